From an optimization exercise on the open Yosys and OpenROAD flow, aimed at small area and a short achievable clock period; shortcuts taken in it are not production practice. Function was checked by simulation only, so behaviour that the tests miss may differ from the original. The runs stand in the order in which they began. Some may have run side by side, so a run need not build on the results above it, and the first need not be the original design. Not every run is shown, and edits may drop behaviour that the tests do not exercise. Power is estimated from default activity; no workload was simulated.

==> design/flow/design.v <==
module adder_for_auipc (
    input [31:0] pc_for_auipc,    
    input [31:0] imm_for_btype,   
    output [31:0] pc_plus_imm_for_auipc 
);
    assign pc_plus_imm_for_auipc = pc_for_auipc + imm_for_btype; 
endmodule
module alu(
  input [31:0] dataA, dataB,
    input [3:0] sel,
    output reg [31:0] out,
    output reg branch_taken  
);
    always @(*) begin
        branch_taken = 1'b0;  
        case(sel)
            4'b0000: out = dataA + dataB;  
            4'b0001: out = dataA << dataB[4:0];  
            4'b0010: out = (dataA < dataB) ? 32'b1 : 32'b0;  
            4'b0011: out = ($unsigned(dataA) < $unsigned(dataB)) ? 32'b1 : 32'b0;  
            4'b0100: out = dataA ^ dataB;  
            4'b0101: out = dataA >> dataB[4:0];  
            4'b0110: out = dataA | dataB;  
            4'b0111: out = dataA & dataB;  
            4'b1000: out = dataA - dataB;  
            4'b1001: out = $signed(dataA) >>> dataB[4:0];  
            4'b1010: begin  
                out = (dataA == dataB) ? 32'b1 : 32'b0;
                branch_taken = (dataA == dataB) ? 1'b1 : 1'b0;
            end
            4'b1011: begin  
                out = (dataA != dataB) ? 32'b1 : 32'b0;
                branch_taken = (dataA != dataB) ? 1'b1 : 1'b0;
            end
            4'b1100: begin  
                out = ($signed(dataA) < $signed(dataB)) ? 32'b1 : 32'b0;
                branch_taken = ($signed(dataA) < $signed(dataB)) ? 1'b1 : 1'b0;
            end
            4'b1101: begin  
                out = ($signed(dataA) >= $signed(dataB)) ? 32'b1 : 32'b0;
                branch_taken = ($signed(dataA) >= $signed(dataB)) ? 1'b1 : 1'b0;
            end
            4'b1110: begin  
                out = (dataA < dataB) ? 32'b1 : 32'b0;
                branch_taken = (dataA < dataB) ? 1'b1 : 1'b0;
            end
            4'b1111: begin  
                out = (dataA >= dataB) ? 32'b1 : 32'b0;
                branch_taken = (dataA >= dataB) ? 1'b1 : 1'b0;
            end
            default: out = 32'b0;
        endcase
    end
endmodule
module control_unit (
  input [31:0] instruction,
  input wire branch_taken,
    output reg [3:0] sel,
    output reg [1:0] sel_bit_mux,
    output addr, sub, sllr, sltr, sltur, xorr, srlr, srar, orr, andr,
    output addi,addi2, slli, slti, sltui, xori, srli, srai, ori, andi,
    output sw, sh, sb, lb, lh, lw, lbu, lhu,
    output jal, jalr,jalreverse,
    output beq, bne, blt, bge, bltu, bgeu,
    output add, sll, slt, sltu, xorrr, srl, sra, orrr, andd,
    output out0, out1, out2, out3,
    output wenb, rs2_imm_sel,
    output lui_enb, auipc_wenb, load_enb, jal_enb, branch_enb, in_to_pr
);
    wire i0, i1, i2, i3, i4, i5, i6, i7, i8;
    wire [8:0] selected_bits;
    assign i0 = instruction[2];
    assign i1 = instruction[3];
    assign i2 = instruction[4];
    assign i3 = instruction[5];
    assign i4 = instruction[6];
    assign i5 = instruction[12];
    assign i6 = instruction[13];
    assign i7 = instruction[14];
    assign i8 = instruction[30];
    assign addr = (~i0)&(~i1)&(i2)&(i3)&(~i4)&(~i5)&(~i6)&(~i7)&(~i8);
    assign sub = (~i0)&(~i1)&(i2)&(i3)&(~i4)&(~i5)&(~i6)&(~i7)&(i8);
    assign sllr = (~i0)&(~i1)&(i2)&(i3)&(~i4)&(i5)&(~i6)&(~i7)&(~i8);
    assign sltr = (~i0)&(~i1)&(i2)&(i3)&(~i4)&(~i5)&(i6)&(~i7)&(~i8);
    assign sltur = (~i0)&(~i1)&(i2)&(i3)&(~i4)&(i5)&(i6)&(~i7)&(~i8);
    assign xorr = (~i0)&(~i1)&(i2)&(i3)&(~i4)&(~i5)&(~i6)&(i7)&(~i8);
    assign srlr = (~i0)&(~i1)&(i2)&(i3)&(~i4)&(i5)&(~i6)&(i7)&(~i8);
    assign srar = (~i0)&(~i1)&(i2)&(i3)&(~i4)&(i5)&(~i6)&(i7)&(i8);
    assign orr = (~i0)&(~i1)&(i2)&(i3)&(~i4)&(~i5)&(i6)&(i7)&(~i8);
    assign andr = (~i0)&(~i1)&(i2)&(i3)&(~i4)&(i5)&(i6)&(i7)&(~i8);
    assign addi = (~i0)&(~i1)&(i2)&(~i3)&(~i4)&(~i5)&(~i6)&(~i7)&(~i8);
  assign addi2 = (~i0)&(~i1)&(i2)&(~i3)&(~i4)&(~i5)&(~i6)&(~i7)&(i8);
    assign slli = (~i0)&(~i1)&(i2)&(~i3)&(~i4)&(i5)&(~i6)&(~i7)&(~i8); 
    assign slti = (~i0)&(~i1)&(i2)&(~i3)&(~i4)&(~i5)&(i6)&(~i7)&(~i8);
    assign sltui = (~i0)&(~i1)&(i2)&(~i3)&(~i4)&(i5)&(i6)&(~i7)&(~i8);
    assign xori = (~i0)&(~i1)&(i2)&(~i3)&(~i4)&(~i5)&(~i6)&(i7)&(~i8);
    assign srli = (~i0)&(~i1)&(i2)&(~i3)&(~i4)&(i5)&(~i6)&(i7)&(~i8);
    assign srai = (~i0)&(~i1)&(i2)&(~i3)&(~i4)&(i5)&(~i6)&(i7)&(i8);
    assign ori = (~i0)&(~i1)&(i2)&(~i3)&(~i4)&(~i5)&(i6)&(i7)&(~i8);
    assign andi = (~i0)&(~i1)&(i2)&(~i3)&(~i4)&(i5)&(i6)&(i7)&(~i8);
    assign sw = (~i0)&(~i1)&(~i2)&(i3)&(~i4)&(~i5)&(i6)&(~i7)&(~i8);
    assign sh = (~i0)&(~i1)&(~i2)&(i3)&(~i4)&(i5)&(~i6)&(~i7)&(~i8);
    assign sb = (~i0)&(~i1)&(~i2)&(i3)&(~i4)&(~i5)&(~i6)&(~i7)&(~i8);
    assign lb = (~i0)&(~i1)&(~i2)&(~i3)&(~i4)&(~i5)&(~i6)&(~i7)&(~i8);
    assign lh = (~i0)&(~i1)&(~i2)&(~i3)&(~i4)&(i5)&(~i6)&(~i7)&(~i8);
    assign lw = (~i0)&(~i1)&(~i2)&(~i3)&(~i4)&(~i5)&(i6)&(~i7)&(~i8);
    assign lbu = (~i0)&(~i1)&(~i2)&(~i3)&(~i4)&(~i5)&(i6)&(i7)&(~i8);
    assign lhu = (~i0)&(~i1)&(~i2)&(~i3)&(~i4)&(i5)&(~i6)&(i7)&(~i8);
    assign load_enb = (lb) | (lh) | (lw) | (lbu) | (lhu);
    assign jal = (i0)&(i1)&(~i2)&(i3)&(i4)&(~i5)&(~i6)&(~i7)&(~i8);
  	assign jalreverse = (i0)&(i1)&(~i2)&(i3)&(i4)&(i5)&(i6)&(i7)&(i8);
    assign jalr = (i0)&(~i1)&(~i2)&(i3)&(i4)&(~i5)&(~i6)&(~i7)&(~i8);
    assign jal_enb = (jal) | (jalr);
    assign lui_enb = (i0)&(~i1)&(i2)&(i3)&(~i4);
    assign auipc_wenb = (i0)&(~i1)&(i2)&(~i3)&(~i4);
    assign beq = (~i0)&(~i1)&(~i2)&(i3)&(i4)&(~i5)&(~i6)&(~i7);
    assign bne = (~i0)&(~i1)&(~i2)&(i3)&(i4)&(i5)&(~i6)&(~i7);
    assign blt = (~i0)&(~i1)&(~i2)&(i3)&(i4)&(~i5)&(~i6)&(i7);
    assign bge = (~i0)&(~i1)&(~i2)&(i3)&(i4)&(i5)&(~i6)&(i7);
    assign bltu = (~i0)&(~i1)&(~i2)&(i3)&(i4)&(~i5)&(i6)&(i7);
    assign bgeu = (~i0)&(~i1)&(~i2)&(i3)&(i4)&(i5)&(i6)&(i7);
  assign branch_enb = (beq) | (bne) | (blt) | (bge) | (bltu) | (bgeu);
    assign add = (addr) | (addi);
    assign sll = (sllr) | (slli);
    assign slt = (sltr) | (slti);
    assign sltu = (sltur) | (sltui);
    assign xorrr = (xorr) | (xori);
    assign srl = (srlr) | (srli);
    assign sra = (srar) | (srai);
    assign orrr = (orr) | (ori);
    assign andd = (andr) | (andi);
      assign out0 = (sub)| (sra) | (beq) | (bne) | (blt) | (bge) | (bltu) | (bgeu);
  assign out1 = (xorrr) | (orrr) | (andd) | (blt)  | (bge) | (bltu) | (bgeu) | (srl);
  assign out2 =  (orrr) | (andd) | (beq)  | (bne) | (bltu) | (bgeu) | (slt) | (sltu) ;
  assign out3 =  (sra) | (bne)  | (bge) | (bgeu) | (andd) | (sll) | (srl) | (sltu) ;
    always @(*) begin
        sel = {out0, out1, out2, out3};
     end 
    assign wenb = (lw) | (jal) | (lh) | (lb) | (addr) | (sub) | (srar) | (sllr) | (orr) | (andr) | (sltur) | (sltr) | (srai) | (xorr) | (srlr) | (andi) | (auipc_wenb) | (ori) | (xori) | (sltui) | (srli) | (slli) | (addi) | (slti) | (sb) | (sh) | (sw) | (lbu) | (lhu) | (jalr) | (lui_enb) | (addi2);
    assign rs2_imm_sel = (lui_enb) | (jal) | (lb) | (lh) |(addi) | (sh) | (sb) | (sw) | (slli) | (srai) | (auipc_wenb) | (ori) | (andi) | (srli) | (xori) | (sltui) | (slti) | (lbu) | (lhu) | (jalr) | (lw) | (jalreverse) | (addi2);
  assign in_to_pr = ~(jal | jalr | branch_taken);
    always @(*) 
    begin
      casez({branch_taken, jalr, {jal | jalreverse}, in_to_pr})
    		4'b1000 : sel_bit_mux = 2'b11;
    		4'b0100 : sel_bit_mux = 2'b10;
    		4'b0010 : sel_bit_mux = 2'b01;
    		4'b0001 : sel_bit_mux = 2'b00;
    		default : sel_bit_mux = 2'b01;
    	endcase
    end
endmodule
module data_mem(
    input load_enb,
    input sb, sh, sw,
    input lb, lh, lw, lbu, lhu,
    input [31:0] mem_rdata,
    output [3:0] wmask,
    output reg [31:0] read_data
);
    always @(*) begin
        if (load_enb) begin
            case (1'b1)
                lb:  read_data = {{24{mem_rdata[7]}}, mem_rdata[7:0]};
                lh:  read_data = {{16{mem_rdata[15]}}, mem_rdata[15:0]};
                lw:  read_data = mem_rdata;
                lbu: read_data = {24'b0, mem_rdata[7:0]};
                lhu: read_data = {16'b0, mem_rdata[15:0]};
                default: read_data = 32'b0;
            endcase
        end
        else begin
            read_data = 32'b0;
        end
    end
    assign wmask = sb ? 4'b0001 : sh ? 4'b0011 : sw ? 4'b1111 : 4'b0000;
endmodule
module decoder(
    input [31:0] instruction,
    output [4:0] rs1, rs2, rdi
);
    assign rs1 = instruction[19:15];
    assign rs2 = instruction[24:20];
    assign rdi = instruction[11:7];
endmodule
module fetch (
    input wire clk,
    input wire rst,
  	input [1:0] sel,
    input [31:0] pc_plus_4,
  	input [31:0] pc_plus_imm, pc_plus_imm_2,
    input [31:0] rs1_plus_imm_for_jalr,
    output wire [31:0] pc
);
    wire [31:0] pc_next;
    pc PC (
        .clk(clk),
        .rst(rst),
        .pc_next(pc_next),
        .pc_write(1'b1),
        .pc_out(pc)
    );
  	mux_4to1 mux4 (
    .sel(sel),
    .pc_plus_4(pc_plus_4),
    .pc_plus_imm(pc_plus_imm),
    .pc_plus_imm_2(pc_plus_imm_2),
    .rs1_plus_imm_for_jalr(rs1_plus_imm_for_jalr),
    .out(pc_next)
  );
endmodule
module immediate_generator(
  input [31:0] instruction,
  output reg [31:0] imm,
  output reg [3:0] sel
);
  always @(*) begin
    casez (instruction[6:0])
      7'b0010011: sel = 4'b0000;  
      7'b0100011: sel = 4'b0001;  
      7'b1100011: sel = 4'b0010;  
      7'b0110111: sel = 4'b0011;  
      7'b1101111: sel = 4'b0100;  
      7'b0110011: sel = 4'b0101;  
      7'b0000011: sel = 4'b0110;  
      7'b1100111: sel = 4'b0111;  
      7'b0010111: sel = 4'b0011;  
      default: sel = 4'b1111;  
    endcase
  end
  always @(*) begin
    case (sel)
      4'b0000: imm = {{20{instruction[31]}}, instruction[31:20]};  
      4'b0001: imm = {{20{instruction[31]}}, instruction[31:25], instruction[11:7]};  
      4'b0010: imm = {{19{instruction[31]}}, instruction[31], instruction[7], instruction[30:25], instruction[11:8], 1'b0};  
      4'b0011: imm = {instruction[31:12], 12'b0};  
      4'b0100: imm = {{11{instruction[31]}}, instruction[31], instruction[19:12], instruction[20], instruction[30:21], 1'b0};  
      4'b0101: imm = 32'b0;  
      4'b0110: imm = {{20{instruction[31]}}, instruction[31:20]};  
      4'b0111: imm = {{20{instruction[31]}}, instruction[31:20]};  
      default: imm = 32'b0;  
    endcase
  end
endmodule
module pc_plus_4(
    input wire [31:0] pc,        
    output wire [31:0] pc_plus4  
);
    assign pc_plus4 = pc + 32'd4;  
endmodule
module mux_rs2 (
    input [31:0] rs2,   
    input [3:0] sel_bit, 
    output reg [31:0] output_data_forstore 
);
    always @(*) begin
      case (sel_bit)
            4'b0000: output_data_forstore = rs2;                 
            4'b0010: output_data_forstore = {24'b0, rs2[7:0]};   
            4'b0100: output_data_forstore = {16'b0, rs2[15:0]};  
            default: output_data_forstore = 32'b0;               
        endcase
    end
endmodule
module mux2to1(
	input wire [31:0] imm_input,
  input wire [31:0] reg_input,
	input select,
	output wire [31:0] out
);
	assign out = select ? imm_input : reg_input;
endmodule	
module mux_4to1(
  	input [1:0] sel,
    input [31:0] pc_plus_4,
  	input [31:0] pc_plus_imm, pc_plus_imm_2,
    input [31:0] rs1_plus_imm_for_jalr,
    output reg [31:0] out
);
    always @(*) begin
        case (sel)
            2'b00: out = pc_plus_4;
            2'b01: out = pc_plus_imm;
            2'b10: out = rs1_plus_imm_for_jalr;
            2'b11: out = pc_plus_imm_2; 
            default: out = 32'b0; 
        endcase
    end
endmodule
module mux8to1(
    input wire [31:0] alu_result, load_result, pc_plus_4, pc_plus_imm, imm_for_b_type,  
    input wire [2:0] sel,  
    output reg [31:0] out  
);
    always @(*) begin
        case (sel)
            3'b000: out = alu_result;      
            3'b001: out = load_result;     
            3'b010: out = pc_plus_4;       
            3'b011: out = pc_plus_imm;     
            3'b100: out = imm_for_b_type;  
            default: out = 32'b0;          
        endcase
    end
endmodule
module pc (
    input wire clk,             
    input wire rst,             
    input wire [31:0] pc_next,  
    input wire pc_write,        
    output reg [31:0] pc_out    
);
    always @(posedge clk or posedge rst) begin
        if (rst)
            pc_out <= 32'h00000000; 
        else if (pc_write)
            pc_out <= pc_next;      
    end
endmodule
module prienc(
	input wire enable,
	output wire mux_select
);
	assign mux_select = enable;
endmodule
module priority_encoder_8to3 (
    input wire alu_result,     
    input wire load_enable,    
    input wire jal_enb,        
    input wire enable_for_auipc,
    input wire lui_enable,      
    output reg [2:0] sel        
);
    wire [4:0] input_concat = {lui_enable, enable_for_auipc, jal_enb, load_enable, alu_result};
    always @(*) begin
        casez (input_concat)
            5'b1????: sel = 3'b100;  
            5'b01???: sel = 3'b011;  
            5'b001??: sel = 3'b010;  
            5'b0001?: sel = 3'b001;  
            5'b00001: sel = 3'b000;  
            default:  sel = 3'b000;  
        endcase
    end
endmodule
module regfile (
    input clk, reset, enable,
    input [31:0] data_in,
    input [4:0] rs1, rs2, rd_select,
  	output reg [31:0] data_out1, data_out2
);
    reg [31:0] registers [31:0];
    integer i; 
    always @(*) begin
        data_out1 = (rs1 == 0) ? 32'b0 : registers[rs1];
        data_out2 = (rs2 == 0) ? 32'b0 : registers[rs2];
    end    
    always @(posedge clk or posedge reset) begin
        if (reset) begin
            for (i = 0; i < 32; i = i + 1)
                registers[i] <= 32'b0;
        end
        else if (enable && rd_select != 0) begin
            registers[rd_select] <= data_in;   
        end
    end
endmodule
module rs1_plus_imm(
	input [31:0] rs1, imm_input,
	output reg [31:0] rs1_plus_im
);
	always @(*) begin 
        rs1_plus_im = rs1+imm_input+4;
    end 
endmodule
module rs2orimm(
	input [31:0] rs2, imm,
	input select,
	output reg [31:0] dataB
);
	always @(*)
	begin
		dataB = select ? imm : rs2;
	end
endmodule
module riscv_sc_top (
    input         clk,
    input         rst,
    output [31:0] imem_addr,
    input  [31:0] imem_data,
    output        dmem_re,
    output [3:0]  dmem_wmask,
    output [31:0] dmem_addr,
    output [31:0] dmem_wdata,
    input  [31:0] dmem_rdata
);
  wire [31:0] pc, pc_imm, pc_plus4, rs1_plus_imm, out_1;
  wire [31:0] instruction;
  wire [4:0]  rs1, rs2, rdi;
  wire [31:0] imm;
  wire [3:0]  sel, sel_imm;
  wire [31:0] alu_out;
  wire [2:0]  out_for;
  wire [31:0] data1, data2, read_data, outputt;
  wire        branch_taken;
  wire [1:0]  sel_bit_mux;
  wire addr, sub, sllr, sltr, sltur, xorr, srlr, srar, orr, andr, addi, addi2, slli, slti, sltui, xori, srli, srai, ori, andi, sw, sh, sb, lb, lh, lw, lbu, lhu, jal, jalr, jalreverse, beq, bne, blt, bge, bltu, bgeu, add, sll, slt, sltu, xorrr, srl, sra, orrr, andd, out0, out1, out2, out3, wenb, rs2_imm_sel, lui_enb, auipc_wenb, load_enb, jal_enb, branch_enb, in_to_pr;
  assign instruction = imem_data;
  assign imem_addr   = pc;
  assign dmem_re     = load_enb;
  assign dmem_addr   = alu_out;
  assign dmem_wdata  = data2;
  fetch uut (
    .clk(clk),
    .rst(rst),
    .sel(sel_bit_mux),
    .pc_plus_4(pc_plus4),
    .pc_plus_imm(pc_imm),
    .pc_plus_imm_2(pc_imm),
    .rs1_plus_imm_for_jalr(rs1_plus_imm),
    .pc(pc)
  );
  decoder dec (
    .instruction(instruction),
    .rs1(rs1),
    .rs2(rs2),
    .rdi(rdi)
  );
  immediate_generator imm_gen (
    .instruction(instruction),
    .imm(imm),
    .sel(sel_imm)
  );
  alu alu (
    .dataA(data1),
    .dataB(out_1),
    .out(alu_out),
    .sel(sel),
    .branch_taken(branch_taken)
  );
  regfile regfile (
    .clk(clk),
    .reset(rst),
    .enable(1'b1),
    .data_in(outputt),
    .rs1(rs1),
    .rs2(rs2),
    .rd_select(rdi),
    .data_out1(data1),
    .data_out2(data2)
  );
  mux2to1 mux2to1 (
    .imm_input(imm),
    .reg_input(data2),
    .select(rs2_imm_sel),
    .out(out_1)
  );
  control_unit control_inst (
    .branch_taken(branch_taken),
    .addr(addr), .sub(sub), .sllr(sllr), .sltr(sltr), .sltur(sltur),
    .xorr(xorr), .srlr(srlr), .srar(srar), .orr(orr), .andr(andr),
    .addi(addi), .addi2(addi2), .slli(slli), .slti(slti), .sltui(sltui),
    .xori(xori), .srli(srli), .srai(srai), .ori(ori), .andi(andi),
    .sw(sw), .sh(sh), .sb(sb), .lb(lb), .lh(lh), .lw(lw), .lbu(lbu), .lhu(lhu),
    .jal(jal), .jalr(jalr), .jalreverse(jalreverse),
    .beq(beq), .bne(bne), .blt(blt), .bge(bge), .bltu(bltu), .bgeu(bgeu),
    .add(add), .sll(sll), .slt(slt), .sltu(sltu), .xorrr(xorrr), .srl(srl),
    .sra(sra), .orrr(orrr), .andd(andd),
    .out0(out0), .out1(out1), .out2(out2), .out3(out3),
    .instruction(instruction),
    .sel(sel),
    .sel_bit_mux(sel_bit_mux),
    .wenb(wenb),
    .rs2_imm_sel(rs2_imm_sel),
    .lui_enb(lui_enb),
    .auipc_wenb(auipc_wenb),
    .load_enb(load_enb),
    .jal_enb(jal_enb),
    .branch_enb(branch_enb),
    .in_to_pr(in_to_pr)
  );
  data_mem DM (
    .load_enb(load_enb),
    .sb(sb), .sh(sh), .sw(sw),
    .lb(lb), .lh(lh), .lw(lw), .lbu(lbu), .lhu(lhu),
    .mem_rdata(dmem_rdata),
    .wmask(dmem_wmask),
    .read_data(read_data)
  );
  adder_for_auipc adder_auipc (
    .pc_for_auipc(pc),
    .imm_for_btype(imm),
    .pc_plus_imm_for_auipc(pc_imm)
  );
  priority_encoder_8to3 prienc2 (
    .alu_result(1'b1),
    .load_enable(load_enb),
    .jal_enb(jal_enb),
    .enable_for_auipc(branch_taken),
    .lui_enable(lui_enb),
    .sel(out_for)
  );
  mux8to1 mux_8to1 (
    .sel(out_for),
    .alu_result(alu_out),
    .load_result(read_data),
    .pc_plus_4(pc),
    .pc_plus_imm(pc_imm),
    .imm_for_b_type(imm),
    .out(outputt)
  );
  pc_plus_4 pc_4 (
    .pc(pc),
    .pc_plus4(pc_plus4)
  );
  rs1_plus_imm rs1_imm (
    .rs1(data1),
    .imm_input(imm),
    .rs1_plus_im(rs1_plus_imm)
  );
endmodule
==> design/flow/run.sh <==
#!/bin/bash
# synth_recipe.tcl (not shown) runs the flow's synth.tcl, then flattens the netlist and writes it again
# the make line also repeats each setting of config.mk as NAME=value (left out here)
make -C /OpenROAD-flow-scripts/flow DESIGN_CONFIG=/design/flow/config.mk WORK_HOME=/design/flow/orfs CLKGATE_MAP_FILE= SYNTH_SCRIPT=/design/flow/synth_recipe.tcl finish
==> design/flow/config.mk <==
export PLATFORM = sky130hd
export DESIGN_NAME = riscv_sc_top
export DESIGN_NICKNAME = riscv_sc_top
export VERILOG_FILES = /design/flow/design.v
export SDC_FILE = /design/flow/constraint.sdc
export NUM_CORES = 4
export LEC_CHECK = 0
export CAP_MARGIN = 20
export CORE_MARGIN = 2
export CORE_UTILIZATION = 30
export PLACE_DENSITY = 0.5
export SETUP_SLACK_MARGIN = 0.4
export SLEW_MARGIN = 20
==> design/flow/constraint.sdc <==
create_clock -name core_clock -period 11.0 [get_ports {clk}]
set_input_delay 2.2000 -clock core_clock [delete_from_list [all_inputs] [get_ports {clk}]]
set_output_delay 2.2000 -clock core_clock [all_outputs]
set_load 0.01 [all_outputs]
==> results of run 1 <==
==> worst min-delay path, delay by kind of cell (launching register included) <==
kind            cells  cell delay (ns)
compound gates      1             0.06
flops               1             0.36
simple gates        1             0.05
==> final cells by class <==
| cell class | instances | area, µm² |
|---|---|---|
| sequential | 1024 | 25600 |
| tap | 2958 | 3700 |
| fill | 22400 | 134000 |
| clock inverter | 46 | 568 |
| clock buffer | 168 | 3390 |
| multi-input combinational | 6233 | 38500 |
| antenna | 31 | 77.6 |
| timing repair buffer | 1462 | 13200 |
| inverter | 152 | 574 |
==> power groups by stage <==
stage	sequential [µW]	clock (µW)	combinational, µW
after floorplan	6300	0	4740
after global placement	7430	0	9890
after detailed placement	7420	0	9910
after CTS	7370	4180	10100
after global routing	7550	4340	10900
final	7550	4160	10400
==> what timing repair did <==
action	CTS	global route
hold endpoints to repair	0	0
buffers inserted	48	4
gates cloned	2	0
hold buffers	0	0
endpoints found under the setup margin	24	15
gates resized for setup	243	52
pin swaps	70	11
==> worst max-delay path by stage <==
stage	slack, ns	endpoint	depth (start not counted)	from
after CTS	0.40	dmem_addr[30]	31	imem_data[23]
after detailed placement	-1.29	dmem_addr[30]	31	imem_data[23]
after floorplan	-5.31	regfile.registers[10][0]$_DFFE_PP0P_	1	rst
after global placement	-1.34	dmem_addr[30]	28	imem_data[21]
final	0.41	dmem_addr[29]	34	imem_data[23]
after global routing	0.33	dmem_addr[29]	34	imem_data[24]
==> logic make-up after synthesis <==
logic type               synth area share, %
AO/OA/AOI/OAI                           27.2
XOR/XNOR                                1.33
adder cells (fa/ha/maj)                 3.70
buffers and inverters                   5.78
flip-flops                              38.6
multiplexers                            2.04
AND/OR/NAND/NOR                         21.4
==> metal layers <==
| metal | part of all wire (%) | GRT usage [%] |
|---|---|---|
| met4 | 8.5 | 30.1 |
| met5 | 0.027 | 0 |
| met3 | 10 | 10.9 |
| met2 | 42 | 62.8 |
| met1 | 39 | 52.8 |
==> state kept, by name, indices dropped and copies added, names as in the netlist <==
name and count:
uut.PC.pc_out 32, regfile.registers 992
==> through the flow <==
step	TNS [ns]	utilization [%]	instance area, µm²	setup slack, ns
2_1_floorplan	-5441.47	-	66400	-5.31
3_3_place_gp	-13.47	36.4	80100	-1.34
3_5_place_dp	-11.22	36.4	80100	-1.29
4_1_cts	0	38.8	85300	0.401
5_1_grt	0	39.0	85600	0.330
6_report	0	39.0	85700	0.411
==> cell usage in the layout (no fill, tap or decap), types with 34 or more instances in the layout <==
cell / instances
a21oi_1: 433
o21ai_0: 818
ha_1: 185
buf_4: 1134
nor4_1: 51
buf_12: 132
a32oi_1: 38
o211ai_1: 68
o21a_1: 40
xnor2_1: 57
buf_6: 38
a222oi_1: 47
dfrtp_1: 1024
nand2_2: 35
a22oi_1: 483
clkbuf_16: 119
a22o_1: 59
xor2_1: 44
inv_1: 144
clkdlybuf4s50_1: 139
mux2_2: 104
a31oi_1: 106
nand2_1: 1105
nand4_1: 154
nor2_1: 400
o21ai_1: 181
and3_1: 111
nand3_1: 672
and2_1: 40
a21o_1: 73
nor2_4: 37
nor3_1: 155
nand2b_1: 34
==> results.yml, run 1 <==
outcome:
  outcome: "finished clean"
timing:
  final-setup-viol-count: 0
  finalHoldViolCount: 0
  relSlewSlack_pct: 22.2
  finClkSkew_ns: 0.113
  drv_slew: 0
  worst_pin_slew_ns: 1.17
  rsz0062_at_grt: "true"
  period_needed_ns: 10.59
  period_share_pct: 96.3
  hold_ws_ns: 0.511
  fmax_ghz: 0.0944
hold_path:
  hold_end: "regfile.registers[8][19]$_DFFE_PP0P_"
  hold_depth: 2
  hold_path_class: "register to register"
  worstHoldStart: "regfile.registers[8][19]$_DFFE_PP0P_"
critical_path:
  r2r_end: "regfile.registers[28][27]$_DFFE_PP0P_"
  cp_max_fo: 8
  end_kind: "primary output"
  path_class: "input pin to primary output"
  crit_path_top_delay_cell: "clkdlybuf4s50_1"
  crit_family: "buffers and inverters"
  crit_buf_inv: 14
  max_stage_delay_ns: 0.54
  critPathRequiredTime_ns: 8.80
  r2r_slack_ns: 3.61
  crit_top_cell: "buf_4"
  start_kind: "input pin"
  reg2reg_from: "regfile.registers[16][4]$_DFFE_PP0P_"
  arrival_ns: 8.39
  ff2ff_path_depth: 26
global_routing:
  grt_overflow: 0
  grt_max_degree: 153
  grt_pass1_vias: 72800
  track_usage_pct: 42.2
  grt_first_pass_wirelength_um: 651000
  antenna_found_initial: 39
place:
  dp.cells: 11800
  io_buffer_count: 166
  post-dp-hpwl_um: 358000
  gp_routability_congestion: 1.03
route:
  postRouteAntennaNets: 0
  drtIter0Drc: 12300
  avgRoutedWirePerCell_um: 40.3
  wl_um: 487000
  dr.pass1.iters: 8
  viasPerCell: 6.42
  drc: 0
  num_vias: 77500
yosys:
  synthTopCellsByCount: "nand2_1 (1140), dfrtp_1 (1024), o21ai_0 (826), nand3_1 (674), clkbuf_1 (535)"
  synth.top_cell.area_share_pct: 38.6
  synth_edf_count: 0
  yosysTopAreaCell: "dfrtp_1"
  ys_seq_area_share_pct: 38.6
  yosys_warnings: 11
  async_reset_ff_share_pct: 100
  avgSynthCellArea_um2: 8.11
  netlist-cell-type-count: 114
  synthCells: 8181
  synthTopCellsByArea: "dfrtp_1 (39%), nand2_1 (6.4%), o21ai_0 (6.2%)"
  synth_area_mm2: 0.0664
  synth_most_common_cell: "nand2_1"
  ys_ff_latch: 1024
  synth_ff_type: "dfrtp_1"
die:
  design.core.area_mm2: 0.220
  die-area_mm2: 0.225
  io_pins: 167
  rows: 172
  fp.dieH_um: 474
  die_w_um: 474
  start_util_pct: 30.2
finish:
  fin_cells: 12100
  area_growth_pct: 29.1
  drive_above_1_share_pct: 21.3
  final_nets: 9252
power_and_ir_drop:
  clkPwrFrac_pct: 18.8
  p_sw_share_pct: 47.9
  ir_drop_mv: 0.146
  share_comb_of_total_power_pct: 47.1
  cellPowerDensity_mw_per_mm2: 258
  power_uw: 22100
  seq_power_share_pct: 34.1
  p_leak_uw: 0.0372
  p_int_uw: 11500
  power.switching_uw: 10600
job:
  drv_cap: 0
cts:
  cts_buffer_depth: 3
  cts_buffers: 119
  cts_tree: "built"
  clock_latency_ns: 0.85
  root_buffer: "clkbuf_16"
  htreeDepth: 3
  cts.sinks: 1024
  path_clk_slew_ns: 0.06
==> inputs of run 2 (changes only) <==
==> design/flow/design.v (replaced) <==
module add32 (
    input  [31:0] a,
    input  [31:0] b,
    input         ci,
    output [31:0] s,
    output        co
);
  wire [31:0] p0 = a ^ b;
  wire [31:0] g0 = (a & b) | {31'b0, p0[0] & ci};
  wire [31:0] g [0:5];
  wire [31:0] p [0:5];
  assign g[0] = g0;
  assign p[0] = p0;
  genvar l, i;
  generate
    for (l = 0; l < 5; l = l + 1) begin : lv
      for (i = 0; i < 32; i = i + 1) begin : bt
        if ((i >> l) & 1) begin : m
          localparam integer J = ((i >> l) << l) - 1;
          assign g[l+1][i] = g[l][i] | (p[l][i] & g[l][J]);
          assign p[l+1][i] = p[l][i] & p[l][J];
        end else begin : t
          assign g[l+1][i] = g[l][i];
          assign p[l+1][i] = p[l][i];
        end
      end
    end
  endgenerate
  assign s  = p0 ^ {g[5][30:0], ci};
  assign co = g[5][31];
endmodule
module riscv_sc_top (
    input         clk,
    input         rst,
    output [31:0] imem_addr,
    input  [31:0] imem_data,
    output        dmem_re,
    output [3:0]  dmem_wmask,
    output [31:0] dmem_addr,
    output [31:0] dmem_wdata,
    input  [31:0] dmem_rdata
);
  wire [31:0] ins = imem_data;
  wire [4:0]  op  = ins[6:2];
  wire [2:0]  f3  = ins[14:12];
  wire        b30 = ins[30];
  wire [4:0]  rs1 = ins[19:15];
  wire [4:0]  rs2 = ins[24:20];
  wire [4:0]  rd  = ins[11:7];
  wire is_op    = op == 5'b01100;
  wire is_opimm = op == 5'b00100;
  wire is_load  = op == 5'b00000;
  wire is_store = op == 5'b01000;
  wire is_br    = op == 5'b11000;
  wire is_jalop = op == 5'b11011;
  wire is_jalrop= op == 5'b11001;
  wire is_lui   = op == 5'b01101;
  wire is_auipc = op == 5'b00101;
  wire arith    = (is_op | is_opimm) & ~b30;          
  wire f_sub    = is_op & b30 & (f3 == 3'b000);
  wire f_sra    = (is_op | is_opimm) & b30 & (f3 == 3'b101);
  wire f_sll    = arith & (f3 == 3'b001);
  wire f_slt    = arith & (f3[2:1] == 2'b01);         
  wire f_xor    = arith & (f3 == 3'b100);
  wire f_srl    = arith & (f3 == 3'b101);
  wire f_or     = arith & (f3 == 3'b110);
  wire f_and    = arith & (f3 == 3'b111);
  wire f_br     = is_br & (f3[2:1] != 2'b01);
  wire f_shift  = f_sll | f_srl | f_sra;
  wire ld_b     = is_load & ~b30 & (f3 == 3'b000);
  wire ld_h     = is_load & ~b30 & (f3 == 3'b001);
  wire ld_w     = is_load & ~b30 & (f3 == 3'b010);
  wire ld_bu    = is_load & ~b30 & (f3 == 3'b110);
  wire ld_hu    = is_load & ~b30 & (f3 == 3'b101);
  wire ld       = ld_b | ld_h | ld_w | ld_bu | ld_hu;
  wire st_b     = is_store & ~b30 & (f3 == 3'b000);
  wire st_h     = is_store & ~b30 & (f3 == 3'b001);
  wire st_w     = is_store & ~b30 & (f3 == 3'b010);
  wire jal      = is_jalop & ~b30 & (f3 == 3'b000);
  wire jalrev   = is_jalop &  b30 & (f3 == 3'b111);
  wire jalr     = is_jalrop & ~b30 & (f3 == 3'b000);
  wire use_imm  = is_lui | is_auipc | jal | jalrev | jalr | ld | st_b | st_h | st_w
                | (is_opimm & (~b30 | (f3 == 3'b000) | (f3 == 3'b101)));
  wire i11 = ins[1:0] == 2'b11;
  wire im_i = i11 & (is_opimm | is_load | is_jalrop);
  wire im_s = i11 & is_store;
  wire im_b = i11 & is_br;
  wire im_u = i11 & (is_lui | is_auipc);
  wire im_j = i11 & is_jalop;
  wire [31:0] imm =
      ({32{im_i}} & {{20{ins[31]}}, ins[31:20]})
    | ({32{im_s}} & {{20{ins[31]}}, ins[31:25], ins[11:7]})
    | ({32{im_b}} & {{20{ins[31]}}, ins[7], ins[30:25], ins[11:8], 1'b0})
    | ({32{im_u}} & {ins[31:12], 12'b0})
    | ({32{im_j}} & {{12{ins[31]}}, ins[19:12], ins[20], ins[30:21], 1'b0});
  reg  [31:0] pc;
  reg  [31:0] rf [1:31];
  reg  [31:1] vld;
  wire [31:0] wd;
  wire [31:1] we;
  wire [31:1] s1, s2;
  wire [32*32-1:0] rfv;
  assign rfv[31:0] = 32'b0;
  genvar g;
  generate
    for (g = 1; g < 32; g = g + 1) begin : word
      assign we[g] = rd == g;
      assign s1[g] = (rs1 == g) & vld[g];
      assign s2[g] = (rs2 == g) & vld[g];
      always @(posedge clk)
        if (we[g]) rf[g] <= wd;
      assign rfv[g*32 +: 32] = rf[g];
    end
  endgenerate
  always @(posedge clk or posedge rst)
    if (rst) vld <= 31'b0;
    else     vld <= vld | we;
  wire [31:0] ra_n, rb_n;
  rf_read rd1 (.s(s1), .d(rfv), .qn(ra_n));
  rf_read rd2 (.s(s2), .d(rfv), .qn(rb_n));
  wire [31:0] ra = ~ra_n;
  wire [31:0] rb = ~rb_n;
  wire        subi  = f_slt & is_opimm;
  wire [31:0] immx  = jalr ? imm + 32'd4 : imm;
  wire [32:0] sumi;
  add32 addi_u (.a(ra), .b(immx ^ {32{subi}}), .ci(subi), .s(sumi[31:0]), .co(sumi[32]));
  wire        subr  = f_sub | (f_slt & is_op) | f_br;
  wire [32:0] sumr;
  add32 addr_u (.a(ra), .b(rb ^ {32{subr}}), .ci(subr), .s(sumr[31:0]), .co(sumr[32]));
  wire        ltu_r = ~sumr[32];
  wire        ltu_i = ~sumi[32];
  wire        lts   = (ra[31] ^ rb[31]) ? ra[31] : ltu_r;
  wire        eq    = ra == rb;
  wire        cnd   = f3[2] ? (f3[1] ? ltu_r : lts) : eq;
  wire        taken = f_br & (cnd ^ f3[0]);
  wire [31:0] B = use_imm ? imm : rb;
  function [31:0] rev32;
    input [31:0] v;
    integer j;
    begin
      for (j = 0; j < 32; j = j + 1) rev32[j] = v[31 - j];
    end
  endfunction
  wire [31:0] sh_in  = f_sll ? rev32(ra) : ra;
  wire [63:0] sh_ext = {{32{f_sra & ra[31]}}, sh_in};
  wire [63:0] sh_r   = sh_ext >> B[4:0];
  wire [31:0] sh_out = f_sll ? rev32(sh_r[31:0]) : sh_r[31:0];
  wire [31:0] ldv =
      ld_w ? dmem_rdata :
      (ld_h | ld_hu) ? {{16{ld_h & dmem_rdata[15]}}, dmem_rdata[15:0]} :
                       {{24{ld_b & dmem_rdata[7]}}, dmem_rdata[7:0]};
  wire [31:0] pc_imm = pc + imm;
  wire [31:0] pc4    = pc + 32'd4;
  wire other   = is_lui | jal | jalr | ld | f_shift | f_xor | f_or | f_and | f_slt | f_br;
  wire sel_si  = ~other & use_imm;
  wire sel_sr  = ~other & ~use_imm;
  wire slt_v   = f_slt & (is_opimm ? ltu_i : ltu_r);
  assign wd = ({32{is_lui}} & imm)
            | ({32{taken}} & pc_imm)
            | ({32{jal | jalr}} & pc)
            | ({32{ld}} & ldv)
            | ({32{f_shift}} & sh_out)
            | ({32{f_xor}} & (ra ^ B))
            | ({32{f_or}} & (ra | B))
            | ({32{f_and}} & (ra & B))
            | {31'b0, slt_v}
            | ({32{sel_si}} & sumi[31:0])
            | ({32{sel_sr}} & sumr[31:0]);
  wire [31:0] pc_next = (taken | jal | jalrev) ? pc_imm :
                        jalr ? sumi[31:0] : pc4;
  always @(posedge clk or posedge rst)
    if (rst) pc <= 32'b0;
    else     pc <= pc_next;
  assign imem_addr  = pc;
  assign dmem_re    = ld;
  assign dmem_wmask = st_w ? 4'b1111 : st_h ? 4'b0011 : st_b ? 4'b0001 : 4'b0000;
  assign dmem_addr  = sumi[31:0];
  assign dmem_wdata = rb;
endmodule
module rf_read (
    input  [31:1]        s,
    input  [32*32-1:0]   d,
    output [31:0]        qn
);
  genvar b, j;
  generate
    for (b = 0; b < 32; b = b + 1) begin : bt
      wire [10:0] n;
      for (j = 0; j < 10; j = j + 1) begin : grp
        rf_aoi222 u (
          .a0(s[3*j+1]), .b0(d[(3*j+1)*32+b]),
          .a1(s[3*j+2]), .b1(d[(3*j+2)*32+b]),
          .a2(s[3*j+3]), .b2(d[(3*j+3)*32+b]),
          .y(n[j]));
      end
      assign n[10] = ~(s[31] & d[31*32+b]);
      rf_and11 o (.a(n), .y(qn[b]));
    end
  endgenerate
endmodule
module rf_aoi222 (input a0, b0, a1, b1, a2, b2, output y);
  assign y = ~((a0 & b0) | (a1 & b1) | (a2 & b2));
endmodule
module rf_and11 (input [10:0] a, output y);
  assign y = &a;
endmodule
--- a/design/flow/config.mk
+++ b/design/flow/config.mk
@@ -9,5 +9,7 @@
 export CORE_MARGIN = 2
-export CORE_UTILIZATION = 30
-export PLACE_DENSITY = 0.5
-export SETUP_SLACK_MARGIN = 0.4
+export CORE_UTILIZATION = 55
+export PLACE_DENSITY = 0.65
+export SETUP_SLACK_MARGIN = 3.0
 export SLEW_MARGIN = 20
+export SYNTH_HIERARCHICAL = 1
+export TNS_END_PERCENT = 5
==> run 2 against run 1 <==
Highest routed layer unchanged; final cell count down 47%; final area down 20%; die area down 55%; fmax up 16%; utilization up 31 points; critical path type unchanged; clock power down 14%; critical path depth down 17; largest power group is now sequential cells; register-to-register slack worse by 0.06 ns.
==> results.yml, run 2 <==
die:
  fp.dieH_um: 319
  start_util_pct: 55.4
  io_pins: 167
  die_w_um: 319
  rows: 115
  die-area_mm2: 0.101
  design.core.area_mm2: 0.0983
job:
  drv_cap: 0
global_routing:
  track_usage_pct: 53.2
  grt_pass1_vias: 47800
  grt_max_degree: 64
  grt_overflow: 0
  grt_first_pass_wirelength_um: 376000
  antenna_found_initial: 15
cts:
  path_clk_slew_ns: 0.06
  cts_buffer_depth: 3
  cts_hold_buf: 0
  cts_buffers: 105
  clock_latency_ns: 0.73
  htreeDepth: 3
  cts.sinks: 1055
  root_buffer: "clkbuf_16"
  cts_tree: "built"
finish:
  mostFrequentLayoutCell: "edfxtp_1"
  fillerInstances: 7009
  seqCellArea_mm2: 0.0314
  reg_top3: "rf x992, pc x32, vld x31"
  largest-register: "rf"
  most-common-layout-cells: "edfxtp_1 (992), a222oi_1 (660), buf_4 (473)"
  fin_cells: 6396
  multiInputGateArea_mm2: 0.0243
  area_growth_pct: 25.7
  final_nets: 5245
  largest_register_ffs: 992
  drive_above_1_share_pct: 25.6
route:
  avgRoutedWirePerCell_um: 43.7
  drc: 0
  wl_um: 280000
  num_vias: 52400
  viasPerCell: 8.19
  drtIter0Drc: 14400
  postRouteAntennaNets: 0
  dr.pass1.iters: 15
yosys:
  synthCells: 4248
  avgSynthCellArea_um2: 12.8
  synth_area_mm2: 0.0544
  yosys_warnings: 9
timing:
  period_share_pct: 82.8
  worst_pin_slew_ns: 1.17
  fmax_ghz: 0.110
  final-setup-viol-count: 0
  drv_slew: 0
  fin_ws_ns: 1.89
  finalHoldViolCount: 0
  rsz0062_at_grt: "true"
  finalSetupTns_ns: 0
  period_needed_ns: 9.11
  relSlewSlack_pct: 21.2
  finClkSkew_ns: 0.0358
power_and_ir_drop:
  power_uw: 13500
  p_leak_uw: 0.0246
  cellPowerDensity_mw_per_mm2: 198
  ir_drop_mv: 0.163
critical_path:
  end_kind: "primary output"
  crit_path_top_delay_cell: "nand4_1"
  cp_max_fo: 6
  start_kind: "input pin"
  crit_chain: "buf_12 > and3_4 > and3_4 > a222oi_1 > nand4_1 > nor3_4 > buf_6 > clkinvlp_4 > ha_4 > a21o_1 > a21o_1 > a221o_1 > a22o_1 > o31a_1 > o21a_1 > a211oi_2 > buf_2"
  max_stage_delay_ns: 0.70
  arrival_ns: 6.91
  critPathRequiredTime_ns: 8.80
  path_class: "input pin to primary output"
place:
  post-dp-hpwl_um: 172000
  dp.cells: 5849
  place_ws_ns: 0.486
  gp_routability_congestion: 1.15
  io_buffer_count: 166
outcome:
  outcome: "finished clean"
hold_path:
  hold_path_class: "register to register"
## run 2: final cells by class
type                    count  share of cell area [%]
clock buffers             134                    4.03
well taps                1287                    2.35
clock inverters            60                   0.889
repair inverters            1                  0.0238
multi-input cells        2916                    35.6
flip-flops and latches   1055                    45.9
repair buffers            752                    10.2
inverters                 178                    1.01
diodes                     13                  0.0476
## run 2: critical path: cells and delay by family
kind	cells	cell delay, ns
buffers and inverters	4	0.63
adder cells (fa/ha/maj)	1	0.26
AND/OR/NAND/NOR	4	1.54
AO/OA/AOI/OAI	8	2.25
## run 2: final timing paths
kind / startpoint / to / slack [ns] / depth (start not counted)
min in group asynchronous: rst / pc[13]$_DFF_PP0_ / 2.13 / 3
worst min register to register: vld[31]$_DFF_PP0_ / vld[31]$_DFF_PP0_ / 0.50 / 1
max in group asynchronous: rst / vld[26]$_DFF_PP0_ / 8.18 / 3
worst max register to register: vld[7]$_DFF_PP0_ / rf[9][8]$_DFFE_PP_ / 3.55 / 27
worst min-delay path: vld[31]$_DFF_PP0_ / vld[31]$_DFF_PP0_ / 0.50 / 1
worst max-delay path: imem_data[17] / dmem_addr[31] / 1.89 / 17
## run 2: stage by stage
stage | hold WS, ns | instance area, µm² | util [%]
final | 0.502 | 68400 | 69.6
after global routing | 0.514 | 68400 | 69.6
after CTS | 0.492 | 67300 | 68.5
after detailed placement | 0.472 | 60000 | 61.0
after global placement | 0.460 | 59900 | 60.9
after floorplan | 0.444 | 54700 | -
## run 2: timing repair
action | in CTS | in global routing
gates cloned | 46 | 9
gates resized for setup | 559 | 98
setup endpoints to repair | 1084 | 1054
pin swaps | 235 | 100
buffers inserted | 219 | 64
endpoints found under the hold margin | 0 | 0
## run 2: routing by layer
layer / track usage [%] / up-vias / routed length, µm
li1: - / 19900 / -
met1: 63.6 / 25000 / 87300
met3: 22.4 / 1535 / 49100
met5: 1.37 / - / 372
met2: 75.0 / 5893 / 112000
met4: 42.8 / 16 / 31100
## run 2: where the power goes
part	internal (µW)	total (µW)	leakage (µW)	switching, µW
clock network	1970	3570	0.00162	1600
registers	5160	5430	0.00972	266
logic	1450	4520	0.0132	3070
==> inputs of run 3 (changes only) <==
--- a/design/flow/design.v
+++ b/design/flow/design.v
@@ -1,3 +1,3 @@
 module add32 (
-    input  [31:0] a,
+    input  [31:0] an,
     input  [31:0] b,
@@ -7,2 +7,3 @@
 );
+  wire [31:0] a  = ~an;
   wire [31:0] p0 = a ^ b;
@@ -30,2 +31,66 @@
   assign co = g[5][31];
+endmodule
+module add32f (
+    input  [31:0] an,
+    input  [31:0] b,
+    input         ci,
+    output [31:0] s,
+    output        co
+);
+  wire [31:0] a  = ~an;
+  wire [31:0] x  = a ^ b;
+  wire [31:0] g [0:5];
+  wire [31:0] t [0:5];
+  assign g[0] = {a[31:1] & b[31:1], (a[0] & b[0]) | (x[0] & ci)};
+  assign t[0] = a | b;
+  genvar l, i;
+  generate
+    for (l = 0; l < 5; l = l + 1) begin : lv
+      for (i = 0; i < 32; i = i + 1) begin : bt
+        localparam FIN = ((i >> (l + 1)) == 0);
+        if ((i >> l) & 1) begin : m
+          localparam integer J = ((i >> l) << l) - 1;
+          if (l % 2 == 0 && FIN) begin : ag
+            pfx_aoi_g u (.gi(g[l][i]), .ti(t[l][i]), .gj(g[l][J]), .y(g[l+1][i]));
+            assign t[l+1][i] = 1'b0;
+          end else if (l % 2 == 0) begin : agt
+            pfx_aoi_gt u (.gi(g[l][i]), .ti(t[l][i]), .gj(g[l][J]), .tj(t[l][J]),
+                          .gy(g[l+1][i]), .ty(t[l+1][i]));
+          end else if (FIN) begin : og
+            pfx_oai_g u (.gi(g[l][i]), .ti(t[l][i]), .gj(g[l][J]), .y(g[l+1][i]));
+            assign t[l+1][i] = 1'b0;
+          end else begin : ogt
+            pfx_oai_gt u (.gi(g[l][i]), .ti(t[l][i]), .gj(g[l][J]), .tj(t[l][J]),
+                          .gy(g[l+1][i]), .ty(t[l+1][i]));
+          end
+        end else begin : p
+          pfx_inv ug (.a(g[l][i]), .y(g[l+1][i]));
+          if (!FIN) begin : tt
+            pfx_inv ut (.a(t[l][i]), .y(t[l+1][i]));
+          end else begin : tz
+            assign t[l+1][i] = 1'b0;
+          end
+        end
+      end
+    end
+  endgenerate
+  assign s  = ~(x ^ {g[5][30:0], ~ci});
+  assign co = ~g[5][31];
+endmodule
+module pfx_aoi_g (input gi, ti, gj, output y);
+  assign y = ~(gi | (ti & gj));
+endmodule
+module pfx_aoi_gt (input gi, ti, gj, tj, output gy, ty);
+  assign gy = ~(gi | (ti & gj));
+  assign ty = ~(ti & tj);
+endmodule
+module pfx_oai_g (input gi, ti, gj, output y);
+  assign y = ~(gi & (ti | gj));
+endmodule
+module pfx_oai_gt (input gi, ti, gj, tj, output gy, ty);
+  assign gy = ~(gi & (ti | gj));
+  assign ty = ~(ti | tj);
+endmodule
+module pfx_inv (input a, output y);
+  assign y = ~a;
 endmodule
@@ -123,8 +188,9 @@
   wire        subi  = f_slt & is_opimm;
-  wire [31:0] immx  = jalr ? imm + 32'd4 : imm;
+  wire [12:0] ij4   = {ins[31], ins[31:20]} + 13'd4;      
+  wire [31:0] immx  = ~jalr ? imm : i11 ? {{19{ij4[12]}}, ij4} : 32'd4;
   wire [32:0] sumi;
-  add32 addi_u (.a(ra), .b(immx ^ {32{subi}}), .ci(subi), .s(sumi[31:0]), .co(sumi[32]));
+  add32f addi_u (.an(ra_n), .b(immx ^ {32{subi}}), .ci(subi), .s(sumi[31:0]), .co(sumi[32]));
   wire        subr  = f_sub | (f_slt & is_op) | f_br;
   wire [32:0] sumr;
-  add32 addr_u (.a(ra), .b(rb ^ {32{subr}}), .ci(subr), .s(sumr[31:0]), .co(sumr[32]));
+  add32 addr_u (.an(ra_n), .b(rb ^ {32{subr}}), .ci(subr), .s(sumr[31:0]), .co(sumr[32]));
   wire        ltu_r = ~sumr[32];
@@ -151,3 +217,5 @@
                        {{24{ld_b & dmem_rdata[7]}}, dmem_rdata[7:0]};
-  wire [31:0] pc_imm = pc + imm;
+  wire [20:0] tim    = ({21{im_b}} & {{9{ins[31]}}, ins[7], ins[30:25], ins[11:8], 1'b0})
+                     | ({21{im_j}} & {ins[31], ins[19:12], ins[20], ins[30:21], 1'b0});
+  wire [31:0] pc_imm = pc + {{11{tim[20]}}, tim};
   wire [31:0] pc4    = pc + 32'd4;
--- a/design/flow/config.mk
+++ b/design/flow/config.mk
@@ -9,4 +9,5 @@
 export CORE_MARGIN = 2
-export CORE_UTILIZATION = 55
-export PLACE_DENSITY = 0.65
+export CORE_UTILIZATION = 65
+export CTS_BUF_LIST = sky130_fd_sc_hd__clkbuf_4 sky130_fd_sc_hd__clkbuf_8
+export PLACE_DENSITY = 0.75
 export SETUP_SLACK_MARGIN = 3.0
==> run 3 against run 2 <==
The flow now stops in global routing; synthesized area rose by 3.1%; synthesized cell count rose by 6.3%.
==> results.yml, run 3 <==
global_routing:
  track_usage_pct: 80.1
  grt_overflow: 121
  grt_max_degree: 65
  antenna_found_initial: 27
outcome:
  outcome: "stopped before the end"
  failing_step: "global routing"
  stop_error: "[ERROR GRT-0232] Routing congestion too high. Check the congestion heatmap in the GUI."
cts:
  htreeDepth: 4
  cts.sinks: 1055
  cts_buffer_depth: 3
  root_buffer: "clkbuf_8"
  cts_hold_buf: 0
  cts_buffers: 161
place:
  io_buffer_count: 166
  post-dp-hpwl_um: 178000
  gp_routability_congestion: 1.15
  place_ws_ns: 0.487
yosys:
  synth_area_mm2: 0.0561
  avgSynthCellArea_um2: 12.4
  yosys_warnings: 10
  synthCells: 4517
die:
  fp.dieH_um: 298
  die_w_um: 298
  start_util_pct: 65.8
  rows: 107
  io_pins: 167
timing:
  crit_endpoint: "dmem_addr[29]"
  worst_endpoint_kind: "primary output"
[run 3: how the worst max path moves through the flow]
stage | start | endpoint | slack [ns]
4_1_cts | imem_data[19] | dmem_addr[5] | 2.69
3_5_place_dp | imem_data[19] | rf[7][20]$_DFFE_PP_ | 0.49
3_3_place_gp | imem_data[16] | dmem_addr[23] | 0.61
2_1_floorplan | imem_data[2] | dmem_addr[16] | 2.83
[run 3: layer usage]
metal	track usage, %	overflow
met5	39.0	0
met4	79.6	66
met3	68.9	3
met2	93.0	51
met1	80.1	1
[run 3: what timing repair did]
action | 4_1_cts
resized for setup | 517
cloned | 14
pin swaps | 161
buffers inserted | 160
setup endpoints to repair | 1087
[run 3: metrics by stage]
step | power, µW | hold slack, ns | instance area, µm² | cells
2_1_floorplan | 7220 | 0.444 | 56300 | 4517
3_3_place_gp | 9030 | 0.463 | 61400 | 5974
3_5_place_dp | 9100 | 0.469 | 61500 | 5980
4_1_cts | 12700 | 0.495 | 67800 | 6451
[run 3: power groups by stage]
stage	registers, µW	logic (µW)	clock network (µW)
after detailed placement	5490	3610	0
after CTS	5420	3870	3390
after floorplan	5430	1790	0
after global placement	5470	3550	0
==> inputs of run 4 (changes only) <==
--- a/design/flow/design.v
+++ b/design/flow/design.v
@@ -49,5 +49,5 @@
       for (i = 0; i < 32; i = i + 1) begin : bt
-        localparam FIN = ((i >> (l + 1)) == 0);
-        if ((i >> l) & 1) begin : m
-          localparam integer J = ((i >> l) << l) - 1;
+        localparam FIN = (i < (2 << l));
+        if (i >= (1 << l)) begin : m
+          localparam integer J = i - (1 << l);
           if (l % 2 == 0 && FIN) begin : ag
@@ -67,7 +67,3 @@
           pfx_inv ug (.a(g[l][i]), .y(g[l+1][i]));
-          if (!FIN) begin : tt
-            pfx_inv ut (.a(t[l][i]), .y(t[l+1][i]));
-          end else begin : tz
-            assign t[l+1][i] = 1'b0;
-          end
+          assign t[l+1][i] = 1'b0;
         end
@@ -172,4 +168,2 @@
       assign we[g] = rd == g;
-      assign s1[g] = (rs1 == g) & vld[g];
-      assign s2[g] = (rs2 == g) & vld[g];
       always @(posedge clk)
@@ -182,6 +176,8 @@
     else     vld <= vld | we;
-  wire [31:0] ra_n, rb_n;
-  rf_read rd1 (.s(s1), .d(rfv), .qn(ra_n));
-  rf_read rd2 (.s(s2), .d(rfv), .qn(rb_n));
-  wire [31:0] ra = ~ra_n;
+  rs_dec dc1 (.r(rs1), .v(vld), .s(s1));
+  rs_dec dc2 (.r(rs2), .v(vld), .s(s2));
+  wire [31:0] ra_n, ra_n2, rb_n;
+  rf_read rd1 (.s(s1), .d(rfv), .qn(ra_n), .qn2(ra_n2));
+  rf_read rd2 (.s(s2), .d(rfv), .qn(rb_n), .qn2());
+  wire [31:0] ra = ~ra_n2;
   wire [31:0] rb = ~rb_n;
@@ -194,3 +190,3 @@
   wire [32:0] sumr;
-  add32 addr_u (.an(ra_n), .b(rb ^ {32{subr}}), .ci(subr), .s(sumr[31:0]), .co(sumr[32]));
+  add32 addr_u (.an(ra_n2), .b(rb ^ {32{subr}}), .ci(subr), .s(sumr[31:0]), .co(sumr[32]));
   wire        ltu_r = ~sumr[32];
@@ -250,3 +246,4 @@
     input  [32*32-1:0]   d,
-    output [31:0]        qn
+    output [31:0]        qn,
+    output [31:0]        qn2
 );
@@ -256,2 +253,3 @@
       wire [10:0] n;
+      wire [2:0]  p;
       for (j = 0; j < 10; j = j + 1) begin : grp
@@ -264,3 +262,7 @@
       assign n[10] = ~(s[31] & d[31*32+b]);
-      rf_and11 o (.a(n), .y(qn[b]));
+      rf_nand4 o0 (.a(n[3:0]), .y(p[0]));
+      rf_nand4 o1 (.a(n[7:4]), .y(p[1]));
+      rf_nand4 o2 (.a({1'b1, n[10:8]}), .y(p[2]));
+      rf_nor3  f1 (.a(p), .y(qn[b]));
+      rf_nor3  f2 (.a(p), .y(qn2[b]));
     end
@@ -271,4 +273,32 @@
 endmodule
-module rf_and11 (input [10:0] a, output y);
-  assign y = &a;
-endmodule
+module rf_nand4 (input [3:0] a, output y);
+  assign y = ~&a;
+endmodule
+module rf_nor3 (input [2:0] a, output y);
+  assign y = ~|a;
+endmodule
+module rs_dec (
+    input  [4:0]  r,
+    input  [31:1] v,
+    output [31:1] s
+);
+  wire [3:0] lo;
+  wire [7:0] hi;
+  rs_dec2 dl (.a(r[1:0]), .y(lo));
+  rs_dec3 dh (.a(r[4:2]), .y(hi));
+  genvar g;
+  generate
+    for (g = 1; g < 32; g = g + 1) begin : w
+      rs_and3 u (.a(lo[g % 4]), .b(hi[g / 4]), .c(v[g]), .y(s[g]));
+    end
+  endgenerate
+endmodule
+module rs_dec2 (input [1:0] a, output [3:0] y);
+  assign y = 4'b1 << a;
+endmodule
+module rs_dec3 (input [2:0] a, output [7:0] y);
+  assign y = 8'b1 << a;
+endmodule
+module rs_and3 (input a, b, c, output y);
+  assign y = a & b & c;
+endmodule
--- a/design/flow/config.mk
+++ b/design/flow/config.mk
@@ -9,6 +9,7 @@
 export CORE_MARGIN = 2
-export CORE_UTILIZATION = 65
-export CTS_BUF_LIST = sky130_fd_sc_hd__clkbuf_4 sky130_fd_sc_hd__clkbuf_8
-export PLACE_DENSITY = 0.75
-export SETUP_SLACK_MARGIN = 3.0
+export CORE_UTILIZATION = 55
+export CTS_BUF_LIST = sky130_fd_sc_hd__clkbuf_4
+export CTS_CLUSTER_SIZE = 24
+export PLACE_DENSITY = 0.65
+export SETUP_SLACK_MARGIN = 2.6
 export SLEW_MARGIN = 20
==> run 4 against run 3 <==
The run now finishes clean; synthesized cell count decreased by 1.7%; synthesized area hardly changed.
==> results.yml, run 4 <==
finish:
  largest_register_ffs: 992
  most-common-layout-cells: "edfxtp_1 (992), a222oi_1 (646), clkbuf_4 (395)"
  area_growth_pct: 21.0
  final_nets: 5521
  drive_above_1_share_pct: 24.9
  fillerInstances: 7735
  final_area_mm2: 0.0679
  mostFrequentLayoutCell: "edfxtp_1"
  largest-register: "rf"
  post-route-util_pct: 66.9
  reg_top3: "rf x992, pc x32, vld x31"
cts:
  cts.sinks: 1055
  path_clk_slew_ns: 0.06
  cts_hold_buf: 0
  cts_tree: "built"
  cts_buffers: 284
  root_buffer: "clkbuf_4"
  htreeDepth: 5
  clock_latency_ns: 1.25
  cts_buffer_depth: 4
critical_path:
  crit_path_top_delay_cell: "a222oi_1"
  start_kind: "input pin"
  critPathRequiredTime_ns: 8.80
  max_stage_delay_ns: 0.70
  reg2reg_from: "vld[14]$_DFF_PP0_"
  crit_top_cell: "a21oi_2"
  path_class: "input pin to primary output"
  r2r_end: "rf[31][2]$_DFFE_PP_"
  cp_max_fo: 16
  crit_buf_inv: 4
  ff2ff_path_depth: 24
  arrival_ns: 6.55
  end_kind: "primary output"
  crit_family: "compound AO/OA/AOI/OAI gates"
  r2r_slack_ns: 3.70
  crit_chain: "buf_4 > and3b_2 > and3_4 > a222oi_1 > nand4_1 > nor3_2 > buf_6 > inv_1 > ha_1 > a21oi_2 > o21ai_2 > a21oi_2 > o21ai_2 > a21oi_2 > xnor2_4 > clkdlybuf4s50_1"
timing:
  period_needed_ns: 8.75
  rsz0062_at_grt: "true"
  final-setup-viol-count: 0
  fmax_ghz: 0.114
  fin_ws_ns: 2.25
  finalSetupTns_ns: 0
  drv_slew: 0
  worst_pin_slew_ns: 1.06
  period_share_pct: 79.5
  finClkSkew_ns: 0.150
  hold_ws_ns: 0.496
  relSlewSlack_pct: 27.6
  finalHoldViolCount: 0
die:
  design.core.area_mm2: 0.101
  io_pins: 167
  die-area_mm2: 0.105
  die_w_um: 323
  start_util_pct: 55.3
  rows: 117
  fp.dieH_um: 323
global_routing:
  grt_first_pass_wirelength_um: 360000
  grt_overflow: 0
  antenna_found_initial: 8
  grt_max_degree: 64
  grt_pass1_vias: 47900
  track_usage_pct: 49.6
power_and_ir_drop:
  ir_drop_mv: 0.143
  cellPowerDensity_mw_per_mm2: 178
  p_leak_uw: 0.0245
route:
  dr.pass1.iters: 17
  postRouteAntennaNets: 0
  num_vias: 51500
  avgRoutedWirePerCell_um: 38.7
  wl_um: 264000
  viasPerCell: 7.55
  drc: 0
  drtIter0Drc: 13300
place:
  gp_routability_congestion: 1.08
  io_buffer_count: 166
  post-dp-hpwl_um: 184000
  dpl_cell_area_mm2: 0.0619
  place_ws_ns: 0.248
hold_path:
  hold_end: "vld[27]$_DFF_PP0_"
  hold_depth: 1
  worstHoldStart: "vld[27]$_DFF_PP0_"
  hold_path_class: "register to register"
job:
  drv_cap: 0
yosys:
  avgSynthCellArea_um2: 12.6
  yosys_warnings: 10
  synth_area_mm2: 0.0561
  synthCells: 4441
outcome:
  outcome: "finished clean"
==> run 4: layout make-up <==
type                    count  area (µm²)  area share [%]
flip-flops and latches   1055       31400            46.2
multi-input cells        3048       25200            37.1
repair buffers            588        5180            7.63
clock buffers             393        2950            4.34
well taps                1368        1710            2.52
inverters                 284        1070            1.57
clock inverters            76         439           0.647
diodes                     11        27.5          0.0405
==> run 4: worst max-delay path by stage <==
stage,from,cells past startpoint,end,slack [ns]
final,imem_data[19],16,dmem_addr[22],2.25
after global routing,imem_data[6],21,dmem_addr[19],2.19
after CTS,imem_data[4],19,dmem_addr[24],2.35
after detailed placement,imem_data[18],27,rf[5][17]$_DFFE_PP_,0.25
after global placement,imem_data[17],27,rf[8][17]$_DFFE_PP_,0.36
after floorplan,imem_data[5],26,rf[10][9]$_DFFE_PP_,2.50
==> run 4: routing by layer <==
layer	routed length (µm)	vias to the layer above	share of wire, %	track usage, %
li1	-	20600	-	-
met1	86600	25000	33	60.5
met2	109000	4984	41	71.2
met3	42200	989	16	17.6
met4	25900	4	9.8	39.7
met5	28	-	0.011	0
==> run 4: through the flow <==
| step | total power (µW) | cells |
|---|---|---|
| CTS | 11900 | 6792 |
| floorplan | 6730 | 4503 |
| global placement | 8380 | 6188 |
| global route | 12400 | 6817 |
| finish | 12100 | 6823 |
| detailed placement | 8400 | 6189 |
==> run 4: worst register-to-register path, cell delays in order, from the launching register on <==
cell and delay (ns):
dfrtp_1 0.51, and3_2 0.47, a222oi_1 0.37, nand4_1 0.46
nor3_2 0.55, inv_1 0.11, ha_1 0.40, a21oi_2 0.26
o21ai_2 0.09, a221oi_2 0.29, o21ai_2 0.15, a211oi_4 0.44
o22ai_2 0.20, a311oi_2 0.41, o21bai_1 0.19, a21oi_1 0.14
o21ai_0 0.11, a221o_1 0.33, o21ai_0 0.10, nand2b_1 0.19
buf_4 0.25, o221ai_1 0.31, a21oi_1 0.26, o21ai_2 0.11
buf_4 0.25
==> run 4: power breakdown <==
group	switching, µW	total [µW]	internal [µW]	leakage (µW)
Clock	1640	3400	1760	0.00203
Combinational	2370	3480	1100	0.0128
Sequential	215	5200	4990	0.00973
==> run 4: repair_timing <==
action | CTS | global route
gates cloned | 7 | 0
setup buffers | 127 | 20
setup endpoints to repair | 1073 | 934
gates resized for setup | 301 | 64
pin swaps | 129 | 27
==> inputs of run 5 (changes only) <==
--- a/design/flow/design.v
+++ b/design/flow/design.v
@@ -5,3 +5,6 @@
     output [31:0] s,
-    output        co
+    output        co,
+    output [31:0] x,       
+    output [31:0] gg,      
+    output [31:0] tt       
 );
@@ -31,2 +34,5 @@
   assign co = g[5][31];
+  assign x  = p0;
+  assign gg = g0;
+  assign tt = a | b;
 endmodule
@@ -183,3 +189,2 @@
   wire [31:0] rb = ~rb_n;
-  wire        subi  = f_slt & is_opimm;
   wire [12:0] ij4   = {ins[31], ins[31:20]} + 13'd4;      
@@ -187,13 +192,14 @@
   wire [32:0] sumi;
-  add32f addi_u (.an(ra_n), .b(immx ^ {32{subi}}), .ci(subi), .s(sumi[31:0]), .co(sumi[32]));
-  wire        subr  = f_sub | (f_slt & is_op) | f_br;
+  add32f addi_u (.an(ra_n), .b(immx), .ci(1'b0), .s(sumi[31:0]), .co(sumi[32]));
+  wire [31:0] B     = use_imm ? imm : rb;
+  wire        subr  = f_sub | f_slt | f_br;
   wire [32:0] sumr;
-  add32 addr_u (.an(ra_n2), .b(rb ^ {32{subr}}), .ci(subr), .s(sumr[31:0]), .co(sumr[32]));
+  wire [31:0] xr, gr, tr;
+  add32 addr_u (.an(ra_n2), .b(B ^ {32{subr}}), .ci(subr), .s(sumr[31:0]), .co(sumr[32]),
+                .x(xr), .gg(gr), .tt(tr));
   wire        ltu_r = ~sumr[32];
-  wire        ltu_i = ~sumi[32];
   wire        lts   = (ra[31] ^ rb[31]) ? ra[31] : ltu_r;
-  wire        eq    = ra == rb;
+  wire        eq    = &xr;                  
   wire        cnd   = f3[2] ? (f3[1] ? ltu_r : lts) : eq;
   wire        taken = f_br & (cnd ^ f3[0]);
-  wire [31:0] B = use_imm ? imm : rb;
   function [31:0] rev32;
@@ -220,3 +226,3 @@
   wire sel_sr  = ~other & ~use_imm;
-  wire slt_v   = f_slt & (is_opimm ? ltu_i : ltu_r);
+  wire slt_v   = f_slt & ltu_r;
   assign wd = ({32{is_lui}} & imm)
@@ -226,5 +232,5 @@
             | ({32{f_shift}} & sh_out)
-            | ({32{f_xor}} & (ra ^ B))
-            | ({32{f_or}} & (ra | B))
-            | ({32{f_and}} & (ra & B))
+            | ({32{f_xor}} & xr)
+            | ({32{f_or}} & tr)
+            | ({32{f_and}} & gr)
             | {31'b0, slt_v}
--- a/design/flow/config.mk
+++ b/design/flow/config.mk
@@ -10,4 +10,2 @@
 export CORE_UTILIZATION = 55
-export CTS_BUF_LIST = sky130_fd_sc_hd__clkbuf_4
-export CTS_CLUSTER_SIZE = 24
 export PLACE_DENSITY = 0.65
==> run 5 against run 4 <==
Clock skew shrank 0.095 ns; final cell count shrank 1.9%; largest cell class unchanged; routed wire length grew 8.1%; register-to-register slack gained 0.17 ns; final area grew 1.2%; critical path depth is the same; sequential power grew 4.0%; synthesized area shrank 0.56%; critical endpoint is now dmem_addr[13]; non-clock buffer count grew 104; sequential cell count is the same.
==> results.yml, run 5 <==
outcome:
  outcome: "finished clean"
timing:
  fmax_ghz: 0.115
  worst_pin_slew_ns: 1.18
  relSlewSlack_pct: 18.9
  drv_slew: 0
  finalHoldViolCount: 0
  finClkSkew_ns: 0.0555
  final-setup-viol-count: 0
  finalSetupTns_ns: 0
  rsz0062_at_grt: "true"
  period_needed_ns: 8.72
  hold_ws_ns: 0.487
  period_share_pct: 79.3
place:
  io_buffer_count: 166
  post-dp-hpwl_um: 183000
  dpl_cell_area_mm2: 0.0617
  gp_routability_congestion: 1.10
  dp.cells: 6236
cts:
  root_buffer: "clkbuf_16"
  cts_tree: "built"
  cts_buffers: 102
  cts_hold_buf: 0
  htreeDepth: 3
  cts.sinks: 1055
  cts_buffer_depth: 3
  path_clk_slew_ns: 0.06
  clock_latency_ns: 0.75
route:
  postRouteAntennaNets: 0
  dr.pass1.iters: 23
  drc: 0
  drtIter0Drc: 14000
  avgRoutedWirePerCell_um: 42.7
  viasPerCell: 8.01
  wl_um: 285000
  num_vias: 53600
global_routing:
  grt_first_pass_wirelength_um: 384000
  grt_pass1_vias: 49700
  track_usage_pct: 53.4
  grt_max_degree: 64
  antenna_found_initial: 22
  grt_overflow: 0
hold_path:
  hold_path_class: "register to register"
critical_path:
  start_kind: "input pin"
  path_class: "input pin to primary output"
  arrival_ns: 6.52
  end_kind: "primary output"
  critPathRequiredTime_ns: 8.80
  cp_max_fo: 12
finish:
  largest_register_ffs: 992
  final_area_mm2: 0.0687
  reg_top3: "rf x992, pc x32, vld x31"
  post-route-util_pct: 68.5
  largest-register: "rf"
  drive_above_1_share_pct: 23.9
  final_nets: 5458
  most-common-layout-cells: "edfxtp_1 (992), a222oi_1 (648), buf_4 (461)"
  fin_cells: 6690
  area_growth_pct: 23.1
  mostFrequentLayoutCell: "edfxtp_1"
die:
  rows: 116
  io_pins: 167
  design.core.area_mm2: 0.100
  start_util_pct: 55.6
  die_w_um: 323
  die-area_mm2: 0.104
  fp.dieH_um: 323
yosys:
  synthCells: 4469
  yosys_warnings: 10
  synth_area_mm2: 0.0558
  avgSynthCellArea_um2: 12.5
job:
  drv_cap: 0
power_and_ir_drop:
  p_leak_uw: 0.0246
  ir_drop_mv: 0.207
  cellPowerDensity_mw_per_mm2: 186
-- run 5: worst paths after layout --
kind / cells after the start / endpoint / startpoint / slack, ns
worst max-delay path: 16 / dmem_addr[13] / imem_data[18] / 2.28
worst min-delay path: 1 / vld[31]$_DFF_PP0_ / vld[31]$_DFF_PP0_ / 0.49
worst max register to register: 24 / rf[26][22]$_DFFE_PP_ / vld[21]$_DFF_PP0_ / 3.87
worst min register to register: 1 / vld[31]$_DFF_PP0_ / vld[31]$_DFF_PP0_ / 0.49
max in group asynchronous: 3 / vld[31]$_DFF_PP0_ / rst / 8.17
min in group asynchronous: 3 / pc[26]$_DFF_PP0_ / rst / 2.09
-- run 5: critical path: stages --
cell and delay, ns:
buf_6 0.22, and3b_2 0.36, and3_2 0.45, a222oi_1 0.64, nand4_1 0.16, buf_4 0.22
nor3_4 0.37, inv_1 0.08, ha_1 0.22, a21oi_2 0.21, o21ai_2 0.13, a21oi_2 0.17
o21ai_2 0.13, inv_1 0.16, xnor2_4 0.18, clkdlybuf4s50_1 0.59
-- run 5: power breakdown --
| part | total, µW | switching [µW] | internal, µW |
|---|---|---|---|
| Clock | 3570 | 1600 | 1970 |
| Combinational | 3830 | 2650 | 1180 |
| Sequential | 5410 | 249 | 5160 |
-- run 5: layout make-up --
cell class              instances  area, µm²
multi-input cells            3087      25000
inverters                     290       1100
flip-flops and latches       1055      31400
fillers                      7281      31600
well taps                    1357       1700
clock inverters                73        698
clock buffers                 116       2650
diodes                         20       50.0
repair buffers                692       6190
-- run 5: timing repair --
| action | in CTS | in global routing |
|---|---|---|
| hold endpoints to repair | 0 | 0 |
| gates resized for setup | 357 | 59 |
| cloned | 33 | 5 |
| setup buffers | 194 | 13 |
| pin swaps | 143 | 44 |
| setup endpoints to repair | 1056 | 1049 |
-- run 5: per-stage QoR --
| step | setup WS, ns | total power, µW |
|---|---|---|
| 2_1_floorplan | 2.43 | 6970 |
| 3_3_place_gp | 0.552 | 8670 |
| 3_5_place_dp | 0.471 | 8690 |
| 4_1_cts | 2.52 | 12400 |
| 5_1_grt | 2.30 | 13000 |
| 6_report | 2.28 | 12800 |
-- run 5: layer usage --
layer	GRT usage (%)	vias to the layer above	share of wire, %
met5	1.30	-	0.10
met4	52.0	16	13
met3	22.6	1712	17
met2	75.2	6062	40
met1	60.2	25200	30
li1	-	20600	-
==> inputs of run 6 (changes only) <==
--- a/design/flow/design.v
+++ b/design/flow/design.v
@@ -189,6 +189,5 @@
   wire [31:0] rb = ~rb_n;
-  wire [12:0] ij4   = {ins[31], ins[31:20]} + 13'd4;      
-  wire [31:0] immx  = ~jalr ? imm : i11 ? {{19{ij4[12]}}, ij4} : 32'd4;
   wire [32:0] sumi;
-  add32f addi_u (.an(ra_n), .b(immx), .ci(1'b0), .s(sumi[31:0]), .co(sumi[32]));
+  add32f addi_u (.an(ra_n), .b(imm), .ci(1'b0), .s(sumi[31:0]), .co(sumi[32]));
+  wire [31:0] jt    = {sumi[31:2] + 30'd1, sumi[1:0]};    
   wire [31:0] B     = use_imm ? imm : rb;
@@ -239,3 +238,3 @@
   wire [31:0] pc_next = (taken | jal | jalrev) ? pc_imm :
-                        jalr ? sumi[31:0] : pc4;
+                        jalr ? jt : pc4;
   always @(posedge clk or posedge rst)
==> run 6 against run 5 <==
Sequential cell count unchanged; combinational power is 8.6% lower; still clean; critical path depth is 16 higher; non-clock buffer count decreased by 61; via count shrank 0.86%; clock power grew 3%; die area grew 1.7%; clock-buffer cell count increased by 10; routed wire length fell by 5.1%.
==> results.yml, run 6 <==
outcome:
  outcome: "finished clean"
cts:
  cts_buffers: 103
  path_clk_slew_ns: 0.06
  cts_tree: "built"
  cts.sinks: 1055
  root_buffer: "clkbuf_16"
  htreeDepth: 3
  cts_buffer_depth: 3
  cts_hold_buf: 0
  clock_latency_ns: 0.75
finish:
  mostFrequentLayoutCell: "edfxtp_1"
  post-route-util_pct: 67.6
  largest_register_ffs: 992
  fillerInstances: 7510
  drive_above_1_share_pct: 22.2
  final_nets: 5540
  most-common-layout-cells: "edfxtp_1 (992), a222oi_1 (655), buf_4 (420)"
  reg_top3: "rf x992, pc x32, vld x31"
  largest-register: "rf"
  area_growth_pct: 21.5
power_and_ir_drop:
  power_uw: 12400
  p_int_uw: 8230
  p_sw_share_pct: 33.9
  p_leak_uw: 0.0244
  seq_power_share_pct: 42.5
  share_comb_of_total_power_pct: 28.1
  power.switching_uw: 4220
  cellPowerDensity_mw_per_mm2: 180
  ir_drop_mv: 0.170
  clkPwrFrac_pct: 29.4
hold_path:
  hold_path_class: "register to register"
place:
  place_ws_ns: 0.677
  io_buffer_count: 166
  gp_routability_congestion: 1.08
  post-dp-hpwl_um: 184000
timing:
  finClkSkew_ns: 0.0690
  fmax_ghz: 0.117
  final-setup-viol-count: 0
  worst_pin_slew_ns: 1.41
  drv_slew: 0
  finalSetupTns_ns: 0
  relSlewSlack_pct: 5.18
  rsz0062_at_grt: "true"
  period_needed_ns: 8.54
  finalHoldViolCount: 0
  fin_ws_ns: 2.46
  period_share_pct: 77.7
die:
  io_pins: 167
  rows: 117
  fp.dieH_um: 325
  die_w_um: 325
  design.core.area_mm2: 0.102
  start_util_pct: 55.6
  die-area_mm2: 0.106
global_routing:
  track_usage_pct: 48.3
  antenna_found_initial: 18
  grt_first_pass_wirelength_um: 363000
  grt_pass1_vias: 48300
  grt_overflow: 0
  grt_max_degree: 58
job:
  drv_cap: 0
critical_path:
  critPathRequiredTime_ns: 11.45
  crit_path_top_delay_cell: "a222oi_1"
  max_stage_delay_ns: 0.61
  crit_top_cell: "buf_4"
  path_class: "input pin to register"
  arrival_ns: 8.99
  cp_max_fo: 19
  start_kind: "input pin"
  end_kind: "register"
  r2r_slack_ns: 3.75
route:
  postRouteAntennaNets: 0
  dr.pass1.iters: 17
  num_vias: 53100
  wl_um: 271000
  drc: 0
  viasPerCell: 7.83
  avgRoutedWirePerCell_um: 40.0
  drtIter0Drc: 13900
yosys:
  synth_area_mm2: 0.0568
  avgSynthCellArea_um2: 12.2
  yosys_warnings: 10
  synthCells: 4640
## run 6: per-layer routing
| metal | track usage, % | up-vias | part of all wire (%) |
|---|---|---|---|
| met5 | 0 | - | 0.030 |
| met4 | 34.5 | 12 | 10 |
| met3 | 16.1 | 1365 | 16 |
| met2 | 72.2 | 5427 | 42 |
| met1 | 58.7 | 25400 | 32 |
| li1 | - | 20900 | - |
## run 6: cell type report
type	count	area, µm²	area share [%]
sequential	1055	31400	45.5
clock inverter	66	795	1.15
tap	1368	1710	2.48
clock buffer	126	2660	3.86
multi-input combinational	3218	25800	37.3
inverter	302	1130	1.64
antenna	14	35.0	0.0508
timing repair buffer	631	5540	8.03
## run 6: worst paths after layout
kind | to | cells after the start | startpoint
setup reg to reg | rf[25][21]$_DFFE_PP_ | 29 | vld[4]$_DFF_PP0_
max in group asynchronous | pc[2]$_DFF_PP0_ | 3 | rst
setup / recovery | rf[25][21]$_DFFE_PP_ | 32 | imem_data[24]
hold reg to reg | vld[30]$_DFF_PP0_ | 1 | vld[30]$_DFF_PP0_
hold / removal | vld[30]$_DFF_PP0_ | 1 | vld[30]$_DFF_PP0_
min in group asynchronous | pc[20]$_DFF_PP0_ | 2 | rst
## run 6: worst max-delay path: cells and delay by family
family,cells,cell delay (ns)
buffers and inverters,7,1.16
AND/OR/NAND/NOR,6,1.56
AO/OA/AOI/OAI,16,3.31
XOR/XNOR,2,0.35
adder cells (fa/ha/maj),1,0.36
## run 6: repair_timing
action,in CTS,in global routing
setup buffers,111,80
endpoints found under the hold margin,0,0
gates resized for setup,288,110
setup endpoints to repair,1056,1048
gates cloned,8,14
pin swaps,113,99
## run 6: through the flow
step | cell area (µm²) | instances | hold WS [ns]
floorplan | 57200 | 4702 | 0.448
global placement | 62400 | 6359 | 0.477
detailed placement | 62400 | 6360 | 0.479
CTS | 67800 | 6671 | 0.502
global route | 69000 | 6769 | 0.516
finish | 69000 | 6780 | 0.504
## run 6: power groups by stage
stage / Sequential (µW) / Clock (µW) / Combinational, µW
2_1_floorplan: 5330 / 0 / 1520
3_3_place_gp: 5330 / 0 / 3040
3_5_place_dp: 5340 / 0 / 3070
4_1_cts: 5260 / 3650 / 3240
5_1_grt: 5290 / 3810 / 3570
6_report: 5280 / 3660 / 3500
==> inputs of run 7 (changes only) <==
--- a/design/flow/design.v
+++ b/design/flow/design.v
@@ -5,6 +5,3 @@
     output [31:0] s,
-    output        co,
-    output [31:0] x,       
-    output [31:0] gg,      
-    output [31:0] tt       
+    output        co
 );
@@ -34,5 +31,2 @@
   assign co = g[5][31];
-  assign x  = p0;
-  assign gg = g0;
-  assign tt = a | b;
 endmodule
@@ -189,16 +183,17 @@
   wire [31:0] rb = ~rb_n;
+  wire        subi  = f_slt & is_opimm;
+  wire [12:0] ij4   = {ins[31], ins[31:20]} + 13'd4;      
+  wire [31:0] immx  = ~jalr ? imm : i11 ? {{19{ij4[12]}}, ij4} : 32'd4;
   wire [32:0] sumi;
-  add32f addi_u (.an(ra_n), .b(imm), .ci(1'b0), .s(sumi[31:0]), .co(sumi[32]));
-  wire [31:0] jt    = {sumi[31:2] + 30'd1, sumi[1:0]};    
-  wire [31:0] B     = use_imm ? imm : rb;
-  wire        subr  = f_sub | f_slt | f_br;
+  add32f addi_u (.an(ra_n), .b(immx ^ {32{subi}}), .ci(subi), .s(sumi[31:0]), .co(sumi[32]));
+  wire        subr  = f_sub | (f_slt & is_op) | f_br;
   wire [32:0] sumr;
-  wire [31:0] xr, gr, tr;
-  add32 addr_u (.an(ra_n2), .b(B ^ {32{subr}}), .ci(subr), .s(sumr[31:0]), .co(sumr[32]),
-                .x(xr), .gg(gr), .tt(tr));
+  add32 addr_u (.an(ra_n2), .b(rb ^ {32{subr}}), .ci(subr), .s(sumr[31:0]), .co(sumr[32]));
   wire        ltu_r = ~sumr[32];
+  wire        ltu_i = ~sumi[32];
   wire        lts   = (ra[31] ^ rb[31]) ? ra[31] : ltu_r;
-  wire        eq    = &xr;                  
+  wire        eq    = ra == rb;
   wire        cnd   = f3[2] ? (f3[1] ? ltu_r : lts) : eq;
   wire        taken = f_br & (cnd ^ f3[0]);
+  wire [31:0] B = use_imm ? imm : rb;
   function [31:0] rev32;
@@ -225,3 +220,3 @@
   wire sel_sr  = ~other & ~use_imm;
-  wire slt_v   = f_slt & ltu_r;
+  wire slt_v   = f_slt & (is_opimm ? ltu_i : ltu_r);
   assign wd = ({32{is_lui}} & imm)
@@ -231,5 +226,5 @@
             | ({32{f_shift}} & sh_out)
-            | ({32{f_xor}} & xr)
-            | ({32{f_or}} & tr)
-            | ({32{f_and}} & gr)
+            | ({32{f_xor}} & (ra ^ B))
+            | ({32{f_or}} & (ra | B))
+            | ({32{f_and}} & (ra & B))
             | {31'b0, slt_v}
@@ -238,3 +233,3 @@
   wire [31:0] pc_next = (taken | jal | jalrev) ? pc_imm :
-                        jalr ? jt : pc4;
+                        jalr ? sumi[31:0] : pc4;
   always @(posedge clk or posedge rst)
==> design/flow/flow/run.sh (new file) <==
#!/bin/bash
# The standard layout, with the port buffers that buffer_ports inserts made
# plain buffers (sky130_fd_sc_hd__buf_2) instead of the default delay cells.
set -e
export BUFFER_PORTS_ARGS="-buffer_cell sky130_fd_sc_hd__buf_2"
bash standard.sh > standard.log 2>&1
==> design/flow/standard.sh (new file) <==
#!/bin/bash
# synth_recipe.tcl (not shown) runs the flow's synth.tcl, then flattens the netlist and writes it again
# the make line also repeats each setting of config.mk as NAME=value (left out here)
make -C /OpenROAD-flow-scripts/flow DESIGN_CONFIG=/design/flow/config.mk WORK_HOME=/design/flow/orfs CLKGATE_MAP_FILE= SYNTH_SCRIPT=/design/flow/synth_recipe.tcl "${@:-finish}"
--- a/design/flow/config.mk
+++ b/design/flow/config.mk
@@ -10,2 +10,4 @@
 export CORE_UTILIZATION = 55
+export CTS_BUF_LIST = sky130_fd_sc_hd__clkbuf_4
+export CTS_CLUSTER_SIZE = 24
 export PLACE_DENSITY = 0.65
removed: design/flow/run.sh
==> run 7 against run 6 <==
Final area is 4.5% lower; register-to-register slack better by 0.05 ns; global-route usage is 1.8 points higher; final cell count is 0.16% lower; utilization is 2.6 points lower; largest cell class unchanged; critical endpoint is now dmem_addr[5].
==> results.yml, run 7 <==
critical_path:
  end_kind: "primary output"
  reg2reg_from: "vld[6]$_DFF_PP0_"
  start_kind: "input pin"
  endpoint: "dmem_addr[5]"
  r2r_end: "rf[14][20]$_DFFE_PP_"
  critPathRequiredTime_ns: 8.80
  crit_start: "imem_data[19]"
  path_class: "input pin to primary output"
  ff2ff_path_depth: 22
  cp_max_fo: 19
  arrival_ns: 6.42
  r2r_slack_ns: 3.80
finish:
  fillerInstances: 7953
  most-common-layout-cells: "edfxtp_1 (992), a222oi_1 (646), clkbuf_4 (400)"
  drive_above_1_share_pct: 25.7
  mostFrequentLayoutCell: "edfxtp_1"
  largest-register: "rf"
  seqCellArea_mm2: 0.0314
  reg_top3: "rf x992, pc x32, vld x31"
  largest_register_ffs: 992
  multiInputGateArea_mm2: 0.0246
  final_nets: 5455
  area_growth_pct: 17.5
cts:
  cts_buffers: 283
  htreeDepth: 5
  path_clk_slew_ns: 0.07
  cts_tree: "built"
  root_buffer: "clkbuf_4"
  clock_latency_ns: 1.20
  cts_buffer_depth: 4
  cts.sinks: 1055
route:
  dr.pass1.iters: 17
  num_vias: 51900
  avgRoutedWirePerCell_um: 39.5
  postRouteAntennaNets: 0
  wl_um: 268000
  drtIter0Drc: 12900
  drc: 0
  viasPerCell: 7.66
place:
  io_buffer_count: 166
  place_ws_ns: 0.671
  gp_routability_congestion: 1.07
  post-dp-hpwl_um: 187000
timing:
  finalSetupTns_ns: 0
  period_needed_ns: 8.62
  worst_pin_slew_ns: 1.27
  relSlewSlack_pct: 14.9
  rsz0062_at_grt: "true"
  drv_slew: 0
  finalHoldViolCount: 0
  fin_ws_ns: 2.38
  period_share_pct: 78.4
  finClkSkew_ns: 0.0875
  fmax_ghz: 0.116
  final-setup-viol-count: 0
die:
  fp.dieH_um: 323
  die_w_um: 323
  io_pins: 167
  die-area_mm2: 0.105
  rows: 117
  design.core.area_mm2: 0.101
  start_util_pct: 55.3
outcome:
  outcome: "finished clean"
global_routing:
  grt_first_pass_wirelength_um: 362000
  grt_pass1_vias: 47100
  grt_overflow: 0
  antenna_found_initial: 22
  grt_max_degree: 64
  track_usage_pct: 50.1
power_and_ir_drop:
  cellPowerDensity_mw_per_mm2: 179
  ir_drop_mv: 0.142
  p_leak_uw: 0.0240
hold_path:
  hold_path_class: "register to register"
yosys:
  yosys_warnings: 10
  avgSynthCellArea_um2: 12.6
  synthCells: 4441
  synth_area_mm2: 0.0561
job:
  drv_cap: 0
-- run 7: layout make-up --
cell class	instances	share of cell area (%)
inverters	284	1.62
repair buffers	529	5.87
well taps	1368	2.60
multi-input cells	3042	37.3
clock buffers	392	4.46
flip-flops and latches	1055	47.6
diodes	16	0.0607
clock inverters	83	0.547
-- run 7: per-stage QoR --
step                      instance area (µm²)  utilization [%]  hold WS (ns)  std cells  power (µW)
final                                   65900             65.0         0.495       6769       11800
after CTS                               65300             64.4         0.490       6718       11500
after floorplan                         56400                -         0.448       4503        6730
after global routing                    65900             65.0         0.510       6757       12000
after global placement                  60700             59.9         0.471       6171        8180
after detailed placement                60700             59.9         0.468       6171        8200
-- run 7: worst max-delay path, stage by stage --
cell      delay (ns)
buf_2           0.32
nor3b_2         0.39
and3_4          0.55
buf_4           0.26
a222oi_1        0.08
nand4_1         0.41
nor3_4          0.10
buf_12          0.17
ha_1            0.18
inv_1           0.12
nand2_1         0.11
nor2_1          0.20
a21oi_2         0.09
inv_1           0.09
inv_1           0.05
xnor2_1         0.78
buf_2           0.28
-- run 7: what timing repair did --
item                       4_1_cts  5_1_grt
buffers inserted                72       35
pin swaps                       60       38
hold buffers                     0        0
gates resized for setup        108       63
setup endpoints to repair     1023     1010
-- run 7: report_power, final --
part | total [µW] | switching [µW] | internal (µW)
registers | 5190 | 203 | 4990
clock network | 3300 | 1630 | 1670
logic | 3280 | 2340 | 943
-- run 7: routing by layer --
layer  track usage, %  vias up  part of all wire [%]
met5                0        -                 0.030
met4             40.8       12                    11
met3             19.0     1177                    17
met2             72.0     5358                    41
met1             60.0    24900                    32
li1                 -    20400                     -
-- run 7: worst min-delay path by stage --
stage,start,endpoint,slack [ns],depth (start not counted)
final,vld[1]$_DFF_PP0_,vld[1]$_DFF_PP0_,0.49,1
after global routing,vld[2]$_DFF_PP0_,vld[2]$_DFF_PP0_,0.51,1
after CTS,vld[5]$_DFF_PP0_,vld[5]$_DFF_PP0_,0.49,1
after detailed placement,vld[18]$_DFF_PP0_,vld[18]$_DFF_PP0_,0.47,1
after global placement,vld[15]$_DFF_PP0_,vld[15]$_DFF_PP0_,0.47,1
after floorplan,vld[10]$_DFF_PP0_,vld[10]$_DFF_PP0_,0.45,1
==> inputs of run 8 (changes only) <==
--- a/design/flow/config.mk
+++ b/design/flow/config.mk
@@ -9,6 +9,6 @@
 export CORE_MARGIN = 2
-export CORE_UTILIZATION = 55
+export CORE_UTILIZATION = 60
 export CTS_BUF_LIST = sky130_fd_sc_hd__clkbuf_4
 export CTS_CLUSTER_SIZE = 24
-export PLACE_DENSITY = 0.65
+export PLACE_DENSITY = 0.7
 export SETUP_SLACK_MARGIN = 2.6
==> run 8 against run 7 <==
First-iteration DRC count is 7.0% higher; critical path depth is 8 higher; clock-buffer cell count is 17 higher; non-clock buffer count is 62 lower; synthesized area is the same; clock power is 2% higher; still clean on timing, DRC and antenna; final cell count decreased by 2.7%; synthesized cell count is the same; clock skew grew 0.011 ns; combinational power down 1%; utilization is 5.2 points higher; via count down 0.49%.
==> results.yml, run 8 <==
cts:
  path_clk_slew_ns: 0.06
  cts_tree: "built"
  htreeDepth: 5
  clock_latency_ns: 1.21
  root_buffer: "clkbuf_4"
  cts_buffer_depth: 4
  cts.sinks: 1055
  cts_hold_buf: 0
  cts_buffers: 282
timing:
  finalHoldViolCount: 0
  fmax_ghz: 0.115
  drv_slew: 0
  relSlewSlack_pct: 8.21
  final-setup-viol-count: 0
  fin_ws_ns: 2.31
  finClkSkew_ns: 0.0986
  finalSetupTns_ns: 0
  period_needed_ns: 8.69
  worst_pin_slew_ns: 1.37
  period_share_pct: 79.0
  rsz0062_at_grt: "true"
route:
  dr.pass1.iters: 15
  postRouteAntennaNets: 0
  num_vias: 51600
  drtIter0Drc: 13800
  wl_um: 257000
  viasPerCell: 7.84
  avgRoutedWirePerCell_um: 39.0
  drc: 0
critical_path:
  end_kind: "register"
  critPathRequiredTime_ns: 11.91
  max_stage_delay_ns: 0.73
  crit_buf_inv: 3
  cp_max_fo: 31
  crit_family: "compound AO/OA/AOI/OAI gates"
  crit_path_top_delay_cell: "nand4_1"
  start_kind: "input pin"
  path_class: "input pin to register"
  arrival_ns: 9.60
place:
  io_buffer_count: 166
  post-dp-hpwl_um: 175000
  dp.cells: 6004
  place_ws_ns: 0.755
  gp_routability_congestion: 1.15
finish:
  fin_cells: 6585
  area_growth_pct: 16.4
  most-common-layout-cells: "edfxtp_1 (992), a222oi_1 (646), clkbuf_4 (412)"
  post-route-util_pct: 70.2
  reg_top3: "rf x992, pc x32, vld x31"
  largest_register_ffs: 992
  drive_above_1_share_pct: 25.5
  mostFrequentLayoutCell: "edfxtp_1"
  final_nets: 5392
  largest-register: "rf"
die:
  die_w_um: 310
  rows: 112
  die-area_mm2: 0.0960
  start_util_pct: 60.3
  fp.dieH_um: 310
  design.core.area_mm2: 0.0930
  io_pins: 167
job:
  drv_cap: 0
global_routing:
  grt_pass1_vias: 47100
  grt_overflow: 0
  grt_first_pass_wirelength_um: 352000
  grt_busiest_layer: "met2"
  grt.met1_usage_pct: 62.4
  grt_max_degree: 64
  antenna_found_initial: 16
  use_met3_pct: 24.5
  track_usage_pct: 52.8
  grtUsageMet2_pct: 72.9
outcome:
  outcome: "finished clean"
yosys:
  synthCells: 4441
  avgSynthCellArea_um2: 12.6
  yosys_warnings: 10
  synth_area_mm2: 0.0561
power_and_ir_drop:
  ir_drop_mv: 0.147
  cellPowerDensity_mw_per_mm2: 180
  p_leak_uw: 0.0237
hold_path:
  hold_path_class: "register to register"
==> run 8: area by class of cell <==
class / count / area (µm²)
diodes: 13 / 32.5
clock buffers: 409 / 3070
clock inverters: 61 / 299
fillers: 6821 / 27700
inverters: 284 / 1070
multi-input cells: 3042 / 24600
flip-flops and latches: 1055 / 31400
well taps: 1254 / 1570
repair buffers: 467 / 3290
==> run 8: metal layers <==
| layer | vias up | routed length, µm |
|---|---|---|
| li1 | 20300 | - |
| met2 | 5605 | 103000 |
| met5 | - | 221 |
| met4 | 20 | 28000 |
| met3 | 1239 | 46400 |
| met1 | 24500 | 79100 |
==> run 8: path summary, 6_finish.rpt <==
| check | from | end | slack [ns] | depth (start not counted) |
|---|---|---|---|---|
| max | imem_data[20] | rf[26][15]$_DFFE_PP_ | 2.31 | 25 |
| min | vld[4]$_DFF_PP0_ | vld[4]$_DFF_PP0_ | 0.49 | 1 |
| max reg2reg | vld[10]$_DFF_PP0_ | rf[26][15]$_DFFE_PP_ | 3.54 | 23 |
| min reg2reg | vld[4]$_DFF_PP0_ | vld[4]$_DFF_PP0_ | 0.49 | 1 |
| max in group asynchronous | rst | vld[21]$_DFF_PP0_ | 8.96 | 3 |
| min in group asynchronous | rst | pc[0]$_DFFE_PP0P_ | 1.29 | 3 |
==> run 8: timing repair <==
action,4_1_cts,5_1_grt
endpoints found under the setup margin,946,995
pin swaps,67,29
resized for setup,129,70
cloned,0,0
setup buffers,77,21
==> run 8: worst reg2reg max path: stages, from the launching register on <==
cell and delay [ns]:
dfrtp_1 0.39, and3_2 0.41, a222oi_1 0.56, nand4_1 0.73, nor3_4 0.65, xnor2_1 0.16, ha_1 0.39, nand2_1 0.13
o21ai_2 0.08, a221oi_2 0.29, o21ai_2 0.16, a211oi_4 0.37, o22ai_2 0.18, a311oi_2 0.33, o21bai_1 0.14, a21oi_1 0.12
o21ai_0 0.11, nand2b_1 0.16, o31ai_1 0.08, o21ai_0 0.13, nand2b_2 0.40, buf_4 0.28, o211ai_1 0.54, buf_6 0.39
==> run 8: power by group <==
| part | switching (µW) | internal (µW) | leakage (µW) |
|---|---|---|---|
| clock | 1620 | 1740 | 0.00204 |
| sequential | 200 | 4990 | 0.00973 |
| combinational | 2330 | 910 | 0.0120 |
==> run 8: metrics by stage <==
stage	hold WS, ns	area, µm²	total power, µW
2_1_floorplan	0.448	56400	6730
3_3_place_gp	0.461	60100	8110
3_5_place_dp	0.465	60100	8140
4_1_cts	0.484	64800	11500
5_1_grt	0.500	65300	12100
6_report	0.492	65300	11800
==> inputs of run 9 (changes only) <==
--- a/design/flow/config.mk
+++ b/design/flow/config.mk
@@ -9,6 +9,6 @@
 export CORE_MARGIN = 2
-export CORE_UTILIZATION = 60
+export CORE_UTILIZATION = 55
 export CTS_BUF_LIST = sky130_fd_sc_hd__clkbuf_4
-export CTS_CLUSTER_SIZE = 24
-export PLACE_DENSITY = 0.7
+export CTS_CLUSTER_SIZE = 40
+export PLACE_DENSITY = 0.72
 export SETUP_SLACK_MARGIN = 2.6
==> run 9 against run 8 <==
Clock skew increased by 0.033 ns; fmax grew 1.7%; non-clock buffer count grew 60; synthesized cell count did not move; die area up 9.0%.
==> results.yml, run 9 <==
place:
  place_ws_ns: 0.969
  gp_routability_congestion: 1.09
  post-dp-hpwl_um: 184000
  io_buffer_count: 166
  dp.cells: 6155
finish:
  area_growth_pct: 17.3
  largest_register_ffs: 992
  mostFrequentLayoutCell: "edfxtp_1"
  drive_above_1_share_pct: 25.6
  most-common-layout-cells: "edfxtp_1 (992), a222oi_1 (646), clkbuf_4 (397)"
  largest-register: "rf"
  reg_top3: "rf x992, pc x32, vld x31"
  fillerInstances: 7784
  fin_cells: 6758
  final_nets: 5455
route:
  wl_um: 261000
  avgRoutedWirePerCell_um: 38.6
  drtIter0Drc: 12400
  num_vias: 51100
  viasPerCell: 7.56
  drc: 0
  postRouteAntennaNets: 0
  dr.pass1.iters: 11
power_and_ir_drop:
  power_uw: 11900
  share_comb_of_total_power_pct: 27.4
  clkPwrFrac_pct: 28.9
  ir_drop_mv: 0.153
  power.switching_uw: 4150
  seq_power_share_pct: 43.7
  p_sw_share_pct: 34.9
  p_int_uw: 7750
  p_leak_uw: 0.0240
  cellPowerDensity_mw_per_mm2: 181
global_routing:
  grt_first_pass_wirelength_um: 355000
  grt_max_degree: 64
  track_usage_pct: 48.9
  grt_overflow: 0
  grt_pass1_vias: 47000
  antenna_found_initial: 13
timing:
  finalSetupTns_ns: 0
  fin_ws_ns: 2.46
  drv_slew: 0
  rsz0062_at_grt: "true"
  relSlewSlack_pct: 8.34
  period_needed_ns: 8.54
  worst_pin_slew_ns: 1.37
  finClkSkew_ns: 0.131
  finalHoldViolCount: 0
  period_share_pct: 77.7
  fmax_ghz: 0.117
  final-setup-viol-count: 0
critical_path:
  cp_max_fo: 22
  arrival_ns: 6.34
  reg2reg_from: "vld[9]$_DFF_PP0_"
  end_kind: "primary output"
  crit_start: "imem_data[19]"
  start_kind: "input pin"
  path_class: "input pin to primary output"
  critPathRequiredTime_ns: 8.80
yosys:
  synthCells: 4441
  avgSynthCellArea_um2: 12.6
  yosys_warnings: 10
  synth_area_mm2: 0.0561
die:
  die-area_mm2: 0.105
  die_w_um: 323
  fp.dieH_um: 323
  io_pins: 167
  design.core.area_mm2: 0.101
  rows: 117
  start_util_pct: 55.3
cts:
  cts_buffer_depth: 4
  root_buffer: "clkbuf_4"
  cts_buffers: 282
  path_clk_slew_ns: 0.07
  htreeDepth: 5
  cts.sinks: 1055
  cts_hold_buf: 0
  cts_tree: "built"
  clock_latency_ns: 1.19
hold_path:
  worstHoldStart: "vld[12]$_DFF_PP0_"
  hold_path_class: "register to register"
outcome:
  outcome: "finished clean"
job:
  drv_cap: 0
## run 9: timing repair
| item | in CTS | in global routing |
|---|---|---|
| setup endpoints to repair | 758 | 986 |
| gates resized for setup | 92 | 75 |
| pin swaps | 83 | 42 |
| buffers inserted | 94 | 26 |
| gates cloned | 1 | 2 |
## run 9: path summary, 6_finish.rpt
| kind | endpoint | slack [ns] | depth (start not counted) |
|---|---|---|---|
| max reg2reg | rf[19][0]$_DFFE_PP_ | 3.69 | 26 |
| max | dmem_addr[30] | 2.46 | 18 |
| max in group asynchronous | vld[16]$_DFF_PP0_ | 8.95 | 3 |
| min | vld[12]$_DFF_PP0_ | 0.48 | 1 |
| min in group asynchronous | vld[1]$_DFF_PP0_ | 1.33 | 3 |
| min reg2reg | vld[12]$_DFF_PP0_ | 0.48 | 1 |
## run 9: area by class of cell
cell class / instances / area, µm² / share of cell area [%]
clock inverters: 69 / 482 / 0.731
diodes: 19 / 47.5 / 0.0722
flip-flops and latches: 1055 / 31400 / 47.6
repair buffers: 527 / 3800 / 5.77
clock buffers: 391 / 2940 / 4.46
inverters: 284 / 1070 / 1.62
well taps: 1368 / 1710 / 2.60
repair inverters: 1 / 5.00 / 0.00760
multi-input cells: 3044 / 24400 / 37.1
## run 9: worst max-delay path, stage by stage
cell and delay [ns]:
clkbuf_4 0.25, and3b_2 0.28, and3_2 0.31, buf_4 0.30
a222oi_1 0.76, nand4_1 0.16, buf_4 0.22, nor3_4 0.33
ha_1 0.25, inv_1 0.08, a21oi_2 0.19, o21ai_2 0.08
a21oi_2 0.12, o21ai_2 0.07, a21oi_2 0.18, xnor2_1 0.15
buf_4 0.21, buf_2 0.15
## run 9: metal layers
metal / wire [µm] / up-vias / track usage, %
li1: - / 20400 / -
met1: 85000 / 24600 / 60.0
met2: 109000 / 5072 / 71.3
met3: 41800 / 1049 / 16.5
met4: 24700 / 6 / 37.5
met5: 39 / - / 0
## run 9: through the flow
| step | utilization (%) | hold slack (ns) | instance area (µm²) |
|---|---|---|---|
| 2_1_floorplan | - | 0.448 | 56400 |
| 3_3_place_gp | 59.7 | 0.470 | 60500 |
| 3_5_place_dp | 59.7 | 0.464 | 60500 |
| 4_1_cts | 64.3 | 0.480 | 65300 |
| 5_1_grt | 64.9 | 0.495 | 65800 |
| 6_report | 64.9 | 0.479 | 65900 |
## run 9: power by group through the flow
stage	clock network (µW)	registers [µW]	logic, µW
floorplan	0	5230	1500
global placement	0	5260	2940
detailed placement	0	5270	2950
CTS	3450	5180	3060
global route	3660	5200	3340
finish	3430	5200	3260
==> inputs of run 10 (changes only) <==
--- a/design/flow/design.v
+++ b/design/flow/design.v
@@ -176,7 +176,10 @@
     else     vld <= vld | we;
+  wire [31:1] s1h, s2h;
   rs_dec dc1 (.r(rs1), .v(vld), .s(s1));
+  rs_dec dc1h (.r(rs1), .v(vld), .s(s1h));
   rs_dec dc2 (.r(rs2), .v(vld), .s(s2));
+  rs_dec dc2h (.r(rs2), .v(vld), .s(s2h));
   wire [31:0] ra_n, ra_n2, rb_n;
-  rf_read rd1 (.s(s1), .d(rfv), .qn(ra_n), .qn2(ra_n2));
-  rf_read rd2 (.s(s2), .d(rfv), .qn(rb_n), .qn2());
+  rf_read rd1 (.s(s1), .sh(s1h), .d(rfv), .qn(ra_n), .qn2(ra_n2));
+  rf_read rd2 (.s(s2), .sh(s2h), .d(rfv), .qn(rb_n), .qn2());
   wire [31:0] ra = ~ra_n2;
@@ -244,3 +247,4 @@
 module rf_read (
-    input  [31:1]        s,
+    input  [31:1]        s,       
+    input  [31:1]        sh,      
     input  [32*32-1:0]   d,
@@ -254,10 +258,11 @@
       wire [2:0]  p;
+      wire [31:1] ss = (b < 16) ? s : sh;
       for (j = 0; j < 10; j = j + 1) begin : grp
         rf_aoi222 u (
-          .a0(s[3*j+1]), .b0(d[(3*j+1)*32+b]),
-          .a1(s[3*j+2]), .b1(d[(3*j+2)*32+b]),
-          .a2(s[3*j+3]), .b2(d[(3*j+3)*32+b]),
+          .a0(ss[3*j+1]), .b0(d[(3*j+1)*32+b]),
+          .a1(ss[3*j+2]), .b1(d[(3*j+2)*32+b]),
+          .a2(ss[3*j+3]), .b2(d[(3*j+3)*32+b]),
           .y(n[j]));
       end
-      assign n[10] = ~(s[31] & d[31*32+b]);
+      assign n[10] = ~(ss[31] & d[31*32+b]);
       rf_nand4 o0 (.a(n[3:0]), .y(p[0]));
--- a/design/flow/config.mk
+++ b/design/flow/config.mk
@@ -11,4 +11,4 @@
 export CTS_BUF_LIST = sky130_fd_sc_hd__clkbuf_4
-export CTS_CLUSTER_SIZE = 40
-export PLACE_DENSITY = 0.72
+export CTS_CLUSTER_SIZE = 24
+export PLACE_DENSITY = 0.65
 export SETUP_SLACK_MARGIN = 2.6
==> run 10 against run 9 <==
Final area up 0.59%; utilization about the same; synthesized cell count increased by 2.0%; via count shrank 0.41%; still clean; register-to-register slack better by 0.10 ns; critical path type unchanged; critical path depth shrank 3; final cell count is 0.55% higher; clock power is essentially flat.
==> results.yml, run 10 <==
outcome:
  outcome: "finished clean"
finish:
  multiInputGateArea_mm2: 0.0252
  reg_top3: "rf x992, pc x32, vld x31"
  final_nets: 5487
  final_area_mm2: 0.0662
  drive_above_1_share_pct: 25.8
  mostFrequentLayoutCell: "edfxtp_1"
  largest-register: "rf"
  area_growth_pct: 16.7
  fin_cells: 6795
  fillerInstances: 8001
  largest_register_ffs: 992
  most-common-layout-cells: "edfxtp_1 (992), a222oi_1 (646), clkbuf_4 (413)"
  seqCellArea_mm2: 0.0314
route:
  wl_um: 245000
  postRouteAntennaNets: 0
  avgRoutedWirePerCell_um: 36.1
  drc: 0
  num_vias: 50900
  dr.pass1.iters: 17
  viasPerCell: 7.49
  drtIter0Drc: 12600
timing:
  final-setup-viol-count: 0
  fmax_ghz: 0.116
  relSlewSlack_pct: 12.0
  period_needed_ns: 8.64
  hold_ws_ns: 0.577
  worst_pin_slew_ns: 1.32
  finClkSkew_ns: 0.157
  period_share_pct: 78.6
  drv_slew: 0
  finalHoldViolCount: 0
  finalSetupTns_ns: 0
  rsz0062_at_grt: "true"
critical_path:
  path_class: "input pin to primary output"
  r2r_end: "rf[20][9]$_DFFE_PP_"
  reg2reg_from: "vld[23]$_DFF_PP0_"
  end_kind: "primary output"
  crit_top_cell: "inv_1"
  crit_family: "simple AND/OR/NAND/NOR gates"
  arrival_ns: 6.44
  cp_max_fo: 16
  crit_chain: "buf_2 > nor2_1 > and3_2 > a222oi_1 > nand4_1 > nor3_4 > fa_1 > inv_1 > inv_1 > o21ai_1 > a21oi_2 > inv_1 > inv_1 > xnor2_2 > buf_2"
  start_kind: "input pin"
  max_stage_delay_ns: 0.65
  crit_buf_inv: 6
  r2r_slack_ns: 3.79
  ff2ff_path_depth: 27
  critPathRequiredTime_ns: 8.80
  crit_path_top_delay_cell: "xnor2_2"
place:
  dpl_cell_area_mm2: 0.0611
  dp.cells: 6226
  gp_routability_congestion: 1.12
  post-dp-hpwl_um: 173000
  io_buffer_count: 166
cts:
  clock_latency_ns: 1.22
  path_clk_slew_ns: 0.06
  cts.sinks: 1055
  htreeDepth: 5
  root_buffer: "clkbuf_4"
  cts_buffers: 287
  cts_hold_buf: 0
  cts_buffer_depth: 4
  cts_tree: "built"
global_routing:
  grt_overflow: 0
  antenna_found_initial: 16
  grt_pass1_vias: 47600
  track_usage_pct: 44.9
  grt_max_degree: 56
  grt_first_pass_wirelength_um: 342000
power_and_ir_drop:
  ir_drop_mv: 0.136
  p_leak_uw: 0.0243
  cellPowerDensity_mw_per_mm2: 177
  power_uw: 11700
hold_path:
  hold_depth: 1
  hold_end: "pc[0]$_DFFE_PP0P_"
  worstHoldStart: "pc[0]$_DFFE_PP0P_"
  hold_path_class: "register to register"
die:
  die-area_mm2: 0.106
  rows: 117
  start_util_pct: 55.6
  fp.dieH_um: 325
  io_pins: 167
  design.core.area_mm2: 0.102
  die_w_um: 325
yosys:
  yosys_warnings: 10
  avgSynthCellArea_um2: 12.5
  synthCells: 4529
  synth_area_mm2: 0.0568
job:
  drv_cap: 0
-- run 10: power by group --
part / switching, µW / internal (µW) / leakage, µW
clock: 1610 / 1800 / 0.00207
combinational: 2180 / 931 / 0.0125
sequential: 218 / 4990 / 0.00973
total: 4010 / 7720 / 0.0243
-- run 10: worst max-delay path by stage --
stage | from | slack [ns] | end | depth (start not counted)
after global placement | imem_data[24] | 0.97 | rf[16][4]$_DFFE_PP_ | 27
after detailed placement | imem_data[24] | 0.82 | rf[18][4]$_DFFE_PP_ | 27
after CTS | imem_data[30] | 2.46 | dmem_addr[9] | 20
after floorplan | imem_data[5] | 2.50 | rf[10][9]$_DFFE_PP_ | 26
final | imem_data[16] | 2.36 | dmem_addr[7] | 15
after global routing | imem_data[16] | 2.49 | dmem_addr[26] | 18
-- run 10: routing by layer --
layer	up-vias	share of wire, %	track usage, %	routed length [µm]
li1	20700	-	-	-
met4	18	7.4	27.3	18100
met1	24600	34	57.6	83600
met3	895	16	15.3	39800
met2	4785	42	65.7	104000
met5	-	0.084	0.815	207
-- run 10: final cells by class --
cell class                 instances  share of cell area, %
antenna                           13                 0.0491
multi-input combinational       3129                   38.1
clock inverter                    66                  0.553
timing repair buffer             470                   5.15
inverter                         284                   1.61
clock buffer                     410                   4.65
tap                             1368                   2.58
sequential                      1055                   47.3
-- run 10: metrics by stage --
step	utilization, %	setup slack (ns)
2_1_floorplan	-	2.50
3_3_place_gp	59.8	0.967
3_5_place_dp	59.9	0.817
4_1_cts	64.3	2.46
5_1_grt	64.9	2.49
6_report	64.9	2.36
-- run 10: repair_timing --
action,4_1_cts,5_1_grt
gates resized for setup,116,77
cloned,0,1
setup buffers,53,26
endpoints found under the setup margin,536,830
pin swaps,42,36
==> inputs of run 11 (changes only) <==
--- a/design/flow/config.mk
+++ b/design/flow/config.mk
@@ -11,4 +11,4 @@
 export CTS_BUF_LIST = sky130_fd_sc_hd__clkbuf_4
-export CTS_CLUSTER_SIZE = 24
-export PLACE_DENSITY = 0.65
+export CTS_CLUSTER_SIZE = 40
+export PLACE_DENSITY = 0.72
 export SETUP_SLACK_MARGIN = 2.6
==> run 11 against run 10 <==
Synthesized area stayed put; global-route usage is 1.4 points higher; final area fell by 0.32%; critical path depth unchanged; final cell count is essentially flat; worst hold slack improved by 0.0097 ns; synthesized cell count is the same; worst setup slack worse by 0.051 ns; first-iteration DRC count up 1.7%; via count grew 1.2%; non-clock buffer count rose by 23; critical endpoint is now dmem_addr[2].
==> results.yml, run 11 <==
timing:
  drv_slew: 0
  finClkSkew_ns: 0.185
  fmax_ghz: 0.115
  worst_pin_slew_ns: 1.22
  period_needed_ns: 8.69
  period_share_pct: 79.0
  finalHoldViolCount: 0
  relSlewSlack_pct: 18.7
  finalSetupTns_ns: 0
  final-setup-viol-count: 0
  rsz0062_at_grt: "true"
place:
  io_buffer_count: 166
  gp_routability_congestion: 1.12
  dpl_cell_area_mm2: 0.0613
  post-dp-hpwl_um: 177000
outcome:
  outcome: "finished clean"
route:
  num_vias: 51500
  drc: 0
  wl_um: 253000
  viasPerCell: 7.59
  avgRoutedWirePerCell_um: 37.2
  postRouteAntennaNets: 0
  drtIter0Drc: 12900
  dr.pass1.iters: 14
power_and_ir_drop:
  ir_drop_mv: 0.142
  cellPowerDensity_mw_per_mm2: 177
  p_leak_uw: 0.0243
die:
  die_w_um: 325
  rows: 117
  fp.dieH_um: 325
  io_pins: 167
  start_util_pct: 55.6
  die-area_mm2: 0.106
  design.core.area_mm2: 0.102
finish:
  final_area_mm2: 0.0660
  reg_top3: "rf x992, pc x32, vld x31"
  fillerInstances: 7984
  seqCellArea_mm2: 0.0314
  largest-register: "rf"
  mostFrequentLayoutCell: "edfxtp_1"
  most-common-layout-cells: "edfxtp_1 (992), a222oi_1 (646), clkbuf_4 (405)"
  multiInputGateArea_mm2: 0.0251
  area_growth_pct: 16.3
  largest_register_ffs: 992
  final_nets: 5507
  drive_above_1_share_pct: 25.9
critical_path:
  max_stage_delay_ns: 0.85
  cp_max_fo: 16
  critPathRequiredTime_ns: 8.80
  crit_chain: "buf_2 > nor2b_2 > and3_2 > a222oi_1 > nand4_1 > nor3_2 > fa_1 > inv_1 > a21oi_2 > inv_1 > inv_1 > inv_1 > inv_1 > xnor2_2 > buf_2"
  arrival_ns: 6.49
  crit_path_top_delay_cell: "xnor2_2"
  crit_top_cell: "inv_1"
  end_kind: "primary output"
  path_class: "input pin to primary output"
  start_kind: "input pin"
yosys:
  yosys_warnings: 10
  avgSynthCellArea_um2: 12.5
  synth_area_mm2: 0.0568
  synthCells: 4529
cts:
  path_clk_slew_ns: 0.07
  htreeDepth: 5
  cts_buffer_depth: 4
  clock_latency_ns: 1.22
  cts_buffers: 284
  cts_tree: "built"
  root_buffer: "clkbuf_4"
  cts.sinks: 1055
global_routing:
  antenna_found_initial: 11
  grt_pass1_vias: 48100
  track_usage_pct: 46.3
  grt_max_degree: 52
  grt_overflow: 0
  grt_first_pass_wirelength_um: 350000
hold_path:
  hold_path_class: "register to register"
job:
  drv_cap: 0
run 11: stage by stage:
step / hold WS (ns) / utilization (%) / total power (µW) / cells / worst slack, ns
after floorplan: 0.480 / - / 6740 / 4591 / 2.50
after global placement: 0.571 / 59.9 / 8100 / 6243 / 1.04
after detailed placement: 0.569 / 60.0 / 8140 / 6247 / 1.01
after CTS: 0.586 / 64.2 / 11400 / 6749 / 2.51
after global routing: 0.601 / 64.7 / 12000 / 6787 / 2.44
final: 0.587 / 64.7 / 11700 / 6791 / 2.31
run 11: layer usage:
layer  up-vias  GRT usage, %  routed length (µm)
met5         -             0                  41
met4         8          30.1               20100
met3       982          16.8               40700
met2      5009          68.6              108000
met1     24900          57.1               84000
li1      20700             -                   -
run 11: critical path, delay by kind of cell:
family / cells / cell delay [ns]
AOI/OAI and AO/OA: 2 / 0.28
adders and majority gates: 1 / 0.42
and+or+nand+nor: 4 / 1.51
buffers and inverters: 7 / 1.20
xor gates and xnor gates: 1 / 0.85
run 11: path summary, 6_finish.rpt:
path | cells past startpoint | slack (ns) | startpoint | endpoint
worst max-delay path | 15 | 2.31 | imem_data[16] | dmem_addr[2]
worst min-delay path | 1 | 0.59 | vld[13]$_DFF_PP0_ | vld[13]$_DFF_PP0_
worst max register to register | 24 | 3.78 | vld[15]$_DFF_PP0_ | rf[4][20]$_DFFE_PP_
worst min register to register | 1 | 0.59 | vld[13]$_DFF_PP0_ | vld[13]$_DFF_PP0_
max in group asynchronous | 3 | 8.80 | rst | pc[6]$_DFF_PP0_
min in group asynchronous | 2 | 0.99 | rst | vld[18]$_DFF_PP0_
run 11: cell type report:
class	instances	area share (%)
clock inverters	57	0.432
clock buffers	398	4.53
well taps	1368	2.59
flip-flops and latches	1055	47.5
inverters	284	1.61
multi-input cells	3129	37.9
diodes	7	0.0265
repair buffers	493	5.36
run 11: where the power goes:
group | internal, µW | leakage, µW | switching [µW]
Combinational | 930 | 0.0126 | 2220
Clock | 1700 | 0.00198 | 1590
Sequential | 4990 | 0.00973 | 224
Total | 7620 | 0.0243 | 4040
run 11: what timing repair did:
| item | CTS | global route |
|---|---|---|
| hold endpoints to repair | 0 | 0 |
| hold buffers | 0 | 0 |
| cloned | 1 | 0 |
| setup buffers | 46 | 34 |
| pin swaps | 41 | 36 |
| endpoints found under the setup margin | 670 | 1054 |
| gates resized for setup | 97 | 80 |
==> inputs of run 12 (changes only) <==
--- a/design/flow/design.v
+++ b/design/flow/design.v
@@ -176,10 +176,7 @@
     else     vld <= vld | we;
-  wire [31:1] s1h, s2h;
   rs_dec dc1 (.r(rs1), .v(vld), .s(s1));
-  rs_dec dc1h (.r(rs1), .v(vld), .s(s1h));
   rs_dec dc2 (.r(rs2), .v(vld), .s(s2));
-  rs_dec dc2h (.r(rs2), .v(vld), .s(s2h));
   wire [31:0] ra_n, ra_n2, rb_n;
-  rf_read rd1 (.s(s1), .sh(s1h), .d(rfv), .qn(ra_n), .qn2(ra_n2));
-  rf_read rd2 (.s(s2), .sh(s2h), .d(rfv), .qn(rb_n), .qn2());
+  rf_read rd1 (.s(s1), .d(rfv), .qn(ra_n), .qn2(ra_n2));
+  rf_read rd2 (.s(s2), .d(rfv), .qn(rb_n), .qn2());
   wire [31:0] ra = ~ra_n2;
@@ -247,4 +244,3 @@
 module rf_read (
-    input  [31:1]        s,       
-    input  [31:1]        sh,      
+    input  [31:1]        s,
     input  [32*32-1:0]   d,
@@ -258,11 +254,10 @@
       wire [2:0]  p;
-      wire [31:1] ss = (b < 16) ? s : sh;
       for (j = 0; j < 10; j = j + 1) begin : grp
         rf_aoi222 u (
-          .a0(ss[3*j+1]), .b0(d[(3*j+1)*32+b]),
-          .a1(ss[3*j+2]), .b1(d[(3*j+2)*32+b]),
-          .a2(ss[3*j+3]), .b2(d[(3*j+3)*32+b]),
+          .a0(s[3*j+1]), .b0(d[(3*j+1)*32+b]),
+          .a1(s[3*j+2]), .b1(d[(3*j+2)*32+b]),
+          .a2(s[3*j+3]), .b2(d[(3*j+3)*32+b]),
           .y(n[j]));
       end
-      assign n[10] = ~(ss[31] & d[31*32+b]);
+      assign n[10] = ~(s[31] & d[31*32+b]);
       rf_nand4 o0 (.a(n[3:0]), .y(p[0]));
--- a/design/flow/config.mk
+++ b/design/flow/config.mk
@@ -12,3 +12,3 @@
 export CTS_CLUSTER_SIZE = 40
-export PLACE_DENSITY = 0.72
+export PLACE_DENSITY = 0.78
 export SETUP_SLACK_MARGIN = 2.6
==> run 12 against run 11 <==
Worst setup slack improved by 0.033 ns; worst hold slack got worse by 0.10 ns; final area fell by 0.86%; global-route usage rose by 1.5 points; combinational power rose by 2%; via count barely moved; register-to-register slack got worse by 0.03 ns; first-iteration DRC count rose by 9.4%; largest power group unchanged.
==> results.yml, run 12 <==
outcome:
  outcome: "finished clean"
critical_path:
  crit_path_top_delay_cell: "xnor2_2"
  crit_top_cell: "inv_1"
  start_kind: "input pin"
  arrival_ns: 6.46
  ff2ff_path_depth: 22
  end_kind: "primary output"
  cp_max_fo: 22
  critPathRequiredTime_ns: 8.80
  crit_chain: "clkbuf_4 > nor2b_2 > and3_4 > buf_4 > a222oi_1 > nand4_1 > nor3_4 > fa_1 > inv_1 > inv_1 > o21ai_1 > a21oi_2 > inv_1 > inv_1 > xnor2_2 > buf_2"
  path_class: "input pin to primary output"
  max_stage_delay_ns: 0.64
yosys:
  synth_area_mm2: 0.0561
  yosys_warnings: 10
  synthCells: 4441
  avgSynthCellArea_um2: 12.6
cts:
  path_clk_slew_ns: 0.06
  cts_buffers: 279
  cts_tree: "built"
  cts_buffer_depth: 4
  clock_latency_ns: 1.27
  root_buffer: "clkbuf_4"
  htreeDepth: 5
  cts.sinks: 1055
global_routing:
  grt_overflow: 0
  grt.met1_usage_pct: 57.3
  grt_max_degree: 64
  grt_busiest_layer: "met2"
  grt_first_pass_wirelength_um: 350000
  grtUsageMet2_pct: 68.3
  track_usage_pct: 47.8
  antenna_found_initial: 19
  grt_pass1_vias: 47200
  use_met3_pct: 19.5
place:
  io_buffer_count: 166
  place_ws_ns: 0.880
  gp_routability_congestion: 1.10
  post-dp-hpwl_um: 178000
  dp.cells: 6131
finish:
  reg_top3: "rf x992, pc x32, vld x31"
  largest_register_ffs: 992
  fillerInstances: 7688
  post-route-util_pct: 64.5
  most-common-layout-cells: "edfxtp_1 (992), a222oi_1 (646), clkbuf_4 (394)"
  drive_above_1_share_pct: 25.1
  fin_cells: 6692
  area_growth_pct: 16.6
  mostFrequentLayoutCell: "edfxtp_1"
  final_nets: 5406
  largest-register: "rf"
route:
  viasPerCell: 7.71
  drc: 0
  wl_um: 255000
  dr.pass1.iters: 17
  drtIter0Drc: 14100
  num_vias: 51600
  avgRoutedWirePerCell_um: 38.0
  postRouteAntennaNets: 0
timing:
  fin_ws_ns: 2.34
  relSlewSlack_pct: 15.7
  finClkSkew_ns: 0.145
  worst_pin_slew_ns: 1.26
  period_needed_ns: 8.66
  rsz0062_at_grt: "true"
  fmax_ghz: 0.115
  finalHoldViolCount: 0
  drv_slew: 0
  finalSetupTns_ns: 0
  period_share_pct: 78.7
  final-setup-viol-count: 0
  hold_ws_ns: 0.482
hold_path:
  hold_depth: 1
  hold_path_class: "register to register"
die:
  design.core.area_mm2: 0.101
  die-area_mm2: 0.105
  rows: 117
  io_pins: 167
  fp.dieH_um: 323
  die_w_um: 323
  start_util_pct: 55.3
job:
  drv_cap: 0
power_and_ir_drop:
  ir_drop_mv: 0.157
  p_leak_uw: 0.0238
  cellPowerDensity_mw_per_mm2: 179
[run 12: what timing repair did]
item                                    CTS  global route
setup endpoints to repair              1033          1045
pin swaps                                65            34
setup buffers                            77            23
endpoints found under the hold margin     0             0
resized for setup                       128            70
hold buffers                              0             0
[run 12: report_power, final]
| group | internal, µW | switching [µW] | leakage (µW) |
|---|---|---|---|
| clock | 1660 | 1620 | 0.00193 |
| combinational | 922 | 2300 | 0.0121 |
| sequential | 4990 | 215 | 0.00973 |
| total | 7570 | 4140 | 0.0238 |
[run 12: path summary, 6_finish.rpt]
kind                                    from              endpoint  slack, ns
setup / recovery               imem_data[16]          dmem_addr[7]       2.34
hold / removal             vld[12]$_DFF_PP0_     vld[12]$_DFF_PP0_       0.48
setup reg to reg           vld[21]$_DFF_PP0_  rf[11][18]$_DFFE_PP_       3.75
hold reg to reg            vld[12]$_DFF_PP0_     vld[12]$_DFF_PP0_       0.48
max in group asynchronous                rst      pc[11]$_DFF_PP0_       8.96
min in group asynchronous                rst     pc[0]$_DFFE_PP0P_       1.28
[run 12: layer usage]
layer / share of wire [%] / vias up
li1: - / 20300
met1: 31 / 24300
met2: 41 / 5639
met3: 18 / 1269
met4: 10 / 18
met5: 0.082 / -
[run 12: critical path, delay by kind of cell]
| family | cells | cell delay [ns] |
|---|---|---|
| buffers and inverters | 7 | 1.29 |
| and+or+nand+nor | 4 | 1.36 |
| xor gates and xnor gates | 1 | 0.64 |
| AOI/OAI and AO/OA | 3 | 0.46 |
| adders and majority gates | 1 | 0.47 |
[run 12: stage by stage]
step | power, µW | cell area, µm²
floorplan | 6730 | 56400
global placement | 8130 | 60300
detailed placement | 8160 | 60400
CTS | 11500 | 64900
global route | 12000 | 65400
finish | 11700 | 65500
[run 12: area by class of cell]
cell class / count / area, µm² / share of cell area (%)
antenna: 9 / 22.5 / 0.0344
clock buffer: 387 / 2910 / 4.44
clock inverter: 63 / 299 / 0.457
inverter: 284 / 1070 / 1.63
multi-input combinational: 3042 / 24600 / 37.6
sequential: 1055 / 31400 / 47.9
tap: 1368 / 1710 / 2.61
timing repair buffer: 484 / 3470 / 5.29

afterwards: timing with drivers on the ports:
The flow's constraints put no driver on any port. The routed layouts listed below were extracted and timed again, unchanged, in two steps. Step 1 sets driving cells, clkbuf_16 on the clock port and buf_2 on the other inputs (assumed; they add their load-dependent delay and slew). Step 2 also shifts input and output timing later by t, the mid clock arrival at the registers, as if the neighbouring blocks saw the same clock. a / b / c = no drivers / after step 1 / after step 2; a / b = the first two.
run | shift t [ns] | slack for setup (ns) | slew at the worst register clock pin (ns)
run 1 | 0.885 | 0.411 / 0.374 / 0.374 | 0.08 / 0.08
run 2 | 0.786 | 1.890 / 1.670 / 1.373 | 0.07 / 0.07
run 4 | 1.245 | 2.251 / 2.219 / 1.360 | 0.08 / 0.08
run 5 | 0.799 | 2.281 / 2.239 / 1.596 | 0.09 / 0.09
run 6 | 0.788 | 2.455 / 2.395 / 1.704 | 0.10 / 0.10
run 7 | 1.223 | 2.380 / 2.345 / 1.390 | 0.08 / 0.08
run 8 | 1.231 | 2.310 / 2.358 / 1.128 | 0.08 / 0.08
run 9 | 1.196 | 2.458 / 2.432 / 1.350 | 0.09 / 0.09
run 10 | 1.214 | 2.359 / 2.336 / 1.341 | 0.08 / 0.08
run 11 | 1.198 | 2.308 / 2.281 / 1.368 | 0.08 / 0.08
run 12 | 1.264 | 2.342 / 2.313 / 1.370 | 0.08 / 0.08
After both steps setup and hold are still met in every run listed. For run 8, which loses most, drivers alone change the setup slack by +0.048 ns; drivers and shift together by -1.182 ns.
